Source: an optimization exercise on an open RTL-to-GDS flow (aim: small area). Production flows keep margins and buffers that such runs may drop. Function was checked by simulation only, so behaviour that the tests miss may differ from the original. Order is by start time. A run may have started before the one above it ended, and the first run may already hold edits. Some runs may be left out. An edit can pass the tests and still lose a function that they never use. The flow treats the clock pin as an ideal source, which a real chip does not have. Power is estimated from default activity; no workload was simulated.

==> flow/design.v <==
module register (out, in, wen, rst, clk);
  parameter n = 1;
  output [n-1:0] out;
  input [n-1:0] in;
  input wen;
  input rst;
  input clk;
  reg [n-1:0] out;
  always @(posedge clk) 
    begin 
      if (rst) 
        out = 0; 
      else if (wen) 
        out = in; 
    end 
endmodule
module PWM(clock_i, rst_i, pos_i, pwm_o
	);
parameter wavelength = 900_000;
parameter offset = 50_000;
parameter sdm = 3125;  
parameter sdd = 16;	 
input clock_i;
input rst_i;
input [7:0] pos_i;
reg reset;
output pwm_o;
reg pwm_o;
reg [7:0] pos_latch;
reg [31:0] counter;
always @ (posedge clock_i)
begin
	if (rst_i) pos_latch <= 8'd0;
	else if (reset) pos_latch <= pos_i;
end
always @ (posedge clock_i)
if (rst_i)
begin
	counter <= 0;
	pwm_o <= 0;
	reset <= 0;
end
else
begin
	counter <= counter + 1;
	if (counter <= ((pos_latch*sdm)/sdd) + offset) pwm_o <= 1;
	else pwm_o <= 0;
	if (counter >= wavelength) 
		begin
			counter <= 0;
			reset <= 1;
		end
	else reset <= 0;
end
endmodule
module shift_8x16_taps(clk, rst, shift, shift_data, tap0, tap1);
input clk, rst, shift;
input [7:0] shift_data;
output [7:0] tap0, tap1;
reg [7:0] sr [15:0];
integer n;
always@(posedge clk)
begin
	if(rst)
	begin
		for(n = 0; n<16; n = n+1)
		begin
			sr[n] <= 8'd0;
		end
	end
	else
	if(shift == 1'b1)
	begin
		for(n = 15; n>0; n = n-1)
		begin
			sr[n] <= sr[n-1];
		end
		sr[0] <= shift_data;
	end
end
assign tap0 = sr[0];
assign tap1 = sr[1];
endmodule
module SPI_slave(clk, rst, SCK, MOSI, MISO, SSEL, byte_received, data);
input clk;
input rst;
input SCK, SSEL, MOSI;
output MISO;
output reg byte_received;	 
output reg [7:0] data;
reg [7:0] byte_data_received;
reg [2:0] SCKr; always @(posedge clk) if(rst) SCKr <= 3'b000; else SCKr <= {SCKr[1:0], SCK};
wire SCK_risingedge = (SCKr[2:1]==2'b01);	 
wire SCK_fallingedge = (SCKr[2:1]==2'b10);	 
reg [2:0] SSELr; always @(posedge clk) if(rst) SSELr <= 3'b000; else SSELr <= {SSELr[1:0], SSEL};
wire SSEL_active = ~SSELr[1];	 
wire SSEL_startmessage = (SSELr[2:1]==2'b10);	 
wire SSEL_endmessage = (SSELr[2:1]==2'b01);	 
reg [1:0] MOSIr; always @(posedge clk) if(rst) MOSIr <= 2'b00; else MOSIr <= {MOSIr[0], MOSI};
wire MOSI_data = MOSIr[1];
reg [2:0] bitcnt;
always @(posedge clk)
begin
	if(rst)
	begin
		bitcnt <= 3'b000;
		byte_data_received <= 8'h00;
	end
	else
	if(~SSEL_active)
		bitcnt <= 3'b000;
	else
	if(SCK_risingedge)
	begin
		bitcnt <= bitcnt + 3'b001;
		byte_data_received <= {byte_data_received[6:0], MOSI_data};
	end
end
always @(posedge clk) if(rst) byte_received <= 1'b0; else byte_received <= SSEL_active && SCK_risingedge && (bitcnt==3'b111);
always @* data = byte_data_received;
reg [7:0] byte_data_sent;
reg [7:0] cnt;
always @(posedge clk) if(rst) cnt <= 8'h00; else if(SSEL_startmessage) cnt <= cnt +8'h1;  
always @(posedge clk)
if(rst)
	byte_data_sent <= 8'h00;
else
if(SSEL_active)
begin
	if(SSEL_startmessage)
		byte_data_sent <= cnt;		 
	else
	if(SCK_fallingedge)
	begin
		if(bitcnt==3'b000)
			byte_data_sent <= 8'h00;  
		else
			byte_data_sent <= {byte_data_sent[6:0], 1'b0};
	end
end
assign MISO = byte_data_sent[7];  
endmodule
module ServoController(clk_i, rst_i, PWM, sclk, miso, mosi, c_en);
input clk_i;
input rst_i;	 
output wire [7:0] PWM;
input sclk, mosi, c_en;
output wire miso;
parameter s_shift = 1'b0;		
parameter s_latch = 1'b1;	
parameter SERVO_COUNT = 8;
wire pwm_0, pwm_1, pwm_2, pwm_3, pwm_4, pwm_5, pwm_6, pwm_7;
wire shift_in;
wire [7:0] shift_data;
wire [7:0] regaddress;
wire [7:0] regdata;
wire pwmpos[SERVO_COUNT - 1:0];
wire write_en0, write_en1, write_en2, write_en3, write_en4, write_en5, write_en6, write_en7;
reg current_state;
reg next_state;
wire en[SERVO_COUNT-1:0];
wire controlen[SERVO_COUNT-1:0];
assign PWM = {pwmpos[7], pwmpos[6], pwmpos[5], pwmpos[4], pwmpos[3], pwmpos[2], pwmpos[1], pwmpos[0]};
assign en[0] = (current_state == s_latch && regaddress == 8'h0);
assign en[1] = (current_state == s_latch && regaddress == 8'h1);
assign en[2] = (current_state == s_latch && regaddress == 8'h2);
assign en[3] = (current_state == s_latch && regaddress == 8'h3);
assign en[4] = (current_state == s_latch && regaddress == 8'h4);
assign en[5] = (current_state == s_latch && regaddress == 8'h5);
assign en[6] = (current_state == s_latch && regaddress == 8'h6);
assign en[7] = (current_state == s_latch && regaddress == 8'h7);
assign controlen[0] = (current_state == s_latch && regaddress == 8'h8);
assign controlen[1] = (current_state == s_latch && regaddress == 8'h9);
assign controlen[2] = (current_state == s_latch && regaddress == 8'hA);
assign controlen[3] = (current_state == s_latch && regaddress == 8'hB);
assign controlen[4] = (current_state == s_latch && regaddress == 8'hC);
assign controlen[5] = (current_state == s_latch && regaddress == 8'hD);
assign controlen[6] = (current_state == s_latch && regaddress == 8'hE);
assign controlen[7] = (current_state == s_latch && regaddress == 8'hF);
wire [7:0] sdata[SERVO_COUNT-1:0];
wire [7:0] cdata[SERVO_COUNT-1:0];
always @(posedge clk_i)
begin
	if(rst_i)
	begin
		next_state <= 1'b0;
		current_state <= 1'b0;
	end
	else
	begin
		if(shift_in) next_state <= next_state + 1'b1;
		current_state <= next_state;
	end
end
genvar i;
generate
for(i=0; i<SERVO_COUNT; i=i+1) begin:data
	register #(8) register(
		.clk(clk_i),
		.in(regdata),
		.out(sdata[i]),
		.rst(rst_i),
		.wen(en[i])
		);	
end
endgenerate
genvar c;
generate
for(c=0; c<SERVO_COUNT; c=c+1) begin:control
	register #(8) register(
		.clk(clk_i),
		.in(regdata),
		.out(cdata[c]),
		.rst(rst_i),
		.wen(controlen[c])
		);	
end
endgenerate
generate
for(i=0; i<SERVO_COUNT; i=i+1) begin:pwmgen
	PWM #(1_000_000, 40_000, 4375, 16) PWMModule(
		.clock_i (clk_i),
		.rst_i (rst_i),
		.pos_i (sdata[i]),
		.pwm_o (pwmpos[i])
	);
end
endgenerate
shift_8x16_taps address_datareg(
	.clk (clk_i),
	.rst (rst_i),
	.shift(shift_in),
	.shift_data(shift_data),
	.tap0(regdata),
	.tap1(regaddress)
	);
SPI_slave spi(
	.clk (clk_i), 
	.rst (rst_i), 
	.SCK (sclk), 
	.MOSI (mosi), 
	.MISO (miso), 
	.SSEL (c_en), 
	.byte_received (shift_in), 
	.data (shift_data)
	);
endmodule
==> flow/run.sh <==
#!/bin/bash
# synth_recipe.tcl (not shown) runs the flow's synth.tcl, then flattens the netlist and writes it again
# the make line also repeats each setting of config.mk as NAME=value (left out here)
make -C /OpenROAD-flow-scripts/flow DESIGN_CONFIG=/design/flow/config.mk WORK_HOME=/design/flow/orfs CLKGATE_MAP_FILE= SYNTH_SCRIPT=/design/flow/synth_recipe.tcl finish
==> flow/config.mk <==
export PLATFORM = sky130hd
export DESIGN_NAME = ServoController
export DESIGN_NICKNAME = ServoController
export VERILOG_FILES = /design/flow/design.v
export SDC_FILE = /design/flow/constraint.sdc
export NUM_CORES = 4
export LEC_CHECK = 0
export CAP_MARGIN = 20
export CORE_MARGIN = 2
export CORE_UTILIZATION = 40
export SLEW_MARGIN = 20
==> flow/constraint.sdc <==
create_clock -name core_clock -period 10.0 [get_ports {clk_i}]
set_input_delay 2.0000 -clock core_clock [delete_from_list [all_inputs] [get_ports {clk_i}]]
set_output_delay 2.0000 -clock core_clock [all_outputs]
set_load 0.01 [all_outputs]
==> run notes, run 1 <==
Synth Flop Type dfxtp_1; drt drc 0; count leader, synth ha_1; RSZ-0062 raised after global routing no; initial antenna violation count 0; Post-Layout Cell Count 4873; post-synth top area share 0.272; IO Pins 14; placed cell count 4773; HP Class flop to flop; Chip Height 293 µm; die width 293 µm; I/O Buffers 13; DRT antenna net count 0; vias in the first global route 23853; top cells by area, synth dfxtp_1, ha_1, fa_1, nor2_1, mux2i_1; worst skew pair latency 0.61 ns; hold buffer count at cts 0; CP Class flop to flop; via count 24683; top achievable clock speed 0.161 GHz; actual slew at the worst max-slew pin 1.01 ns; total routed wirelength 64500 µm; Worst Path Max Fanout 7; Seq/Total Area, Yosys 0.272; max cap viols 0; synthesized area 0.0334 mm²; DIE AREA 0.0859 mm²; Post-synth ARST share 0; count of different cell masters after synthesis 87; cell row count 106; area growth from synthesis to layout 9.80%; routed vias/inst 5.07; Worst Path Arrival 6.72 ns; EDFF count, synth 0; Initial Util 0.402; Final TNS setup 0 ns; total CTS buffers 53; Relative slew margins 0.325; Routability Congestion 0.801; drt first pass iters 5; Root Buffer clkbuf_16; CTS Sinks 454; Hold Vio Cnt, Final 0; Clock transition at path regs 0.07 ns; clock buffer depth 3; GRT overflow 0; Iteration-0 DRC Markers 960; Seq cells post-synth 454; crit path time final 6.21 ns; core area 0.0832 mm²; Nets 4421; largest net degree at the start of global routing 96; FF-to-FF path depth 19; CP Capture Type flop; first-pass GRT wire length 113000 µm; post-CTS setup buffer count 0; fraction of layout cells with a size suffix above 1 0.0330; status finished clean; Post-DP HPWL 49200 µm; H-tree Lvls 2; worst path required time 10.52 ns; worst hold stages 2; Ys Warns 6; Final setup viols 0; diodes inserted 0; area leader, netlist dfxtp_1; period utilization 0.621; startpoint class of the critical path flop; Pins Over Slew Limit 0; CTS tree yes; Mean Syn Cell Area 9.09 µm²; top cell types by occurrence after synthesis ha_1, dfxtp_1, nor2_1; Post-Synthesis Cells 3676; GRT Total Usage 0.153; Layout Skew 0.0231 ns; WL/cell 13.2 µm; reg2reg setup slack 3.79 ns; post-CTS sizing 0
[critical path, stage by stage, from the launching register on]
cell,delay (ns)
dfxtp_1,0.52
fa_1,0.48
fa_1,0.51
fa_1,0.50
ha_1,0.30
ha_1,0.36
a21oi_1,0.27
o22ai_1,0.15
o21ba_2,0.24
or2_2,0.31
a221o_1,0.33
nor3_1,0.30
nand2_1,0.11
xnor2_1,0.18
ha_1,0.26
a21o_1,0.16
a21o_1,0.16
a2111oi_0,0.54
o2111ai_1,0.22
a211oi_1,0.23
[kinds of logic after synthesis]
group                      share of synthesized area
and+or+nand+nor                                0.167
adders and majority gates                      0.275
AOI/OAI and AO/OA                              0.124
DFF                                            0.272
buffers and inverters                         0.0414
xor gates and xnor gates                      0.0747
muxes                                         0.0459
other                                       0.000112
[through the flow]
step           setup slack, ns  utilization  area (µm²)  hold WS (ns)
2_1_floorplan             4.26            -       33800         0.414
3_3_place_gp              3.90        0.420       34900         0.419
3_5_place_dp              3.74        0.420       34900         0.438
4_1_cts                   3.72        0.441       36700         0.448
5_1_grt                   3.20        0.441       36700         0.479
6_report                  3.79        0.441       36700         0.445
[cell type report]
class,count,area [µm²]
Fill cell,8124,46500
Inverter,261,980
Multi-Input combinational cell,2961,23300
Clock inverter,34,387
Clock buffer,66,1430
Tap cell,1080,1350
Timing Repair Buffer,17,161
Sequential cell,454,9090
[state kept, by name, indices dropped and copies added (netlist names)]
name,flops
spi.bitcnt,3
pwmgen.PWMModule.reset,8
spi.SSELr,3
pwmgen.PWMModule.counter,256
spi.byte_data_sent,8
spi.cnt,8
next_state,1
pwmgen.PWMModule.pos_latch,64
data.register.out,64
address_datareg.sr,16
pwmgen.PWMModule.pwm_o,8
current_state,1
spi.MOSIr,2
spi.SCKr,3
spi.byte_data_received,8
spi.byte_received,1
[per-layer routing]
| metal | vias up | global-route usage | part of all wire |
|---|---|---|---|
| met5 | - | 0 | 0 |
| li1 | 13013 | - | - |
| met4 | 0 | 0.0315 | 0.016 |
| met2 | 194 | 0.254 | 0.45 |
| met1 | 11414 | 0.212 | 0.51 |
| met3 | 62 | 0.0190 | 0.025 |
[path summary, 6_finish.rpt]
check	from	endpoint
max	pwmgen[4].PWMModule.pos_latch[5]	pwmgen[4].PWMModule.pwm_o
min reg2reg	spi.MOSIr[1]	spi.byte_data_received[0]
min	spi.MOSIr[1]	spi.byte_data_received[0]
max reg2reg	pwmgen[4].PWMModule.pos_latch[5]	pwmgen[4].PWMModule.pwm_o
[cell usage in the layout, fill, tap and decap left out, drive strengths merged, types with 17 or more instances in the layout]
cell / synthesis / routed
and3: 60 / 60
nor2b: 55 / 55
o21a: 23 / 23
nor3: 36 / 36
ha: 556 / 556
nand2: 168 / 168
a21o: 75 / 75
o31ai: 17 / 17
o21ai: 119 / 119
nor2: 428 / 428
nand3: 115 / 115
clkbuf: 73 / 66
nor4: 38 / 38
inv: 261 / 267
nand3b: 24 / 24
nand4: 49 / 49
nand2b: 44 / 44
a211oi: 20 / 20
fa: 112 / 112
o211ai: 31 / 31
conb: 1 / 96
xnor2: 135 / 135
a21oi: 193 / 193
or3: 26 / 26
xor2: 150 / 150
mux2i: 151 / 151
dfxtp: 454 / 454
and4: 17 / 17
a21boi: 18 / 18
Power of run 1 is not shown: the default activity estimate is doubtful for this run.
==> inputs of run 2 (changes only) <==
==> flow/design.v (replaced) <==
module ServoController(clk_i, rst_i, PWM, sclk, miso, mosi, c_en);
input clk_i;
input rst_i;	 
output wire [7:0] PWM;
input sclk, mosi, c_en;
output wire miso;
reg [2:0] SCKr;
reg [2:0] SSELr;
reg [1:0] MOSIr;
always @(posedge clk_i)
	if (rst_i) begin
		SCKr <= 3'b000;
		SSELr <= 3'b000;
		MOSIr <= 2'b00;
	end else begin
		SCKr <= {SCKr[1:0], sclk};
		SSELr <= {SSELr[1:0], c_en};
		MOSIr <= {MOSIr[0], mosi};
	end
wire sck_rise = (SCKr[2:1] == 2'b01);
wire sck_fall = (SCKr[2:1] == 2'b10);
wire ssel_active = ~SSELr[1];
wire ssel_start = (SSELr[2:1] == 2'b10);
reg [2:0] bitcnt;
always @(posedge clk_i)
	if (rst_i) bitcnt <= 3'b000;
	else if (~ssel_active) bitcnt <= 3'b000;
	else if (sck_rise) bitcnt <= bitcnt + 3'b001;
reg [7:0] rx;
always @(posedge clk_i)
	if (ssel_active && sck_rise) rx <= {rx[6:0], MOSIr[1]};
reg br;		 
reg br_d1;	 
reg par;	 
always @(posedge clk_i) begin
	br <= ~rst_i & ssel_active & sck_rise & (bitcnt == 3'b111);
	br_d1 <= br;
	par <= ~rst_i & (par ^ br);
end
wire wr_ev = par & (br | br_d1);
reg pinv;		 
reg [2:0] paddr;	 
always @(posedge clk_i)
	if (rst_i) begin
		pinv <= 1'b0;
		paddr <= 3'b000;
	end else if (wr_ev) begin
		pinv <= |rx[7:3];
		paddr <= rx[2:0];
	end
wire [7:0] wdata = rx & {8{~rst_i}};
reg [7:0] sd [0:7];	 
reg [7:0] pos [0:7];	 
reg z;
reg nfirst;	 
reg [3:0] p;
reg [7:0] s;
reg [8:0] k;
wire term = (k == 9'h000);
wire wrap = term & (s == 8'hff);
wire load = ~z & (p == 4'h0) & (s == 8'd183) & (k == 9'h07a);	 
wire longstep = (s[3:0] == 4'd15) | (s[3:0] == 4'd2) | (s[3:0] == 4'd4) |
		(s[3:0] == 4'd6) | (s[3:0] == 4'd9) | (s[3:0] == 4'd11) |
		(s[3:0] == 4'd13);
always @(posedge clk_i) begin
	z <= rst_i | load;
	nfirst <= ~rst_i & (nfirst | load);
	if (rst_i) p <= 4'h0;
	else if (z | wrap) p <= {p[2:0], ~(p[3] ^ p[2])};
	if (z) begin
		s <= 8'd110;
		k <= 9'h0b6;
	end else if (term) begin
		s <= s + 8'd1;
		k <= longstep ? 9'h036 : 9'h06c;
	end else
		k <= {k[7:0], ~(k[8] ^ k[4])};
end
wire phase_b = (p == 4'h3);
wire pwm_all = (p == 4'h1) | (phase_b & (s == 8'd0));
wire pwm_cmp = phase_b & nfirst;
function ge8(input [7:0] a, input [7:0] b);
	integer j;
	reg c;
	begin
		c = 1'b1;
		for (j = 0; j < 8; j = j + 1)
			c = (a[j] & ~b[j]) | ((a[j] | ~b[j]) & c);
		ge8 = c;
	end
endfunction
genvar i;
generate
for (i = 0; i < 8; i = i + 1) begin : ch
	always @(posedge clk_i) begin
		if (rst_i | (wr_ev & ~pinv & (paddr == i))) sd[i] <= wdata;
		if (load) pos[i] <= sd[i];
	end
	assign PWM[i] = pwm_all | (pwm_cmp & ge8(pos[i], s));
end
endgenerate
reg [7:0] cnt;
always @(posedge clk_i)
	if (rst_i) cnt <= 8'h00;
	else if (ssel_start) cnt <= cnt + 8'h1;
reg [7:0] byte_data_sent;
always @(posedge clk_i)
	if (rst_i)
		byte_data_sent <= 8'h00;
	else if (ssel_active) begin
		if (ssel_start)
			byte_data_sent <= cnt;
		else if (sck_fall) begin
			if (bitcnt == 3'b000)
				byte_data_sent <= 8'h00;
			else
				byte_data_sent <= {byte_data_sent[6:0], 1'b0};
		end
	end
assign miso = byte_data_sent[7];
endmodule
==> run 2 against run 1 <==
Register-to-register slack better by 3.4 ns. Synthesized cell count down 85%. Sequential share of layout area up 37 points. Core utilization up 2.2 points. Clock skew down 0.0080 ns. Synthesized area down 78%. Worst setup slack better by 1.2 ns. Die area down 77%. Via count down 83%. Global-route usage about the same. Design area down 77%. Critical path depth down 12. Highest routed layer unchanged.
==> run notes, run 2 <==
Fillers 1593 (was 8124); Worst Path Arrival 3.05 ns (was 6.72 ns); drt first pass iters 5 (unchanged); Mean Syn Cell Area 13.7 µm² (was 9.09 µm²); sequential group share of total power 0.555; DP Area 0.00781 mm² (was 0.0349 mm²); Nets 567 (was 4421); Root Buffer clkbuf_16 (unchanged); Routability Congestion 0.839 (was 0.801); area leader, netlist edfxtp_1 (was dfxtp_1); largest net degree at the start of global routing 67 (was 96); multi-input logic area 0.00209 mm² (was 0.0233 mm²); count of different cell masters after synthesis 60 (was 87); Switch Pwr 0.351 mW; post-CTS sizing 0 (unchanged); Relative slew margins 0.330 (was 0.325); post-CTS setup buffer count 0 (unchanged); initial antenna violation count 0 (unchanged); startpoint class of the critical path flop (unchanged); Internal Pwr Total 1.25 mW; Synth Flop Type edfxtp_1 (was dfxtp_1); HP Class flop to flop (unchanged); CTS Sinks 193 (was 454); worst hold stages 0 (was 2); reg2reg setup slack 7.20 ns (was 3.79 ns); top cells by area, synth edfxtp_1, dfxtp_1, nor2b_1, nor2_1, nand2b_1 (was dfxtp_1, ha_1, fa_1, nor2_1, mux2i_1); clock buffer depth 2 (was 3); fraction of layout cells with a size suffix above 1 0.0920 (was 0.0330); Reg2Reg Launch Point s[0] (was pwmgen[4].PWMModule.pos_latch[5]); Comb power frac 0.025; post-synth top area share 0.547 (was 0.272); most frequent cells in the layout edfxtp_1, dfxtp_1, nor2_1 (was ha_1, dfxtp_1, nor2_1); actual slew at the worst max-slew pin 1.00 ns (was 1.01 ns); RSZ-0062 raised after global routing no (unchanged); Ys Warns 3 (was 6); Hold Path Sink br_d1 (was spi.byte_data_received[0]); worst vdd ir 0.131 mV; switching part of the total 0.219; drt drc 0 (unchanged); synthesized area 0.00747 mm² (was 0.0334 mm²); Worst Path Max Fanout 11 (was 7); Clock transition at path regs 0.07 ns (about the same); die width 141 µm (was 293 µm); vias in the first global route 4209 (was 23853); WL/cell 18.1 µm (was 13.2 µm); period utilization 0.505 (was 0.621); diodes inserted 0 (unchanged); IO Pins 14 (unchanged); hold buffer count at cts 0 (unchanged); Initial Util 0.412 (was 0.402); CTS tree yes (unchanged); H-tree Lvls 4 (was 2); Final setup viols 0 (unchanged); worst skew pair latency 0.43 ns (was 0.61 ns); EDFF count, synth 136 (was 0); top cell types by occurrence after synthesis edfxtp_1, dfxtp_1, nor2_1 (was ha_1, dfxtp_1, nor2_1); Post-DP HPWL 9440 µm (was 49200 µm); I/O Buffers 13 (unchanged); top achievable clock speed 0.198 GHz (was 0.161 GHz); Post-Synthesis Cells 544 (was 3676); FF-to-FF path depth 6 (was 19); total leakage power 2.92 nW; Seq/Total Area, Yosys 0.699 (was 0.272); power density over cell area 191 mW/mm²; Iteration-0 DRC Markers 379 (was 960); FF+latch area 0.00523 mm² (was 0.00909 mm²); via count 4245 (was 24683); status finished clean (unchanged); max cap viols 0 (unchanged); GRT Total Usage 0.153 (about the same); Chip Height 141 µm (was 293 µm); area growth from synthesis to layout 12.5% (was 9.80%); cell row count 49 (was 106); Layout Skew 0.0151 ns (was 0.0231 ns); Pins Over Slew Limit 0 (unchanged); CP Class flop to primary output (was flop to flop); Final TNS setup 0 ns (unchanged); routed vias/inst 5.35 (was 5.07); Hold Vio Cnt, Final 0 (unchanged); Seq cells post-synth 193 (was 454); GRT overflow 0 (unchanged); Worst R2R End pos[2][1] (was pwmgen[4].PWMModule.pwm_o); core area 0.0181 mm² (was 0.0832 mm²); clock power share 0.420; total CTS buffers 17 (was 53); WHS 0.393 ns (was 0.445 ns); Post-synth ARST share 0 (unchanged); leading cell type in the layout, fill and taps excluded edfxtp_1 (was ha_1); crit path time final 5.05 ns (was 6.21 ns); first-pass GRT wire length 22700 µm (was 113000 µm); DIE AREA 0.0198 mm² (was 0.0859 mm²); count leader, synth edfxtp_1 (was ha_1); final instance area 0.00840 mm² (was 0.0367 mm²); total routed wirelength 14400 µm (was 64500 µm); DRT antenna net count 0 (unchanged); CP Capture Type primary output (was flop); worst path required time 8.00 ns (was 10.52 ns); hold_sp br (was spi.MOSIr[1])
## run 2: layout make-up
| type | count | area share |
|---|---|---|
| clock buffers | 17 | 0.0506 |
| clock inverters | 14 | 0.0204 |
| inverters | 17 | 0.00759 |
| multi-input cells | 309 | 0.249 |
| flip-flops and latches | 193 | 0.622 |
| well taps | 229 | 0.0341 |
| repair buffers | 15 | 0.0167 |
## run 2: power by group through the flow
stage	sequential, mW	combinational, mW	clock (mW)
2_1_floorplan	0.902	0.0250	0
3_3_place_gp	0.906	0.0396	0
3_5_place_dp	0.907	0.0406	0
4_1_cts	0.889	0.0406	0.687
5_1_grt	0.892	0.0437	0.720
6_report	0.889	0.0399	0.672
## run 2: how the worst max path moves through the flow
stage | from | slack [ns] | end
2_1_floorplan | k[0] | 1.91 | z
3_3_place_gp | s[1] | 5.52 | PWM[6]
3_5_place_dp | s[1] | 5.47 | PWM[6]
4_1_cts | s[1] | 4.99 | PWM[6]
5_1_grt | s[1] | 4.84 | PWM[6]
6_report | s[1] | 4.95 | PWM[6]
## run 2: critical path, cell delays in order, from the launching register on
cell,delay (ns)
dfxtp_1,0.42
inv_2,0.22
ha_1,0.22
nand3_1,0.08
a21oi_1,0.72
a2111oi_0,0.17
nor2_1,0.21
clkdlybuf4s50_1,0.57
## run 2: stage by stage
stage | instances | setup WS (ns) | util | power (mW)
floorplan | 544 | 1.91 | - | 0.927
global placement | 763 | 5.52 | 0.430 | 0.946
detailed placement | 763 | 5.47 | 0.430 | 0.948
CTS | 794 | 4.99 | 0.463 | 1.62
global route | 794 | 4.84 | 0.463 | 1.66
finish | 794 | 4.95 | 0.463 | 1.60
## run 2: logic make-up (layout without fill, tap and decap cells)
group | Yosys count | in the layout | synth area share
AO/OA/AOI/OAI | 85 | 85 | 0.0837
XOR/XNOR | 17 | 17 | 0.0199
adder cells (fa/ha/maj) | 27 | 27 | 0.0402
buffers and inverters | 42 | 63 | 0.0218
flip-flops | 193 | 193 | 0.699
multiplexers | 8 | 8 | 0.0107
AND/OR/NAND/NOR | 172 | 172 | 0.124
## run 2: routing by layer
metal / routed length, µm / track usage / vias up / part of all wire
met4: 281 / 0.0653 / 0 / 0.020
met3: 543 / 0.0316 / 21 / 0.038
met2: 6830 / 0.237 / 104 / 0.48
met5: 0 / 0 / - / 0
met1: 6700 / 0.210 / 2094 / 0.47
li1: - / - / 2026 / -
==> inputs of run 3 (changes only) <==
--- a/flow/design.v
+++ b/flow/design.v
@@ -99,23 +99,20 @@
 	assign PWM[i] = pwm_all | (pwm_cmp & ge8(pos[i], s));
 end
 endgenerate
-reg [7:0] cnt;
+reg [7:0] q;
 always @(posedge clk_i)
-	if (rst_i) cnt <= 8'h00;
-	else if (ssel_start) cnt <= cnt + 8'h1;
-reg [7:0] byte_data_sent;
+	if (rst_i) q <= 8'hff;
+	else if (ssel_start) q <= q + 8'h1;
+reg sv;
 always @(posedge clk_i)
-	if (rst_i)
-		byte_data_sent <= 8'h00;
-	else if (ssel_active) begin
-		if (ssel_start)
-			byte_data_sent <= cnt;
-		else if (sck_fall) begin
-			if (bitcnt == 3'b000)
-				byte_data_sent <= 8'h00;
-			else
-				byte_data_sent <= {byte_data_sent[6:0], 1'b0};
-		end
-	end
-assign miso = byte_data_sent[7];
+	if (rst_i) sv <= 1'b0;
+	else if (ssel_start) sv <= 1'b1;
+	else if (ssel_active & sck_fall & (bitcnt == 3'b000)) sv <= 1'b0;
+reg rs;
+always @(posedge clk_i) rs <= ~rst_i & (sck_rise | (rs & ~ssel_start));
+wire [2:0] idx = ~bitcnt + {2'b00, SCKr[2] & rs};
+wire miso_now = sv & q[idx];
+reg miso_prev;
+always @(posedge clk_i) miso_prev <= miso;
+assign miso = SSELr[2] ? miso_prev : miso_now;
 endmodule
--- a/flow/config.mk
+++ b/flow/config.mk
@@ -7,5 +7,6 @@
 export LEC_CHECK = 0
 export CAP_MARGIN = 20
 export CORE_MARGIN = 2
-export CORE_UTILIZATION = 40
+export CORE_UTILIZATION = 65
+export CTS_BUF_LIST = sky130_fd_sc_hd__clkbuf_4 sky130_fd_sc_hd__clkbuf_8
 export SLEW_MARGIN = 20
==> run 3 against run 2 <==
Sequential cell count down 5. Core utilization up 26 points. Count of clock-buffer cells in the layout grew 4. Synthesized area rose by 2.1%. Die area is 36% lower. Sequential power shrank 2%. First-iteration DRC count shrank 14%. Final cell count decreased by 11%. Via count fell by 1.7%. Worst setup slack worse by 0.042 ns. Critical path type unchanged. Critical endpoint is now PWM[5]. Largest cell class unchanged.
==> run notes, run 3 <==
first-pass GRT wire length 21500 µm (was 22700 µm); Mean Syn Cell Area 14.2 µm² (was 13.7 µm²); Post-DP HPWL 8940 µm (was 9440 µm); IO Pins 14 (unchanged); H-tree Lvls 4 (unchanged); diodes inserted 0 (unchanged); fraction of layout cells with a size suffix above 1 0.114 (was 0.0920); synthesized area 0.00763 mm² (was 0.00747 mm²); total CTS buffers 17 (unchanged); most frequent cells in the layout edfxtp_1, dfxtp_1, nor2b_1 (was edfxtp_1, dfxtp_1, nor2_1); routed vias/inst 5.92 (was 5.35); CP Capture Type primary output (unchanged); core area 0.0114 mm² (was 0.0181 mm²); CTS Sinks 188 (was 193); Clock transition at path regs 0.09 ns (was 0.07 ns); max cap viols 0 (unchanged); kind of cell adding the most delay to the critical path simple AND/OR/NAND/NOR gates (was compound AO/OA/AOI/OAI gates); HP Class flop to flop (unchanged); count of different cell masters after synthesis 72 (was 60); Ys Warns 3 (unchanged); DRT antenna net count 0 (unchanged); post-CTS setup buffer count 0 (unchanged); initial antenna violation count 0 (unchanged); worst skew pair latency 0.44 ns (was 0.43 ns); WL/cell 18.7 µm (was 18.1 µm); largest net degree at the start of global routing 67 (unchanged); area growth from synthesis to layout 8.20% (was 12.5%); drt first pass iters 4 (was 5); Synth Flop Type edfxtp_1 (unchanged); Post-Synthesis Cells 536 (was 544); Chip Height 112 µm (was 141 µm); worst-path cell chain inv_1 > ha_1 > nand2_1 > nor2_1 > or3b_2 > nand3b_1 > clkdlybuf4s50_1 (was inv_2 > ha_1 > nand3_1 > a21oi_1 > a2111oi_0 > nor2_1 > clkdlybuf4s50_1); GRT Total Usage 0.223 (was 0.153); Post-Layout Cell Count 705 (was 794); hold buffer count at cts 0 (unchanged); I/O Buffers 13 (unchanged); crit path time final 5.09 ns (was 5.05 ns); Relative slew margins 0.349 (was 0.330); placed cell count 673 (was 763); total leakage power 2.95 nW (was 2.92 nW); clock buffer depth 2 (unchanged); Initial Util 0.668 (was 0.412); startpoint class of the critical path flop (unchanged); GRT overflow 0 (unchanged); Worst Path Max Fanout 12 (was 11); cell row count 39 (was 49); area leader, netlist edfxtp_1 (unchanged); reg2reg setup slack 7.29 ns (was 7.20 ns); period utilization 0.509 (was 0.505); DIE AREA 0.0126 mm² (was 0.0198 mm²); actual slew at the worst max-slew pin 0.974 ns (was 1.00 ns); Root Buffer clkbuf_8 (was clkbuf_16); total routed wirelength 13200 µm (was 14400 µm); slowest stage cell, crit path nor2_1 (was a21oi_1); EDFF count, synth 136 (unchanged); Iteration-0 DRC Markers 327 (was 379); Routability Congestion 0.788 (was 0.839); Worst Path Arrival 3.09 ns (was 3.05 ns); CP Class flop to primary output (unchanged); worst path required time 8.00 ns (about the same); Worst path max stage delay 0.71 ns (was 0.72 ns); Nets 565 (was 567); top cells by area, synth edfxtp_1, dfxtp_1, nor2b_1, nand2b_1, maj3_1 (was edfxtp_1, dfxtp_1, nor2b_1, nor2_1, nand2b_1); Seq cells post-synth 188 (was 193); vias in the first global route 4236 (was 4209); worst vdd ir 0.139 mV (was 0.131 mV); top achievable clock speed 0.197 GHz (was 0.198 GHz); status finished clean (unchanged); top cell types by occurrence after synthesis edfxtp_1, dfxtp_1, nor2b_1 (was edfxtp_1, dfxtp_1, nor2_1); CTS tree yes (unchanged); Layout Skew 0.0140 ns (was 0.0151 ns); Post-synth ARST share 0 (unchanged); WHS 0.380 ns (was 0.393 ns); RSZ-0062 raised after global routing no (unchanged); Final setup viols 0 (unchanged); Final TNS setup 0 ns (unchanged); count leader, synth edfxtp_1 (unchanged); drt drc 0 (unchanged); power density over cell area 172 mW/mm² (was 191 mW/mm²); via count 4171 (was 4245); post-CTS sizing 0 (unchanged); Seq/Total Area, Yosys 0.672 (was 0.699); final instance area 0.00825 mm² (was 0.00840 mm²); die width 112 µm (was 141 µm); leading cell type in the layout, fill and taps excluded edfxtp_1 (unchanged); Hold Vio Cnt, Final 0 (unchanged); CP Buf/Inv Count 2 (unchanged); post-synth top area share 0.535 (was 0.547); DP Area 0.00784 mm² (was 0.00781 mm²); Pins Over Slew Limit 0 (unchanged)
run 3: cells by family (layout without fill, tap and decap cells):
group,count (synthesis),in the layout,share of synthesized area
mux,11,11,0.0179
compound gates,78,78,0.0866
fa+ha+maj,33,33,0.0471
xor+xnor,15,15,0.0172
flops,188,188,0.672
simple gates,174,174,0.136
buf+inv,37,63,0.0231
run 3: through the flow:
stage / power [mW] / util / setup WS (ns)
3_5_place_dp: 0.936 / 0.687 / 5.40
6_report: 1.42 / 0.723 / 4.91
5_1_grt: 1.47 / 0.723 / 4.69
2_1_floorplan: 0.916 / - / 4.87
4_1_cts: 1.43 / 0.723 / 4.90
3_3_place_gp: 0.934 / 0.687 / 5.50
run 3: final cells by class:
type / instances / area (µm²)
Clock buffer: 21 / 264
Clock inverter: 11 / 145
Fill cell: 747 / 3170
Inverter: 16 / 60.1
Multi-Input combinational cell: 311 / 2330
Sequential cell: 188 / 5120
Tap cell: 143 / 179
Timing Repair Buffer: 15 / 145
run 3: power breakdown:
group          internal [mW]  switching [mW]  leakage [nW]  total [mW]
Sequential             0.860          0.0115          1.72       0.872
Clock                  0.259           0.246         0.208       0.505
Combinational         0.0194          0.0272          1.02      0.0466
run 3: final timing paths:
kind         start   endpoint  cells past startpoint
min reg2reg     br      br_d1                      0
min             br      br_d1                      0
max reg2reg   s[0]  pos[0][6]                      5
max           p[2]     PWM[5]                      7
run 3: layer usage:
metal / part of all wire / track usage
met1: 0.43 / 0.287
met2: 0.51 / 0.372
met5: 0 / 0
met4: 0.017 / 0.0821
met3: 0.044 / 0.0562
==> inputs of run 4 (changes only) <==
==> flow/flow/run.sh (new file) <==
#!/bin/bash
# Standard ORFS flow with smaller port buffers and a clock tree without dummy loads.
bash standard.sh \
  'BUFFER_PORTS_ARGS=-buffer_cell sky130_fd_sc_hd__buf_1' \
  'CTS_ARGS=-sink_clustering_enable -repair_clock_nets -dont_use_dummy_load -buf_list {sky130_fd_sc_hd__clkbuf_4 sky130_fd_sc_hd__clkbuf_8}' \
  finish > flow.log 2>&1
==> flow/standard.sh (new file) <==
#!/bin/bash
# synth_recipe.tcl (not shown) runs the flow's synth.tcl, then flattens the netlist and writes it again
# the make line also repeats each setting of config.mk as NAME=value (left out here)
make -C /OpenROAD-flow-scripts/flow DESIGN_CONFIG=/design/flow/config.mk WORK_HOME=/design/flow/orfs CLKGATE_MAP_FILE= SYNTH_SCRIPT=/design/flow/synth_recipe.tcl "${@:-finish}"
--- a/flow/config.mk
+++ b/flow/config.mk
@@ -8,5 +8,4 @@
 export CAP_MARGIN = 20
 export CORE_MARGIN = 2
 export CORE_UTILIZATION = 65
-export CTS_BUF_LIST = sky130_fd_sc_hd__clkbuf_4 sky130_fd_sc_hd__clkbuf_8
 export SLEW_MARGIN = 20
removed: flow/run.sh
==> run 4 against run 3 <==
Design area shrank 3.2%. Hold slack gained 0.0057 ns. Non-clock buffer count decreased by 1. Worst setup slack improved by 0.46 ns. Fmax is 9.9% higher. Register-to-register slack better by 0.04 ns. Synthesized area is the same. Still clean on timing, DRC and antenna. Core utilization is 2.3 points lower. Wire length rose by 0.64%. Highest routed layer unchanged. Combinational power is 9.2% lower.
==> run notes, run 4 <==
status finished clean (unchanged); slowest stage cell, crit path nor2_1 (unchanged); worst-path cell chain inv_1 > ha_1 > nand2_1 > nor2_1 > o221a_2 > o2111ai_1 > nand3_1 > buf_1 (was inv_1 > ha_1 > nand2_1 > nor2_1 > or3b_2 > nand3b_1 > clkdlybuf4s50_1); Final setup viols 0 (unchanged); Worst Path Arrival 2.63 ns (was 3.09 ns); Post-synth ARST share 0 (unchanged); Chip Height 112 µm (unchanged); Worst R2R End pos[5][2] (was pos[0][6]); count of different cell masters after synthesis 72 (unchanged); hold_sp br (unchanged); synthesized area 0.00763 mm² (unchanged); hold buffer count at cts 0 (unchanged); WL/cell 19.3 µm (was 18.7 µm); multiplexer area fraction after synthesis 0.0179 (unchanged); Fillers 784 (was 747); first-pass GRT wire length 21700 µm (was 21500 µm); Adder-Cell Fraction of Synth Area 0.0471 (unchanged); diodes inserted 0 (unchanged); initial antenna violation count 0 (unchanged); IO Pins 14 (unchanged); WHS 0.385 ns (was 0.380 ns); Iteration-0 DRC Markers 269 (was 327); xor/xnor share of the synthesized area 0.0172 (unchanged); area growth from synthesis to layout 4.76% (was 8.20%); fraction of layout cells with a size suffix above 1 0.0934 (was 0.114); worst hold stages 0 (unchanged); power density over cell area 160 mW/mm² (was 172 mW/mm²); I/O Buffers 13 (unchanged); Seq/Total Area, Yosys 0.672 (unchanged); die width 112 µm (unchanged); Mean Syn Cell Area 14.2 µm² (unchanged); GRT overflow 0 (unchanged); placed cell count 672 (was 673); Pins Over Slew Limit 0 (unchanged); Post-Synthesis Cells 536 (unchanged); Synth Area in Simple Gates 0.136 (unchanged); cell row count 39 (unchanged); Internal Pwr Total 1.03 mW (was 1.14 mW); post-CTS setup buffer count 0 (unchanged); EDFF count, synth 136 (unchanged); routed vias/inst 6.01 (was 5.92); Relative slew margins 0.344 (was 0.349); Routability Congestion 0.787 (was 0.788); reg2reg setup slack 7.33 ns (was 7.29 ns); GRT Total Usage 0.228 (was 0.223); Switch Pwr 0.252 mW (was 0.284 mW); Ys Warns 3 (unchanged); total leakage power 2.83 nW (was 2.95 nW); CTS tree yes (unchanged); worst skew pair latency 0.46 ns (was 0.44 ns); Initial Util 0.668 (unchanged); drt drc 0 (unchanged); total routed wirelength 13300 µm (was 13200 µm); CP Capture Type primary output (unchanged); count leader, synth edfxtp_1 (unchanged); worst vdd ir 0.135 mV (was 0.139 mV); sequential group share of total power 0.682 (was 0.613); worst path required time 8.00 ns (about the same); Clock transition at path regs 0.08 ns (was 0.09 ns); Nets 564 (was 565); leading cell type in the layout, fill and taps excluded edfxtp_1 (unchanged); Post-DP HPWL 9150 µm (was 8940 µm); top cells by area, synth edfxtp_1, dfxtp_1, nor2b_1, nand2b_1, maj3_1 (unchanged); actual slew at the worst max-slew pin 0.985 ns (was 0.974 ns); HP Class flop to flop (unchanged); total CTS buffers 17 (unchanged); max cap viols 0 (unchanged); largest family of logic cells by synthesized area simple AND/OR/NAND/NOR gates (unchanged); vias in the first global route 4190 (was 4236); Synth Flop Type edfxtp_1 (unchanged); drt first pass iters 5 (was 4); Layout Skew 0.0359 ns (was 0.0140 ns); Comb power frac 0.033 (about the same); Seq cells post-synth 188 (unchanged); post-CTS sizing 0 (unchanged); via count 4144 (was 4171); largest net degree at the start of global routing 67 (unchanged); crit path time final 4.63 ns (was 5.09 ns); area leader, netlist edfxtp_1 (unchanged); CP Class flop to primary output (unchanged); post-synth top area share 0.535 (unchanged); total power 1.28 mW (was 1.42 mW); switching part of the total 0.197 (was 0.200); DIE AREA 0.0126 mm² (unchanged); DRT antenna net count 0 (unchanged); Synth Area in Compound Gates 0.0866 (unchanged); FF-to-FF path depth 5 (unchanged); startpoint class of the critical path flop (unchanged); clock buffer depth 2 (unchanged); Hold Vio Cnt, Final 0 (unchanged); Worst path max stage delay 0.69 ns (was 0.71 ns); Hold Path Sink br_d1 (unchanged); Final TNS setup 0 ns (unchanged); period utilization 0.463 (was 0.509); Post-Layout Cell Count 689 (was 705); clock power share 0.284 (was 0.355); Root Buffer clkbuf_8 (unchanged); Reg2Reg Launch Point s[0] (unchanged); top cell types by occurrence after synthesis edfxtp_1, dfxtp_1, nor2b_1 (unchanged); top achievable clock speed 0.216 GHz (was 0.197 GHz); CP Launch Point p[2] (unchanged); core area 0.0114 mm² (unchanged); Worst Path Max Fanout 12 (unchanged); CTS Sinks 188 (unchanged); H-tree Lvls 4 (unchanged); most frequent cells in the layout edfxtp_1, dfxtp_1, nor2b_1 (unchanged); RSZ-0062 raised after global routing no (unchanged)
run 4: kinds of logic (layout without fill, tap and decap cells):
logic type / after synthesis / in the layout
and+or+nand+nor: 174 / 174
adders and majority gates: 33 / 33
buffers and inverters: 37 / 47
DFF: 188 / 188
muxes: 11 / 11
xor gates and xnor gates: 15 / 15
AOI/OAI and AO/OA: 78 / 78
run 4: through the flow:
stage / instance area, µm² / utilization / setup slack [ns]
floorplan: 7630 / - / 4.87
global placement: 7760 / 0.679 / 5.91
detailed placement: 7760 / 0.679 / 5.80
CTS: 7990 / 0.700 / 5.33
global route: 7990 / 0.700 / 5.12
finish: 7990 / 0.700 / 5.37
run 4: worst max-delay path by stage:
| stage | endpoint | slack [ns] | cells after the start |
|---|---|---|---|
| finish | PWM[7] | 5.37 | 8 |
| floorplan | pos[0][0] | 4.87 | 4 |
| CTS | PWM[7] | 5.33 | 8 |
| global route | PWM[7] | 5.12 | 8 |
| detailed placement | PWM[7] | 5.80 | 8 |
| global placement | PWM[5] | 5.91 | 7 |
run 4: worst max-delay path: cells and delay by family, from the launching register on:
family | cells | cell delay (ns)
flops | 1 | 0.32
compound gates | 2 | 0.49
simple gates | 3 | 1.02
fa+ha+maj | 1 | 0.16
buf+inv | 2 | 0.21
run 4: cell type report:
| class | count | area [µm²] | share of cell area |
|---|---|---|---|
| inverter | 16 | 60.1 | 0.00752 |
| sequential | 188 | 5120 | 0.641 |
| tap | 143 | 179 | 0.0224 |
| timing repair buffer | 14 | 57.6 | 0.00720 |
| clock buffer | 17 | 234 | 0.0293 |
| multi-input combinational | 311 | 2330 | 0.292 |
run 4: power by group through the flow:
stage | clock [mW] | combinational [mW] | sequential [mW]
after global placement | 0 | 0.0416 | 0.889
after floorplan | 0 | 0.0311 | 0.885
after detailed placement | 0 | 0.0429 | 0.890
final | 0.364 | 0.0423 | 0.872
after CTS | 0.371 | 0.0430 | 0.873
after global routing | 0.400 | 0.0471 | 0.875
run 4: layer usage:
layer	wire, µm	vias to the layer above	track usage
met5	0	-	0
met4	167	0	0.0837
met3	594	19	0.0508
met2	6510	93	0.366
met1	6030	2037	0.310
li1	-	1995	-
==> inputs of run 5 (changes only) <==
==> flow/flow/run.sh (replaced) <==
#!/bin/bash
bash standard.sh \
  'BUFFER_PORTS_ARGS=-buffer_cell sky130_fd_sc_hd__buf_1' \
  'CTS_ARGS=-sink_clustering_enable -repair_clock_nets -dont_use_dummy_load -sink_clustering_size 20 -buf_list {sky130_fd_sc_hd__clkbuf_16 sky130_fd_sc_hd__clkbuf_4}' \
  finish > flow.log 2>&1
--- a/flow/config.mk
+++ b/flow/config.mk
@@ -7,5 +7,5 @@
 export LEC_CHECK = 0
 export CAP_MARGIN = 20
 export CORE_MARGIN = 2
-export CORE_UTILIZATION = 65
+export CORE_UTILIZATION = 70
 export SLEW_MARGIN = 20
==> run 5 against run 4 <==
Via count increased by 1.6%. Critical endpoint is now PWM[5]. Count of clock-buffer cells in the layout unchanged. Highest routed layer unchanged. Wire length increased by 3.9%.
==> run notes, run 5 <==
leading cell type in the layout, fill and taps excluded edfxtp_1 (unchanged); CP Capture Type primary output (unchanged); Relative slew margins 0.337 (was 0.344); fraction of layout cells with a size suffix above 1 0.0934 (unchanged); count of different cell masters after synthesis 72 (unchanged); area growth from synthesis to layout 7.22% (was 4.76%); top cell types by occurrence after synthesis edfxtp_1, dfxtp_1, nor2b_1 (unchanged); worst vdd ir 0.184 mV (was 0.135 mV); worst-path cell chain inv_1 > ha_1 > nand2_1 > nor2_1 > or3b_2 > nand3b_1 > buf_1 (was inv_1 > ha_1 > nand2_1 > nor2_1 > o221a_2 > o2111ai_1 > nand3_1 > buf_1); most frequent cells in the layout edfxtp_1, dfxtp_1, nor2b_1 (unchanged); area leader, netlist edfxtp_1 (unchanged); crit path time final 4.75 ns (was 4.63 ns); actual slew at the worst max-slew pin 0.994 ns (was 0.985 ns); Initial Util 0.710 (was 0.668); total power 1.45 mW (was 1.28 mW); Chip Height 108 µm (was 112 µm); routed vias/inst 6.14 (was 6.01); GRT Total Usage 0.261 (was 0.228); HP Class flop to flop (unchanged); drt drc 0 (unchanged); top achievable clock speed 0.211 GHz (was 0.216 GHz); first-pass GRT wire length 22200 µm (was 21700 µm); core area 0.0107 mm² (was 0.0114 mm²); DRT antenna net count 0 (unchanged); fin util 0.761 (was 0.700); Synth Flop Type edfxtp_1 (unchanged); I/O Buffers 13 (unchanged); Final setup viols 0 (unchanged); EDFF count, synth 136 (unchanged); post-CTS setup buffer count 0 (unchanged); top cells by area, synth edfxtp_1, dfxtp_1, nor2b_1, nand2b_1, maj3_1 (unchanged); startpoint class of the critical path flop (unchanged); CP Class flop to primary output (unchanged); hold buffer count at cts 0 (unchanged); Worst Path Max Fanout 12 (unchanged); vias in the first global route 4330 (was 4190); worst skew pair latency 0.43 ns (was 0.46 ns); WHS 0.392 ns (was 0.385 ns); Fillers 681 (was 784); Final TNS setup 0 ns (unchanged); switching part of the total 0.190 (was 0.197); count leader, synth edfxtp_1 (unchanged); CTS tree yes (unchanged); post-CTS sizing 0 (unchanged); drt first pass iters 4 (was 5); Seq/Total Area, Yosys 0.672 (unchanged); total leakage power 2.91 nW (was 2.83 nW); Worst Path Arrival 2.75 ns (was 2.63 ns); Ys Warns 3 (unchanged); Post-Synthesis Cells 536 (unchanged); FF+latch area 0.00512 mm² (unchanged); Nets 564 (unchanged); max cap viols 0 (unchanged); Pins Over Slew Limit 0 (unchanged); post-synth top area share 0.535 (unchanged); clock power share 0.366 (was 0.284); CTS Sinks 188 (unchanged); Worst path max stage delay 0.72 ns (was 0.69 ns); IO Pins 14 (unchanged); Post-DP HPWL 9140 µm (was 9150 µm); Post-Layout Cell Count 686 (was 689); via count 4209 (was 4144); Layout Skew 0.0169 ns (was 0.0359 ns); cell row count 38 (was 39); Hold Vio Cnt, Final 0 (unchanged); Comb power frac 0.030 (was 0.033); worst path required time 8.00 ns (about the same); power density over cell area 177 mW/mm² (was 160 mW/mm²); die width 108 µm (was 112 µm); WL/cell 20.2 µm (was 19.3 µm); Clock transition at path regs 0.06 ns (was 0.08 ns); Seq cells post-synth 188 (unchanged); RSZ-0062 raised after global routing no (unchanged); multi-input logic area 0.00233 mm² (unchanged); Internal Pwr Total 1.17 mW (was 1.03 mW); Post-synth ARST share 0 (unchanged); DIE AREA 0.0117 mm² (was 0.0126 mm²); Routability Congestion 0.781 (was 0.787); status finished clean (unchanged); period utilization 0.475 (was 0.463); Iteration-0 DRC Markers 290 (was 269); Mean Syn Cell Area 14.2 µm² (unchanged); Root Buffer clkbuf_16 (was clkbuf_8); synthesized area 0.00763 mm² (unchanged); GRT overflow 0 (unchanged); total routed wirelength 13800 µm (was 13300 µm); slowest stage cell, crit path nor2_1 (unchanged); H-tree Lvls 4 (unchanged); largest net degree at the start of global routing 67 (unchanged); initial antenna violation count 0 (unchanged); diodes inserted 0 (unchanged); total CTS buffers 17 (unchanged); placed cell count 669 (was 672); sequential group share of total power 0.604 (was 0.682); clock buffer depth 2 (unchanged); Switch Pwr 0.275 mW (was 0.252 mW)
run 5: logic make-up after synthesis:
group           share of synthesized area
flops                               0.672
simple gates                        0.136
compound gates                     0.0866
buf+inv                            0.0231
fa+ha+maj                          0.0471
xor+xnor                           0.0172
mux                                0.0179
run 5: layer usage:
metal	vias to the layer above	wire [µm]	GRT usage
li1	1993	-	-
met5	-	0	0
met1	2069	5860	0.326
met4	0	337	0.118
met2	119	6940	0.435
met3	28	688	0.0627
run 5: power groups by stage:
stage | Sequential (mW) | Combinational (mW) | Clock (mW)
5_1_grt | 0.876 | 0.0473 | 0.572
3_3_place_gp | 0.889 | 0.0409 | 0
2_1_floorplan | 0.885 | 0.0311 | 0
4_1_cts | 0.874 | 0.0433 | 0.537
6_report | 0.874 | 0.0433 | 0.530
3_5_place_dp | 0.890 | 0.0426 | 0
run 5: worst max-delay path: cells and delay by family (launching register included):
family	cells	cell delay (ns)
DFF	1	0.33
buffers and inverters	2	0.23
and+or+nand+nor	4	1.61
adders and majority gates	1	0.18
run 5: final timing paths:
path / endpoint / slack [ns] / cells after the start / startpoint
max reg2reg: pos[5][1] / 7.24 / 5 / s[0]
max: PWM[5] / 5.25 / 7 / p[2]
min reg2reg: br_d1 / 0.39 / 0 / br
min: br_d1 / 0.39 / 0 / br
run 5: area by class of cell:
class | instances | area share
flip-flops and latches | 188 | 0.627
multi-input cells | 311 | 0.285
clock buffers | 17 | 0.0520
well taps | 140 | 0.0214
inverters | 16 | 0.00734
repair buffers | 14 | 0.00704
run 5: per-stage QoR:
step | worst slack, ns | area, µm²
finish | 5.25 | 8180
global route | 5.06 | 8180
CTS | 5.24 | 8180
detailed placement | 5.70 | 7750
global placement | 5.87 | 7750
floorplan | 4.87 | 7630
==> inputs of run 6 (changes only) <==
==> flow/flow/run.sh (replaced) <==
#!/bin/bash
# Layout flow: the standard synthesis, then an area-oriented re-mapping of
# its combinational logic (registers untouched), then the standard ORFS flow
# with small port buffers and a clock tree without dummy loads.
set -u
HERE=$(pwd)
R=$HERE/orfs/results/$FLOW_PLATFORM/ServoController/base
LIB=$FLOW_HOME/platforms/$FLOW_PLATFORM/lib/sky130_fd_sc_hd__tt_025C_1v80.lib

bash standard.sh synth > synth.log 2>&1 || { echo "standard synthesis failed"; exit 1; }
cp $R/1_2_yosys.v standard_1_2_yosys.v

python3 flow/mkmap.py $LIB combmap.v > mkmap.log 2>&1
export LIB MAP=$HERE/combmap.v TOP=$FLOW_TOP IN_V=$HERE/standard_1_2_yosys.v OUT_V=$HERE/resyn.v ABC_SCRIPT=$HERE/flow/resyn.abc
export DONT_USE="$(sed -n '/DONT_USE_CELLS/,/^#/p' $FLOW_HOME/platforms/$FLOW_PLATFORM/config.mk | grep -o 'sky130_fd_sc_hd__[a-z0-9_]*' | tr '\n' ' ')"
if yosys -c flow/resyn.tcl > resyn.log 2>&1 && [ -s resyn.v ]; then
  cp resyn.v $R/1_2_yosys.v
  rm -f $R/1_synth.odb
else
  echo "re-mapping failed; keeping the standard netlist"
fi

bash standard.sh \
  'BUFFER_PORTS_ARGS=-buffer_cell sky130_fd_sc_hd__buf_1' \
  'CTS_ARGS=-sink_clustering_enable -repair_clock_nets -dont_use_dummy_load -buf_list {sky130_fd_sc_hd__clkbuf_8}' \
  finish > flow.log 2>&1
==> flow/flow/mkmap.py (new file) <==
# Writes a yosys techmap file that gives every combinational sky130hd cell
# its logic function (from the liberty 'function' attributes).
import re, sys
lib = sys.argv[1]
txt = open(lib).read()
out = []
# split into cell blocks
for m in re.finditer(r'\n\s*cell\s*\(\s*"?(\w+)"?\s*\)\s*\{', txt):
    name = m.group(1)
    start = m.end()
    depth = 1; i = start
    while depth:
        c = txt[i]
        if c == '{': depth += 1
        elif c == '}': depth -= 1
        i += 1
    body = txt[start:i]
    if re.search(r'\b(ff|latch|statetable)\s*\(', body): continue
    pins = []
    for pm in re.finditer(r'\n\s*pin\s*\(\s*"?(\w+)"?\s*\)\s*\{', body):
        ps = pm.end(); d = 1; j = ps
        while d:
            c = body[j]
            if c == '{': d += 1
            elif c == '}': d -= 1
            j += 1
        pb = body[ps:j]
        dirm = re.search(r'direction\s*:\s*"?(\w+)"?', pb)
        fm = re.search(r'\bfunction\s*:\s*"([^"]*)"', pb)
        pins.append((pm.group(1), dirm.group(1) if dirm else None, fm.group(1) if fm else None))
    ins = [p for p in pins if p[1] == 'input']
    outs = [p for p in pins if p[1] == 'output']
    if not outs or any(o[2] is None for o in outs): continue
    if any(p[1] not in ('input', 'output') for p in pins): continue
    def conv(f):
        f = f.replace('!', '~').replace('+', '|').replace('*', '&')
        f = re.sub(r'\)\s*\(', ') & (', f)
        # implicit AND by space between operands
        f = re.sub(r'(\w|\))\s+(?=[\w(~])', r'\1 & ', f)
        return f
    ports = [p[0] for p in ins] + [p[0] for p in outs]
    s = "module %s(%s);\n" % (name, ", ".join(ports))
    for p in ins: s += "  input %s;\n" % p[0]
    for p in outs: s += "  output %s;\n  assign %s = %s;\n" % (p[0], p[0], conv(p[2]))
    s += "endmodule\n"
    out.append(s)
open(sys.argv[2], 'w').write("(* techmap_celltype = \"\" *)\n" if False else "")
open(sys.argv[2], 'a').write("".join(out))
print(len(out), "cells")
==> flow/flow/resyn.abc (new file) <==
strash
dch -f
amap
topo
==> flow/flow/resyn.tcl (new file) <==
# Re-map the combinational logic of the standard synthesis netlist for area.
# Flip-flops are kept as they are (same instances, names and cell types).
# env: IN_V OUT_V LIB MAP TOP ABC_SCRIPT DONT_USE
yosys read_liberty -lib -ignore_miss_dir $::env(LIB)
yosys read_verilog -defer $::env(IN_V)
yosys hierarchy -top $::env(TOP)
yosys tee -o $::env(OUT_V).before.stat stat -liberty $::env(LIB)
yosys read_verilog -lib $::env(MAP)
yosys techmap -map $::env(MAP)
yosys techmap
yosys opt -purge
set du {}
foreach c $::env(DONT_USE) { lappend du -dont_use $c }
yosys abc -liberty $::env(LIB) {*}$du -script $::env(ABC_SCRIPT)
yosys opt_clean -purge
yosys splitnets
yosys opt_clean -purge
yosys hilomap -singleton -hicell sky130_fd_sc_hd__conb_1 HI -locell sky130_fd_sc_hd__conb_1 LO
yosys insbuf -buf sky130_fd_sc_hd__buf_4 A X
yosys check -assert
yosys tee -o $::env(OUT_V).stat stat -liberty $::env(LIB)
yosys write_verilog -noattr -nohex -nodec $::env(OUT_V)
==> run 6 against run 5 <==
Largest power group unchanged. Sequential cell count did not move. Register-to-register slack got worse by 0.60 ns. Still clean on timing, DRC and antenna. Worst setup slack got worse by 0.11 ns. Power fell by 13%. Hold slack improved by 0.00097 ns. Via count rose by 0.21%. Critical path type unchanged. Sequential power barely moved. Clock skew rose by 0.011 ns.
==> run notes, run 6 <==
status finished clean (unchanged); DRT antenna net count 0 (unchanged); HP Class flop to flop (unchanged); core area 0.00964 mm² (was 0.0107 mm²); leading cell type in the layout, fill and taps excluded edfxtp_1 (unchanged); vias in the first global route 3975 (was 4330); synthesized area 0.00688 mm² (was 0.00763 mm²); area growth from synthesis to layout 7.05% (was 7.22%); period utilization 0.486 (was 0.475); first-pass GRT wire length 20100 µm (was 22200 µm); Relative slew margins 0.359 (was 0.337); reg2reg setup slack 6.64 ns (was 7.24 ns); worst-path cell chain clkinv_1 > nand2_1 > nor4_1 > o21ai_0 > buf_4 > clkinv_1 > nor2_1 > clkinv_1 > o311a_1 > buf_1 (was inv_1 > ha_1 > nand2_1 > nor2_1 > or3b_2 > nand3b_1 > buf_1); CTS Sinks 188 (unchanged); Worst Path Arrival 2.86 ns (was 2.75 ns); Final setup viols 0 (unchanged); Chip Height 103 µm (was 108 µm); worst skew pair latency 0.44 ns (was 0.43 ns); largest net degree at the start of global routing 34 (was 67); Pins Over Slew Limit 0 (unchanged); cell row count 36 (was 38); Mean Syn Cell Area 13.4 µm² (was 14.2 µm²); placed cell count 665 (was 669); total CTS buffers 17 (unchanged); RSZ-0062 raised after global routing no (unchanged); via count 4218 (was 4209); post-CTS sizing 0 (unchanged); GRT overflow 0 (unchanged); Layout Skew 0.0275 ns (was 0.0169 ns); Nets 556 (was 564); Hold Vio Cnt, Final 0 (unchanged); routed vias/inst 6.18 (was 6.14); drt drc 0 (unchanged); kind of cell adding the most delay to the critical path buffers and inverters (was simple AND/OR/NAND/NOR gates); actual slew at the worst max-slew pin 0.951 ns (was 0.994 ns); Root Buffer clkbuf_8 (was clkbuf_16); Post-Synthesis Cells 515 (was 536); DIE AREA 0.0106 mm² (was 0.0117 mm²); Iteration-0 DRC Markers 254 (was 290); initial antenna violation count 0 (unchanged); diodes inserted 0 (unchanged); Post-Layout Cell Count 682 (was 686); H-tree Lvls 4 (unchanged); Fillers 608 (was 681); total routed wirelength 12900 µm (was 13800 µm); Clock transition at path regs 0.09 ns (was 0.06 ns); fraction of layout cells with a size suffix above 1 0.0401 (was 0.0934); Final TNS setup 0 ns (unchanged); power density over cell area 172 mW/mm² (was 177 mW/mm²); multi-input logic area 0.00160 mm² (was 0.00233 mm²); max cap viols 0 (unchanged); total leakage power 2.43 nW (was 2.91 nW); FF+latch area 0.00512 mm² (unchanged); die width 103 µm (was 108 µm); IO Pins 14 (unchanged); fin util 0.764 (was 0.761); WL/cell 18.8 µm (was 20.2 µm); clock buffer depth 2 (unchanged); Worst Path Max Fanout 16 (was 12); total power 1.27 mW (was 1.45 mW); top achievable clock speed 0.206 GHz (was 0.211 GHz); startpoint class of the critical path flop (unchanged); WHS 0.393 ns (was 0.392 ns); Ys Warns 3 (unchanged); slowest stage cell, crit path dfxtp_1 (was nor2_1); hold buffer count at cts 0 (unchanged); worst path required time 8.00 ns (about the same); Worst path max stage delay 0.49 ns (was 0.72 ns); drt first pass iters 5 (was 4); crit path time final 4.86 ns (was 4.75 ns); I/O Buffers 13 (unchanged); Initial Util 0.714 (was 0.710); Routability Congestion 0.860 (was 0.781); CP Buf/Inv Count 5 (was 2); worst vdd ir 0.161 mV (was 0.184 mV); Post-DP HPWL 8800 µm (was 9140 µm); GRT Total Usage 0.263 (was 0.261); crit-path most repeated cell clkinv_1; CP Capture Type primary output (unchanged); most frequent cells in the layout edfxtp_1, nor2_1, dfxtp_1 (was edfxtp_1, dfxtp_1, nor2b_1); CTS tree yes (unchanged); post-CTS setup buffer count 0 (unchanged); CP Class flop to primary output (unchanged)
[run 6: cell types whose count changed in the layout (fill, tap and decap cells not counted), sizes merged, moves of 18 or more]
cell,before,now
nor2b,38,20
nand2b,37,0
maj3,22,0
nor2,36,60
clkinv,0,44
nand2,11,42
o21ai,2,22
[run 6: layout make-up]
cell class | count | area share
sequential | 188 | 0.696
multi-input combinational | 283 | 0.217
clock buffer | 17 | 0.0318
tap | 133 | 0.0226
inverter | 44 | 0.0224
timing repair buffer | 17 | 0.0107
[run 6: metrics by stage]
stage / cell area (µm²) / setup WS [ns]
final: 7370 / 5.14
after global routing: 7370 / 4.87
after CTS: 7370 / 5.14
after detailed placement: 7130 / 5.63
after global placement: 7130 / 5.73
after floorplan: 6880 / 1.73
[run 6: worst reg2reg max path: stages (launching register included)]
cell      delay (ns)
dfxtp_1         0.32
or4_1           0.59
nor3_1          0.43
clkinv_1        0.35
o41ai_1         0.88
clkinv_1        0.33
a221oi_1        0.36
[run 6: power breakdown]
part | switching [mW] | internal (mW) | total (mW)
clock | 0.206 | 0.150 | 0.357
combinational | 0.0287 | 0.0101 | 0.0388
sequential | 0.00943 | 0.861 | 0.871
total | 0.244 | 1.02 | 1.27
[run 6: worst paths after layout]
path / start / endpoint / depth (start not counted)
max reg2reg: k[2] / p[2] / 6
min: br / br_d1 / 0
min reg2reg: br / br_d1 / 0
max: s[3] / PWM[2] / 10
[run 6: routing by layer]
layer	part of all wire	track usage	vias to the layer above
li1	-	-	2022
met1	0.42	0.349	2022
met2	0.50	0.428	149
met3	0.057	0.0637	25
met4	0.026	0.103	0
met5	0	0	-
==> inputs of run 7 (changes only) <==
--- a/flow/design.v
+++ b/flow/design.v
@@ -11,12 +11,11 @@
 	if (rst_i) begin
 		SCKr <= 3'b000;
 		SSELr <= 3'b000;
-		MOSIr <= 2'b00;
 	end else begin
 		SCKr <= {SCKr[1:0], sclk};
 		SSELr <= {SSELr[1:0], c_en};
-		MOSIr <= {MOSIr[0], mosi};
 	end
+always @(posedge clk_i) MOSIr <= {MOSIr[0], mosi};
 wire sck_rise = (SCKr[2:1] == 2'b01);
 wire sck_fall = (SCKr[2:1] == 2'b10);
 wire ssel_active = ~SSELr[1];
==> flow/flow/run.sh (replaced) <==
#!/bin/bash
# Layout flow: the standard synthesis, then an area-oriented re-mapping of
# its combinational logic (registers untouched), then the standard ORFS flow
# with small port buffers and a clock tree without dummy loads, whose
# buffers are downsized after CTS where the clock-pin slew allows.
set -u
HERE=$(pwd)
R=$HERE/orfs/results/$FLOW_PLATFORM/ServoController/base
P=$FLOW_HOME/platforms/$FLOW_PLATFORM
LIB=$P/lib/sky130_fd_sc_hd__tt_025C_1v80.lib
ARGS=('BUFFER_PORTS_ARGS=-buffer_cell sky130_fd_sc_hd__buf_1'
      'CTS_ARGS=-sink_clustering_enable -repair_clock_nets -dont_use_dummy_load -buf_list {sky130_fd_sc_hd__clkbuf_8}')

bash standard.sh synth > synth.log 2>&1 || { echo "standard synthesis failed"; exit 1; }
cp $R/1_2_yosys.v standard_1_2_yosys.v

python3 flow/mkmap.py $LIB combmap.v > mkmap.log 2>&1
export LIB MAP=$HERE/combmap.v TOP=$FLOW_TOP IN_V=$HERE/standard_1_2_yosys.v OUT_V=$HERE/resyn.v ABC_SCRIPT=$HERE/flow/resyn.abc
export DONT_USE="$(sed -n '/DONT_USE_CELLS/,/^#/p' $P/config.mk | grep -o 'sky130_fd_sc_hd__[a-z0-9_]*' | tr '\n' ' ')"
if yosys -c flow/resyn.tcl > resyn.log 2>&1 && [ -s resyn.v ]; then
  cp resyn.v $R/1_2_yosys.v
  rm -f $R/1_synth.odb
else
  echo "re-mapping failed; keeping the standard netlist"
fi

bash standard.sh "${ARGS[@]}" cts > flow_to_cts.log 2>&1 || { echo "flow up to CTS failed"; exit 1; }

cp $R/4_cts.odb 4_cts_before_downsize.odb
if ODB=$R/4_cts.odb SDC=$R/4_cts.sdc TLEF=$P/lef/sky130_fd_sc_hd.tlef LEF=$P/lef/sky130_fd_sc_hd_merged.lef \
   RC=$P/setRC.tcl SMALL="sky130_fd_sc_hd__clkbuf_4" LIMIT_NS=0.110 \
   openroad -no_init -exit flow/downsize_clk.tcl > downsize_clk.log 2>&1; then
  touch $R/4_cts.odb
else
  echo "clock buffer downsizing failed; keeping the CTS result"
  cp 4_cts_before_downsize.odb $R/4_cts.odb
fi
rm -f 4_cts_before_downsize.odb

bash standard.sh "${ARGS[@]}" finish > flow.log 2>&1
==> flow/flow/downsize_clk.tcl (new file) <==
# Replace clock-tree buffers by a smaller size where the flip-flop clock-pin
# slew stays below a limit (placement parasitics), then write the database back.
# env: ODB SDC LIB TLEF LEF RC SMALL LIMIT_NS
read_lef $::env(TLEF)
read_lef $::env(LEF)
read_liberty $::env(LIB)
read_db $::env(ODB)
read_sdc $::env(SDC)
source $::env(RC)
set_propagated_clock [all_clocks]
estimate_parasitics -placement
proc worst_clk_slew {} {
  set w 0
  foreach pin [get_pins -hierarchical */CLK] {
    set s [get_property $pin slew_max]
    if {$s > $w} {set w $s}
  }
  return $w
}
set limit $::env(LIMIT_NS)
puts "start worst clock-pin slew [worst_clk_slew]"
set bufs {}
foreach inst [get_cells *] {
  set m [get_property $inst ref_name]
  if {[string match sky130_fd_sc_hd__clkbuf_* $m]} { lappend bufs [list [get_property $inst full_name] $m] }
}
set n 0
foreach b $bufs {
  lassign $b name master
  foreach small $::env(SMALL) {
    if {$small eq $master} break
    replace_cell [get_cells $name] $small
    estimate_parasitics -placement
    if {[worst_clk_slew] > $limit} {
      replace_cell [get_cells $name] $master
      estimate_parasitics -placement
    } else { incr n; break }
  }
}
puts "downsized $n of [llength $bufs] clock buffers; worst clock-pin slew [worst_clk_slew]"
report_worst_slack -min
report_worst_slack -max
write_db $::env(ODB)
==> run 7 against run 6 <==
Worst setup slack worse by 0.20 ns. Design area is 1.6% lower. Synthesized area is 0.78% lower. Critical path depth is 1 lower. Sequential power is 0.7% lower. Fmax is 3.9% lower. Still clean on timing, DRC and antenna. Highest routed layer unchanged.
==> run notes, run 7 <==
status finished clean (unchanged); hold buffer count at cts 0 (unchanged); total routed wirelength 12400 µm (was 12900 µm); crit-path most repeated cell clkinv_1 (unchanged); core area 0.00964 mm² (unchanged); die width 103 µm (about the same); CP Capture Type primary output (unchanged); Relative slew margins 0.463 (was 0.359); cell row count 36 (unchanged); Worst Path Arrival 3.06 ns (was 2.86 ns); Switch Pwr 0.235 mW (was 0.244 mW); switching part of the total 0.193 (about the same); DRT antenna net count 0 (unchanged); kind of cell adding the most delay to the critical path buffers and inverters (unchanged); RSZ-0062 raised after global routing no (unchanged); worst skew pair latency 0.56 ns (was 0.44 ns); crit path time final 5.06 ns (was 4.86 ns); FF+latch area 0.00512 mm² (unchanged); hold_sp MOSIr[0] (was br); synthesized area 0.00683 mm² (was 0.00688 mm²); routed vias/inst 6.11 (was 6.18); Clock transition at path regs 0.08 ns (was 0.09 ns); Reg2Reg Launch Point k[2] (unchanged); slowest stage cell, crit path or4_1 (was dfxtp_1); Post-Synthesis Cells 514 (was 515); area growth from synthesis to layout 6.16% (was 7.05%); clock buffer depth 2 (unchanged); clock power share 0.260 (was 0.282); leading cell type in the layout, fill and taps excluded edfxtp_1 (unchanged); worst-path cell chain clkinv_1 > nand2_1 > or4_1 > o22ai_1 > clkinv_1 > nand2_1 > clkinv_1 > a31oi_1 > buf_1 (was clkinv_1 > nand2_1 > nor4_1 > o21ai_0 > buf_4 > clkinv_1 > nor2_1 > clkinv_1 > o311a_1 > buf_1); multi-input logic area 0.00153 mm² (was 0.00160 mm²); Worst R2R End p[0] (was p[2]); H-tree Lvls 4 (unchanged); Routability Congestion 0.844 (was 0.860); CTS tree yes (unchanged); total leakage power 2.40 nW (was 2.43 nW); Iteration-0 DRC Markers 252 (was 254); first-pass GRT wire length 19200 µm (was 20100 µm); drt first pass iters 6 (was 5); Hold Vio Cnt, Final 0 (unchanged); CTS Sinks 188 (unchanged); I/O Buffers 13 (unchanged); sequential group share of total power 0.711 (was 0.688); post-CTS sizing 0 (unchanged); Comb power frac 0.029 (was 0.031); CP Buf/Inv Count 4 (was 5); IO Pins 14 (unchanged); Pins Over Slew Limit 0 (unchanged); most frequent cells in the layout edfxtp_1, nor2_1, dfxtp_1 (unchanged); initial antenna violation count 0 (unchanged); fraction of layout cells with a size suffix above 1 0.0366 (was 0.0401); Final TNS setup 0 ns (unchanged); largest net degree at the start of global routing 67 (was 34); reg2reg setup slack 6.23 ns (was 6.64 ns); fin util 0.752 (was 0.764); Internal Pwr Total 0.981 mW (was 1.02 mW); GRT overflow 0 (unchanged); worst vdd ir 0.119 mV (was 0.161 mV); Layout Skew 0.0389 ns (was 0.0275 ns); Initial Util 0.708 (was 0.714); top achievable clock speed 0.197 GHz (was 0.206 GHz); post-CTS setup buffer count 0 (unchanged); FF-to-FF path depth 13 (was 6); Mean Syn Cell Area 13.3 µm² (was 13.4 µm²); WL/cell 18.3 µm (was 18.8 µm); total CTS buffers 17 (unchanged); HP Class flop to flop (unchanged); via count 4150 (was 4218); Hold Path Sink MOSIr[1] (was br_d1); max cap viols 0 (unchanged); Worst Path Max Fanout 16 (unchanged); startpoint class of the critical path flop (unchanged); Fillers 646 (was 608); Worst path max stage delay 0.52 ns (was 0.49 ns); Post-DP HPWL 8630 µm (was 8800 µm); power density over cell area 168 mW/mm² (was 172 mW/mm²); diodes inserted 0 (unchanged); worst hold stages 0 (unchanged); Final setup viols 0 (unchanged); period utilization 0.506 (was 0.486); vias in the first global route 3945 (was 3975); worst path required time 8.00 ns (about the same); Nets 553 (was 556); DIE AREA 0.0106 mm² (about the same); Chip Height 103 µm (about the same); GRT Total Usage 0.253 (was 0.263); actual slew at the worst max-slew pin 0.806 ns (was 0.951 ns); drt drc 0 (unchanged); Root Buffer clkbuf_8 (unchanged); Ys Warns 3 (unchanged); CP Class flop to primary output (unchanged)
==> run 7: how the worst max path moves through the flow <==
stage,start,end,slack (ns),depth (start not counted)
after floorplan,s[2],pos[0][0],2.10,4
after global placement,s[3],PWM[1],5.59,9
after detailed placement,s[3],PWM[1],5.51,9
after CTS,s[3],PWM[1],5.01,9
after global routing,s[3],PWM[1],4.63,9
final,s[3],PWM[1],4.94,9
==> run 7: area by class of cell <==
type | instances | share of cell area
Sequential cell | 188 | 0.707
Clock buffer | 17 | 0.0254
Tap cell | 133 | 0.0230
Timing Repair Buffer | 15 | 0.00880
Inverter | 49 | 0.0254
Multi-Input combinational cell | 277 | 0.211
==> run 7: worst reg2reg max path: stages (launching register included) <==
cell and delay [ns]:
dfxtp_1 0.32, or4_1 0.57, nor4_1 0.49, clkinv_1 0.34
nor2_1 0.21, nand2_1 0.10, nor2_1 0.18, nand2_1 0.11
nor2_1 0.16, nand2_1 0.11, o21ai_0 0.49, clkinv_1 0.29
a22oi_1 0.24, nor2_1 0.06
==> run 7: per-layer routing <==
metal / up-vias / part of all wire / GRT usage
met4: 0 / 0.023 / 0.110
met1: 2004 / 0.41 / 0.299
li1: 1989 / - / -
met2: 135 / 0.53 / 0.447
met5: - / 0 / 0
met3: 22 / 0.046 / 0.0549
==> run 7: power groups by stage <==
stage                     clock, mW  combinational (mW)  sequential, mW
after floorplan                   0              0.0223           0.879
after global placement            0              0.0342           0.881
after detailed placement          0              0.0355           0.883
after CTS                     0.363              0.0355           0.865
after global routing          0.351              0.0394           0.867
final                         0.316              0.0355           0.865
==> run 7: stage by stage <==
stage               power, mW  std cells  area [µm²]  setup slack (ns)  hold slack, ns
finish                   1.22        679        7250              4.94           0.334
CTS                      1.26        679        7300              5.01           0.339
global route             1.26        679        7250              4.63           0.348
detailed placement      0.918        662        7070              5.51           0.315
global placement        0.915        662        7070              5.59           0.319
floorplan               0.901        514        6830              2.10           0.310
==> inputs of run 8 (changes only) <==
--- a/flow/flow/run.sh
+++ b/flow/flow/run.sh
@@ -28,7 +28,7 @@
 
 cp $R/4_cts.odb 4_cts_before_downsize.odb
 if ODB=$R/4_cts.odb SDC=$R/4_cts.sdc TLEF=$P/lef/sky130_fd_sc_hd.tlef LEF=$P/lef/sky130_fd_sc_hd_merged.lef \
-   RC=$P/setRC.tcl SMALL="sky130_fd_sc_hd__clkbuf_4" LIMIT_NS=0.110 \
+   RC=$P/setRC.tcl SMALL="sky130_fd_sc_hd__clkbuf_4" LIMIT_NS=0.118 \
    openroad -no_init -exit flow/downsize_clk.tcl > downsize_clk.log 2>&1; then
   touch $R/4_cts.odb
 else
--- a/flow/config.mk
+++ b/flow/config.mk
@@ -7,5 +7,5 @@
 export LEC_CHECK = 0
 export CAP_MARGIN = 20
 export CORE_MARGIN = 2
-export CORE_UTILIZATION = 70
+export CORE_UTILIZATION = 85
 export SLEW_MARGIN = 20
==> run 8 against run 7 <==
Still clean on timing, DRC and antenna. Worst setup slack worse by 0.47 ns. Clock power grew 3%. First-iteration DRC count grew to 2.9 times the previous value. Count of clock-buffer cells in the layout is the same. Hold slack improved by 0.056 ns. Die area decreased by 17%. Fmax decreased by 8.5%. Via count rose by 13%. Synthesized area stayed put. Clock skew up 0.0025 ns.
==> run notes, run 8 <==
cell row count 32 (was 36); Root Buffer clkbuf_8 (unchanged); core area 0.00777 mm² (was 0.00964 mm²); clock power share 0.265 (was 0.260); Iteration-0 DRC Markers 720 (was 252); slowest stage cell, crit path or4_1 (unchanged); worst path required time 8.00 ns (about the same); crit-path most repeated cell clkinv_1 (unchanged); hold buffer count at cts 0 (unchanged); fraction of layout cells with a size suffix above 1 0.0366 (unchanged); max cap viols 0 (unchanged); clock buffer depth 2 (unchanged); Clock transition at path regs 0.12 ns (was 0.08 ns); actual slew at the worst max-slew pin 0.803 ns (was 0.806 ns); I/O Buffers 13 (unchanged); pre-CTS setup slack 5.41 ns (was 5.51 ns); die width 93.6 µm (was 103 µm); HP Class flop to flop (unchanged); diodes inserted 0 (unchanged); Hold Vio Cnt, Final 0 (unchanged); post-CTS setup buffer count 0 (unchanged); period utilization 0.554 (was 0.506); Mean Syn Cell Area 13.3 µm² (unchanged); GRT Total Usage 0.406 (was 0.253); power density over cell area 171 mW/mm² (was 168 mW/mm²); CP Capture Type primary output (unchanged); Final setup viols 0 (unchanged); total CTS buffers 17 (unchanged); largest net degree at the start of global routing 67 (unchanged); Initial Util 0.879 (was 0.708); worst-path cell chain clkinv_1 > nand2_1 > or4_1 > o22ai_1 > clkinv_1 > nand2_1 > clkinv_1 > nor3_1 > buf_1 (was clkinv_1 > nand2_1 > or4_1 > o22ai_1 > clkinv_1 > nand2_1 > clkinv_1 > a31oi_1 > buf_1); Relative slew margins 0.465 (was 0.463); Post-Synthesis Cells 514 (unchanged); drt drc 0 (unchanged); routed vias/inst 7.26 (was 6.11); worst skew pair latency 0.57 ns (was 0.56 ns); DRT antenna net count 0 (unchanged); synthesized area 0.00683 mm² (unchanged); crit path time final 5.54 ns (was 5.06 ns); Internal Pwr Total 0.973 mW (was 0.981 mW); Chip Height 93.6 µm (was 103 µm); Routability Congestion 0.869 (was 0.844); initial antenna violation count 0 (unchanged); IO Pins 14 (unchanged); Comb power frac 0.031 (was 0.029); Worst Path Max Fanout 16 (unchanged); via count 4705 (was 4150); Post-DP HPWL 9460 µm (was 8630 µm); sequential group share of total power 0.704 (was 0.711); switching part of the total 0.209 (was 0.193); WL/cell 25.1 µm (was 18.3 µm); Final TNS setup 0 ns (unchanged); DIE AREA 0.00877 mm² (was 0.0106 mm²); most frequent cells in the layout edfxtp_1, nor2_1, dfxtp_1 (unchanged); first-pass GRT wire length 25200 µm (was 19200 µm); final worst slack 4.46 ns (was 4.94 ns); leading cell type in the layout, fill and taps excluded edfxtp_1 (unchanged); H-tree Lvls 4 (unchanged); total leakage power 2.39 nW (was 2.40 nW); GRT overflow 0 (unchanged); total routed wirelength 16300 µm (was 12400 µm); CP Class flop to primary output (unchanged); startpoint class of the critical path flop (unchanged); RSZ-0062 raised after global routing no (unchanged); area growth from synthesis to layout 5.40% (was 6.16%); Nets 553 (unchanged); vias in the first global route 4607 (was 3945); CTS Sinks 188 (unchanged); Ys Warns 3 (unchanged); top achievable clock speed 0.181 GHz (was 0.197 GHz); drt first pass iters 7 (was 6); CTS tree yes (unchanged); worst vdd ir 0.131 mV (was 0.119 mV); total power 1.23 mW (was 1.22 mW); Worst path max stage delay 0.51 ns (was 0.52 ns); Layout Skew 0.0414 ns (was 0.0389 ns); Pins Over Slew Limit 0 (unchanged); status finished clean (unchanged); Worst Path Arrival 3.54 ns (was 3.06 ns); Switch Pwr 0.258 mW (was 0.235 mW); post-CTS sizing 0 (unchanged)
[run 8: metrics by stage]
step | instances | util | area (µm²) | hold slack (ns)
after global placement | 631 | 0.905 | 7030 | 0.320
after global routing | 648 | 0.927 | 7200 | 0.406
after detailed placement | 631 | 0.905 | 7030 | 0.315
after floorplan | 514 | - | 6830 | 0.310
final | 648 | 0.927 | 7200 | 0.390
after CTS | 648 | 0.935 | 7260 | 0.336
[run 8: critical path: cells and delay by family, from the launching register on]
| kind | cells | cell delay, ns |
|---|---|---|
| compound gates | 1 | 0.47 |
| buf+inv | 4 | 0.94 |
| flops | 1 | 0.38 |
| simple gates | 4 | 1.18 |
[run 8: power groups by stage]
stage          Combinational [mW]  Clock (mW)  Sequential [mW]
6_report                   0.0381       0.326            0.867
3_5_place_dp               0.0358           0            0.883
4_1_cts                    0.0370       0.371            0.866
3_3_place_gp               0.0335           0            0.881
2_1_floorplan              0.0223           0            0.879
5_1_grt                    0.0415       0.350            0.868
[run 8: path summary, 6_finish.rpt]
| check | startpoint | endpoint | slack [ns] | depth (start not counted) |
|---|---|---|---|---|
| worst max-delay path | s[3] | PWM[6] | 4.46 | 9 |
| worst min-delay path | MOSIr[0] | MOSIr[1] | 0.39 | 0 |
| worst max register to register | k[0] | p[0] | 5.89 | 13 |
| worst min register to register | MOSIr[0] | MOSIr[1] | 0.39 | 0 |
[run 8: metal layers]
layer	share of wire	vias up	global-route usage	routed length, µm
li1	-	1988	-	-
met1	0.34	2169	0.482	5560
met2	0.51	441	0.685	8270
met3	0.096	107	0.107	1570
met4	0.054	0	0.217	875
met5	0	-	0	0
[run 8: layout make-up]
type                       count  area, µm²
inverter                      49        184
timing repair buffer          15       63.8
clock buffer                  17        171
multi-input combinational    277       1530
fill                         234        569
tap                          102        128
sequential                   188       5120
==> inputs of run 9 (changes only) <==
--- a/flow/design.v
+++ b/flow/design.v
@@ -53,38 +53,39 @@
 reg z;
 reg nfirst;	 
 reg [3:0] p;
-reg [7:0] s;
+reg [7:0] sn;
 reg [8:0] k;
-wire term = (k == 9'h000);
-wire wrap = term & (s == 8'hff);
-wire load = ~z & (p == 4'h0) & (s == 8'd183) & (k == 9'h07a);	 
-wire longstep = (s[3:0] == 4'd15) | (s[3:0] == 4'd2) | (s[3:0] == 4'd4) |
-		(s[3:0] == 4'd6) | (s[3:0] == 4'd9) | (s[3:0] == 4'd11) |
-		(s[3:0] == 4'd13);
+wire term = (k == 9'h04d);
+wire wrap = term & (sn == 8'h00);				 
+wire load = ~z & (p == 4'h0) & (sn == 8'h48) & (k == 9'h07f);	 
+wire [3:0] sl = ~sn[3:0];
+wire longstep = (sl == 4'd15) | (sl == 4'd2) | (sl == 4'd4) |
+		(sl == 4'd6) | (sl == 4'd9) | (sl == 4'd11) |
+		(sl == 4'd13);
 always @(posedge clk_i) begin
 	z <= rst_i | load;
 	nfirst <= ~rst_i & (nfirst | load);
 	if (rst_i) p <= 4'h0;
 	else if (z | wrap) p <= {p[2:0], ~(p[3] ^ p[2])};
 	if (z) begin
-		s <= 8'd110;
-		k <= 9'h0b6;
+		sn <= 8'h91;	 
+		k <= 9'h16f;
 	end else if (term) begin
-		s <= s + 8'd1;
-		k <= longstep ? 9'h036 : 9'h06c;
+		sn <= sn - 8'd1;
+		k <= longstep ? 9'h1f7 : 9'h1ef;
 	end else
-		k <= {k[7:0], ~(k[8] ^ k[4])};
+		k <= {k[7:0], ~(k[8] ^ k[1])};
 end
 wire phase_b = (p == 4'h3);
-wire pwm_all = (p == 4'h1) | (phase_b & (s == 8'd0));
+wire pwm_all = (p == 4'h1) | (phase_b & (sn == 8'hff));
 wire pwm_cmp = phase_b & nfirst;
-function ge8(input [7:0] a, input [7:0] b);
+function ge8(input [7:0] a, input [7:0] bn);
 	integer j;
 	reg c;
 	begin
 		c = 1'b1;
 		for (j = 0; j < 8; j = j + 1)
-			c = (a[j] & ~b[j]) | ((a[j] | ~b[j]) & c);
+			c = (a[j] & bn[j]) | ((a[j] | bn[j]) & c);
 		ge8 = c;
 	end
 endfunction
@@ -95,7 +96,7 @@
 		if (rst_i | (wr_ev & ~pinv & (paddr == i))) sd[i] <= wdata;
 		if (load) pos[i] <= sd[i];
 	end
-	assign PWM[i] = pwm_all | (pwm_cmp & ge8(pos[i], s));
+	assign PWM[i] = pwm_all | (pwm_cmp & ge8(pos[i], sn));
 end
 endgenerate
 reg [7:0] q;
--- a/flow/flow/run.sh
+++ b/flow/flow/run.sh
@@ -28,7 +28,7 @@
 
 cp $R/4_cts.odb 4_cts_before_downsize.odb
 if ODB=$R/4_cts.odb SDC=$R/4_cts.sdc TLEF=$P/lef/sky130_fd_sc_hd.tlef LEF=$P/lef/sky130_fd_sc_hd_merged.lef \
-   RC=$P/setRC.tcl SMALL="sky130_fd_sc_hd__clkbuf_4" LIMIT_NS=0.118 \
+   RC=$P/setRC.tcl SMALL="sky130_fd_sc_hd__clkbuf_4" LIMIT_NS=0.110 \
    openroad -no_init -exit flow/downsize_clk.tcl > downsize_clk.log 2>&1; then
   touch $R/4_cts.odb
 else
--- a/flow/config.mk
+++ b/flow/config.mk
@@ -7,5 +7,5 @@
 export LEC_CHECK = 0
 export CAP_MARGIN = 20
 export CORE_MARGIN = 2
-export CORE_UTILIZATION = 85
+export CORE_UTILIZATION = 70
 export SLEW_MARGIN = 20
==> run 9 against run 8 <==
Synthesized cell count fell by 1.9%. Worst setup slack improved by 0.56 ns. Non-clock buffer count did not move. Sequential power fell by 0.5%. Critical path type unchanged.
==> run notes, run 9 <==
power density over cell area 168 mW/mm² (was 171 mW/mm²); Worst Path Max Fanout 22 (was 16); Worst Path Arrival 2.98 ns (was 3.54 ns); via count 4113 (was 4705); cell row count 36 (was 32); Hold Vio Cnt, Final 0 (unchanged); worst skew pair latency 0.58 ns (was 0.57 ns); Iteration-0 DRC Markers 292 (was 720); first-pass GRT wire length 19600 µm (was 25200 µm); HP Class flop to flop (unchanged); DRT antenna net count 0 (unchanged); Initial Util 0.710 (was 0.879); clock buffer depth 2 (unchanged); drt first pass iters 5 (was 7); core area 0.00964 mm² (was 0.00777 mm²); total routed wirelength 12500 µm (was 16300 µm); Nets 543 (was 553); GRT Total Usage 0.259 (was 0.406); total CTS buffers 17 (unchanged); post-CTS setup buffer count 0 (unchanged); post-CTS sizing 0 (unchanged); Fillers 625 (was 234); most frequent cells in the layout edfxtp_1, nor2_1, dfxtp_1 (unchanged); Relative slew margins 0.461 (was 0.465); CTS tree yes (unchanged); hold buffer count at cts 0 (unchanged); Mean Syn Cell Area 13.6 µm² (was 13.3 µm²); die width 103 µm (was 93.6 µm); routed vias/inst 6.15 (was 7.26); Chip Height 103 µm (was 93.6 µm); Routability Congestion 0.833 (was 0.869); synthesized area 0.00684 mm² (was 0.00683 mm²); worst vdd ir 0.146 mV (was 0.131 mV); Post-DP HPWL 8640 µm (was 9460 µm); Final setup viols 0 (unchanged); top achievable clock speed 0.201 GHz (was 0.181 GHz); IO Pins 14 (unchanged); I/O Buffers 13 (unchanged); drt drc 0 (unchanged); total power 1.22 mW (was 1.23 mW); diodes inserted 0 (unchanged); WL/cell 18.7 µm (was 25.1 µm); largest net degree at the start of global routing 67 (unchanged); Layout Skew 0.0389 ns (was 0.0414 ns); leading cell type in the layout, fill and taps excluded edfxtp_1 (unchanged); Root Buffer clkbuf_8 (unchanged); RSZ-0062 raised after global routing no (unchanged); area growth from synthesis to layout 6.23% (was 5.40%); startpoint class of the critical path flop (unchanged); GRT overflow 0 (unchanged); period utilization 0.498 (was 0.554); vias in the first global route 3921 (was 4607); Pins Over Slew Limit 0 (unchanged); max cap viols 0 (unchanged); DIE AREA 0.0106 mm² (was 0.00877 mm²); initial antenna violation count 0 (unchanged); CP Class flop to primary output (unchanged); CP Capture Type primary output (unchanged); Ys Warns 3 (unchanged); Clock transition at path regs 0.08 ns (was 0.12 ns); status finished clean (unchanged); worst path required time 8.00 ns (about the same); fraction of layout cells with a size suffix above 1 0.0373 (was 0.0366); Final TNS setup 0 ns (unchanged); CTS Sinks 188 (unchanged); Post-Synthesis Cells 504 (was 514); total leakage power 2.42 nW (was 2.39 nW); actual slew at the worst max-slew pin 0.809 ns (was 0.803 ns); crit path time final 4.98 ns (was 5.54 ns); H-tree Lvls 4 (unchanged)
-- run 9: path summary, 6_finish.rpt --
check / cells after the start / slack [ns] / to / from
hold reg to reg: 0 / 0.33 / MOSIr[1] / MOSIr[0]
setup / recovery: 10 / 5.02 / PWM[1] / sn[1]
setup reg to reg: 8 / 7.29 / p[0] / sn[2]
hold / removal: 0 / 0.33 / MOSIr[1] / MOSIr[0]
-- run 9: worst max-delay path, cell delays in order (launching register included) --
cell and delay, ns:
dfxtp_1 0.82, o22a_1 0.25, a21oi_1 0.04, a21oi_1 0.20, a221oi_1 0.07, nor2_1 0.14, a221oi_1 0.06, a2111oi_0 0.45
nor2_1 0.10, o21ai_0 0.12, buf_1 0.18
-- run 9: stage by stage --
stage / setup slack [ns] / instance area [µm²] / hold slack, ns / util / std cells
after floorplan: 1.98 / 6840 / 0.310 / - / 504
after global placement: 5.78 / 7080 / 0.319 / 0.735 / 652
after detailed placement: 5.66 / 7080 / 0.323 / 0.735 / 652
after CTS: 5.18 / 7310 / 0.341 / 0.759 / 669
after global routing: 4.68 / 7270 / 0.347 / 0.754 / 669
final: 5.02 / 7270 / 0.334 / 0.754 / 669
-- run 9: routing by layer --
layer / share of wire / wire length, µm / global-route usage / vias up
met5: 0 / 0 / 0 / -
met4: 0.030 / 376 / 0.105 / 0
met3: 0.062 / 771 / 0.0773 / 37
met2: 0.52 / 6560 / 0.444 / 154
met1: 0.38 / 4810 / 0.309 / 1956
li1: - / - / - / 1966
-- run 9: area by class of cell --
type                       instances  area [µm²]  area share
clock buffer                      17         190      0.0262
tap                              133         166      0.0229
sequential                       188        5120       0.705
timing repair buffer              15        63.8     0.00878
inverter                          46         173      0.0237
multi-input combinational        270        1550       0.214
-- run 9: power by group --
part	leakage, nW	internal (mW)	switching [mW]
combinational	0.588	0.00958	0.0268
sequential	1.73	0.856	0.00786
clock	0.104	0.120	0.205
==> inputs of run 10 (changes only) <==
--- a/flow/flow/run.sh
+++ b/flow/flow/run.sh
@@ -28,7 +28,7 @@
 
 cp $R/4_cts.odb 4_cts_before_downsize.odb
 if ODB=$R/4_cts.odb SDC=$R/4_cts.sdc TLEF=$P/lef/sky130_fd_sc_hd.tlef LEF=$P/lef/sky130_fd_sc_hd_merged.lef \
-   RC=$P/setRC.tcl SMALL="sky130_fd_sc_hd__clkbuf_4" LIMIT_NS=0.110 \
+   RC=$P/setRC.tcl SMALL="sky130_fd_sc_hd__clkbuf_4" LIMIT_NS=0.112 \
    openroad -no_init -exit flow/downsize_clk.tcl > downsize_clk.log 2>&1; then
   touch $R/4_cts.odb
 else
--- a/flow/config.mk
+++ b/flow/config.mk
@@ -7,5 +7,5 @@
 export LEC_CHECK = 0
 export CAP_MARGIN = 20
 export CORE_MARGIN = 2
-export CORE_UTILIZATION = 70
+export CORE_UTILIZATION = 80
 export SLEW_MARGIN = 20
==> run 10 against run 9 <==
Wire length up 17%. Critical path depth unchanged. Die area down 12%. Fmax down 6.1%. Hold slack better by 0.027 ns. Largest cell class unchanged. Highest routed layer unchanged.
==> run notes, run 10 <==
status finished clean (unchanged); DIE AREA 0.00931 mm² (was 0.0106 mm²); Initial Util 0.829 (was 0.710); core area 0.00826 mm² (was 0.00964 mm²); H-tree Lvls 4 (unchanged); Final setup viols 0 (unchanged); actual slew at the worst max-slew pin 0.828 ns (was 0.809 ns); drt drc 0 (unchanged); total CTS buffers 17 (unchanged); CP Capture Type primary output (unchanged); RSZ-0062 raised after global routing no (unchanged); Mean Syn Cell Area 13.6 µm² (unchanged); Post-Synthesis Cells 504 (unchanged); clock power share 0.259 (was 0.265); final worst slack 4.70 ns (was 5.02 ns); Clock transition at path regs 0.10 ns (was 0.08 ns); Comb power frac 0.031 (was 0.030); WHS 0.362 ns (was 0.334 ns); diodes inserted 0 (unchanged); Pins Over Slew Limit 0 (unchanged); worst vdd ir 0.116 mV (was 0.146 mV); area growth from synthesis to layout 5.45% (was 6.23%); Worst Path Max Fanout 22 (unchanged); fin util 0.874 (was 0.754); fraction of layout cells with a size suffix above 1 0.0373 (unchanged); die width 96.5 µm (was 103 µm); Relative slew margins 0.448 (was 0.461); largest net degree at the start of global routing 67 (unchanged); vias in the first global route 4149 (was 3921); sequential group share of total power 0.709 (was 0.705); total leakage power 2.41 nW (was 2.42 nW); Iteration-0 DRC Markers 468 (was 292); worst skew pair latency 0.56 ns (was 0.58 ns); Final TNS setup 0 ns (unchanged); period utilization 0.530 (was 0.498); post-CTS setup buffer count 0 (unchanged); Ys Warns 3 (unchanged); leading cell type in the layout, fill and taps excluded edfxtp_1 (unchanged); crit path time final 5.30 ns (was 4.98 ns); Post-DP HPWL 9460 µm (was 8640 µm); switching part of the total 0.203 (was 0.196); post-CTS sizing 0 (unchanged); hold buffer count at cts 0 (unchanged); Routability Congestion 0.878 (was 0.833); Nets 543 (unchanged); max cap viols 0 (unchanged); clock buffer depth 2 (unchanged); IO Pins 14 (unchanged); CTS tree yes (unchanged); most frequent cells in the layout edfxtp_1, nor2_1, dfxtp_1 (unchanged); Hold Vio Cnt, Final 0 (unchanged); startpoint class of the critical path flop (unchanged); placed cell count 624 (was 652); initial antenna violation count 0 (unchanged); drt first pass iters 8 (was 5); Chip Height 96.5 µm (was 103 µm); first-pass GRT wire length 21700 µm (was 19600 µm); GRT overflow 0 (unchanged); worst path required time 8.00 ns (about the same); power density over cell area 169 mW/mm² (was 168 mW/mm²); via count 4521 (was 4113); GRT Total Usage 0.335 (was 0.259); CTS Sinks 188 (unchanged); top achievable clock speed 0.189 GHz (was 0.201 GHz); CP Class flop to primary output (unchanged); pre-CTS setup slack 5.60 ns (was 5.66 ns); synthesized area 0.00684 mm² (unchanged); Post-Layout Cell Count 641 (was 669); Root Buffer clkbuf_8 (unchanged); Worst Path Arrival 3.30 ns (was 2.98 ns); Layout Skew 0.0273 ns (was 0.0389 ns); routed vias/inst 7.05 (was 6.15); total routed wirelength 14700 µm (was 12500 µm); cell row count 33 (was 36); WL/cell 22.9 µm (was 18.7 µm); DRT antenna net count 0 (unchanged); Switch Pwr 0.247 mW (was 0.240 mW); I/O Buffers 13 (unchanged); Internal Pwr Total 0.972 mW (was 0.985 mW); HP Class flop to flop (unchanged)
-- run 10: cell types whose count changed in the layout (fill, tap and decap cells not counted) --
cell      change
clkbuf_4      +3
clkbuf_8      -3
-- run 10: worst max-delay path, cell delays in order, from the launching register on --
cell and delay [ns]:
dfxtp_1 0.81, o22a_1 0.26, a21oi_1 0.05, a21oi_1 0.22, a221oi_1 0.07, nor2_1 0.16, a221oi_1 0.08, a2111oi_0 0.64
nor2_1 0.10, o21ai_0 0.16, buf_1 0.21
-- run 10: power by group through the flow --
stage / registers, mW / logic (mW) / clock network (mW)
2_1_floorplan: 0.878 / 0.0228 / 0
3_3_place_gp: 0.880 / 0.0350 / 0
3_5_place_dp: 0.882 / 0.0373 / 0
4_1_cts: 0.865 / 0.0376 / 0.365
5_1_grt: 0.866 / 0.0424 / 0.339
6_report: 0.865 / 0.0383 / 0.316
-- run 10: area by class of cell --
type                       instances  area, µm²
clock buffer                      17        171
inverter                          46        173
fill                             354       1040
timing repair buffer              15       63.8
sequential                       188       5120
multi-input combinational        270       1550
tap                              105        131
-- run 10: layer usage --
metal	up-vias	share of wire	global-route usage
met4	0	0.041	0.141
met2	338	0.52	0.579
met3	76	0.092	0.0962
met1	2133	0.35	0.395
li1	1974	-	-
met5	-	0	0
-- run 10: path summary, 6_finish.rpt --
check / start / to / slack (ns) / cells past startpoint
max: sn[1] / PWM[1] / 4.70 / 10
min: MOSIr[0] / MOSIr[1] / 0.36 / 0
min reg2reg: MOSIr[0] / MOSIr[1] / 0.36 / 0
max reg2reg: sn[3] / p[1] / 7.17 / 8
-- run 10: metrics by stage --
step	cell area (µm²)	power [mW]
2_1_floorplan	6840	0.901
3_3_place_gp	7050	0.915
3_5_place_dp	7050	0.919
4_1_cts	7280	1.27
5_1_grt	7220	1.25
6_report	7220	1.22
==> inputs of run 11 (changes only) <==
--- a/flow/flow/run.sh
+++ b/flow/flow/run.sh
@@ -15,9 +15,31 @@
 cp $R/1_2_yosys.v standard_1_2_yosys.v
 
 python3 flow/mkmap.py $LIB combmap.v > mkmap.log 2>&1
-export LIB MAP=$HERE/combmap.v TOP=$FLOW_TOP IN_V=$HERE/standard_1_2_yosys.v OUT_V=$HERE/resyn.v ABC_SCRIPT=$HERE/flow/resyn.abc
+export LIB MAP=$HERE/combmap.v TOP=$FLOW_TOP IN_V=$HERE/standard_1_2_yosys.v
 export DONT_USE="$(sed -n '/DONT_USE_CELLS/,/^#/p' $P/config.mk | grep -o 'sky130_fd_sc_hd__[a-z0-9_]*' | tr '\n' ' ')"
-if yosys -c flow/resyn.tcl > resyn.log 2>&1 && [ -s resyn.v ]; then
+# Re-map with each ABC script of flow/resyn_scripts.txt (4 at a time) and
+# keep the netlist with the smallest cell area.
+mkdir -p resyn
+n=0
+while IFS= read -r line; do
+  [ -z "$line" ] && continue
+  n=$((n+1))
+  echo "$line" | tr ';' '\n' > resyn/s$n.abc
+  ( ABC_SCRIPT=$HERE/resyn/s$n.abc OUT_V=$HERE/resyn/r$n.v timeout 600 yosys -c flow/resyn.tcl > resyn/r$n.log 2>&1 ) &
+  if (( n % 4 == 0 )); then wait; fi
+done < flow/resyn_scripts.txt
+wait
+best=""; best_area=""
+for i in $(seq 1 $n); do
+  if [ -s resyn/r$i.v ] && [ -s resyn/r$i.v.stat ]; then
+    a=$(grep "Chip area" resyn/r$i.v.stat | awk '{print $NF}')
+    echo "script $i: $a" >> resyn/summary.log
+    if [ -z "$best" ] || awk -v a=$a -v b=$best_area 'BEGIN{exit !(a<b)}'; then best=$i; best_area=$a; fi
+  fi
+done
+if [ -n "$best" ]; then
+  echo "chosen script $best ($best_area)" >> resyn/summary.log
+  cp resyn/r$best.v resyn.v
   cp resyn.v $R/1_2_yosys.v
   rm -f $R/1_synth.odb
 else
@@ -28,7 +50,7 @@
 
 cp $R/4_cts.odb 4_cts_before_downsize.odb
 if ODB=$R/4_cts.odb SDC=$R/4_cts.sdc TLEF=$P/lef/sky130_fd_sc_hd.tlef LEF=$P/lef/sky130_fd_sc_hd_merged.lef \
-   RC=$P/setRC.tcl SMALL="sky130_fd_sc_hd__clkbuf_4" LIMIT_NS=0.112 \
+   RC=$P/setRC.tcl SMALL="sky130_fd_sc_hd__clkbuf_4" LIMIT_NS=0.110 \
    openroad -no_init -exit flow/downsize_clk.tcl > downsize_clk.log 2>&1; then
   touch $R/4_cts.odb
 else
==> flow/flow/resyn_scripts.txt (new file) <==
strash;dch -f;amap;topo
strash;dc2;dch -f;amap;topo
&get -n;&st;&deepsyn -I 10 -J 50 -S 7;&put;amap;topo
&get -n;&st;&deepsyn -I 10 -J 50 -S 1;&put;amap;topo
&get -n;&st;&deepsyn -I 10 -J 50 -S 2;&put;dch -f;amap;topo
&get -n;&st;&deepsyn -I 3 -J 20;&put;amap;topo
strash;dch -f;map -a;topo
&get -n;&st;&dch -f;&nf -R 1000 -p;&put
--- a/flow/config.mk
+++ b/flow/config.mk
@@ -7,5 +7,5 @@
 export LEC_CHECK = 0
 export CAP_MARGIN = 20
 export CORE_MARGIN = 2
-export CORE_UTILIZATION = 80
+export CORE_UTILIZATION = 70
 export SLEW_MARGIN = 20
removed: flow/flow/resyn.abc
==> run 11 against run 10 <==
Non-clock buffer count stayed put. Register-to-register slack got worse by 0.49 ns. Worst setup slack gained 0.44 ns. Final cell count rose by 3.4%. Sequential power about the same. Power down 0.59%. First-iteration DRC count fell by 42%. Core utilization down 10 points. Clock skew is 0.013 ns higher. Wire length is 22% lower. Global-route usage shrank 9.5 points. Synthesized cell count down 0.40%. Critical endpoint is now PWM[0].
==> run notes, run 11 <==
slowest stage cell, crit path dfxtp_1 (unchanged); cell row count 35 (was 33); Final TNS setup 0 ns (unchanged); worst path required time 8.00 ns (about the same); HP Class flop to flop (unchanged); Critical Path End PWM[0] (was PWM[1]); post-CTS sizing 0 (unchanged); WL/cell 17.3 µm (was 22.9 µm); hold buffer count at cts 0 (unchanged); CTS Sinks 188 (unchanged); crit path time final 4.86 ns (was 5.30 ns); most frequent cells in the layout edfxtp_1, nor2_1, dfxtp_1 (unchanged); Post-DP HPWL 7880 µm (was 9460 µm); status finished clean (unchanged); CP Capture Type primary output (unchanged); Final setup viols 0 (unchanged); GRT overflow 0 (unchanged); routed vias/inst 6.00 (was 7.05); DIE AREA 0.0105 mm² (was 0.00931 mm²); actual slew at the worst max-slew pin 0.804 ns (was 0.828 ns); worst skew pair latency 0.56 ns (about the same); largest net degree at the start of global routing 67 (unchanged); vias in the first global route 3784 (was 4149); Clock transition at path regs 0.10 ns (about the same); worst hold stages 0 (unchanged); CP Class flop to primary output (unchanged); Fillers 582 (was 354); fraction of layout cells with a size suffix above 1 0.0375 (was 0.0373); area growth from synthesis to layout 6.15% (was 5.45%); reg2reg setup slack 6.68 ns (was 7.17 ns); Post-Synthesis Cells 502 (was 504); total leakage power 2.38 nW (was 2.41 nW); top achievable clock speed 0.206 GHz (was 0.189 GHz); Iteration-0 DRC Markers 273 (was 468); Initial Util 0.728 (was 0.829); Worst Path Max Fanout 18 (was 22); CP Buf/Inv Count 2 (was 1); Routability Congestion 0.827 (was 0.878); max cap viols 0 (unchanged); via count 3981 (was 4521); CP Launch Point sn[3] (was sn[1]); Pins Over Slew Limit 0 (unchanged); RSZ-0062 raised after global routing no (unchanged); die width 102 µm (was 96.5 µm); Mean Syn Cell Area 13.5 µm² (was 13.6 µm²); startpoint class of the critical path flop (unchanged); power density over cell area 169 mW/mm² (about the same); core area 0.00928 mm² (was 0.00826 mm²); post-CTS setup buffer count 0 (unchanged); worst-path cell chain clkinv_1 > o21ai_0 > nor3_1 > o21ai_1 > o211ai_1 > buf_1 (was o22a_1 > a21oi_1 > a21oi_1 > a221oi_1 > nor2_1 > a221oi_1 > a2111oi_0 > nor2_1 > o21ai_0 > buf_1); initial antenna violation count 0 (unchanged); IO Pins 14 (unchanged); period utilization 0.486 (was 0.530); H-tree Lvls 4 (unchanged); clock buffer depth 2 (unchanged); diodes inserted 0 (unchanged); Reg2Reg Launch Point k[0] (was sn[3]); Chip Height 102 µm (was 96.5 µm); leading cell type in the layout, fill and taps excluded edfxtp_1 (unchanged); Ys Warns 3 (unchanged); kind of cell adding the most delay to the critical path compound AO/OA/AOI/OAI gates (unchanged); Post-Layout Cell Count 663 (was 641); Nets 541 (was 543); Relative slew margins 0.464 (was 0.448); placed cell count 646 (was 624); drt first pass iters 5 (was 8); worst vdd ir 0.174 mV (was 0.116 mV); Worst R2R End p[3] (was p[1]); synthesized area 0.00676 mm² (was 0.00684 mm²); Layout Skew 0.0404 ns (was 0.0273 ns); CP Depth 6 (was 10); Hold Vio Cnt, Final 0 (unchanged); drt drc 0 (unchanged); Worst Path Arrival 2.86 ns (was 3.30 ns); FF-to-FF path depth 12 (was 8); total CTS buffers 17 (unchanged); DRT antenna net count 0 (unchanged); first-pass GRT wire length 18300 µm (was 21700 µm); Worst path max stage delay 0.73 ns (was 0.81 ns); total routed wirelength 11400 µm (was 14700 µm); CTS tree yes (unchanged); Root Buffer clkbuf_8 (unchanged); GRT Total Usage 0.239 (was 0.335); I/O Buffers 13 (unchanged)
[run 11: worst min-delay path by stage]
stage,from,endpoint
2_1_floorplan,MOSIr[0],MOSIr[1]
3_3_place_gp,MOSIr[0],MOSIr[1]
3_5_place_dp,MOSIr[0],MOSIr[1]
4_1_cts,MOSIr[0],MOSIr[1]
5_1_grt,MOSIr[0],MOSIr[1]
6_report,MOSIr[0],MOSIr[1]
[run 11: cell type report]
type / count / area (µm²) / share of cell area
Sequential cell: 188 / 5120 / 0.715
Multi-Input combinational cell: 266 / 1460 / 0.203
Clock buffer: 17 / 184 / 0.0256
Inverter: 48 / 180 / 0.0251
Tap cell: 129 / 161 / 0.0225
Timing Repair Buffer: 15 / 63.8 / 0.00890
[run 11: layer usage]
| metal | up-vias | global-route usage | share of wire |
|---|---|---|---|
| met5 | - | 0 | 0 |
| met3 | 22 | 0.0602 | 0.039 |
| met1 | 1926 | 0.299 | 0.43 |
| met2 | 104 | 0.409 | 0.52 |
| met4 | 0 | 0.0872 | 0.017 |
| li1 | 1929 | - | - |
[run 11: metrics by stage]
step,setup slack (ns),area (µm²),hold WS (ns),power [mW],util
finish,5.14,7170,0.339,1.21,0.773
global route,4.85,7170,0.352,1.25,0.773
CTS,4.99,7220,0.345,1.26,0.778
detailed placement,5.48,6990,0.322,0.914,0.753
global placement,5.68,6990,0.318,0.912,0.753
floorplan,1.90,6760,0.310,0.899,-
[run 11: report_power, final]
group | internal, mW | switching, mW | total (mW)
sequential | 0.855 | 0.00792 | 0.863
clock | 0.115 | 0.200 | 0.316
combinational | 0.00891 | 0.0246 | 0.0335
total | 0.979 | 0.233 | 1.21
==> inputs of run 12 (changes only) <==
--- a/flow/flow/run.sh
+++ b/flow/flow/run.sh
@@ -50,7 +50,7 @@
 
 cp $R/4_cts.odb 4_cts_before_downsize.odb
 if ODB=$R/4_cts.odb SDC=$R/4_cts.sdc TLEF=$P/lef/sky130_fd_sc_hd.tlef LEF=$P/lef/sky130_fd_sc_hd_merged.lef \
-   RC=$P/setRC.tcl SMALL="sky130_fd_sc_hd__clkbuf_4" LIMIT_NS=0.110 \
+   RC=$P/setRC.tcl SMALL="sky130_fd_sc_hd__clkbuf_4" LIMIT_NS=0.112 \
    openroad -no_init -exit flow/downsize_clk.tcl > downsize_clk.log 2>&1; then
   touch $R/4_cts.odb
 else
--- a/flow/config.mk
+++ b/flow/config.mk
@@ -7,5 +7,5 @@
 export LEC_CHECK = 0
 export CAP_MARGIN = 20
 export CORE_MARGIN = 2
-export CORE_UTILIZATION = 70
+export CORE_UTILIZATION = 80
 export SLEW_MARGIN = 20
==> run 12 against run 11 <==
Synthesized area is the same. Still clean. Clock skew shrank 0.0093 ns. First-iteration DRC count grew 48%. Highest routed layer unchanged. Wire length grew 10%. Register-to-register slack gained 0.04 ns. Core utilization grew 9.6 points.
==> run notes, run 12 <==
Hold Path Sink MOSIr[1] (unchanged); period utilization 0.501 (was 0.486); actual slew at the worst max-slew pin 0.822 ns (was 0.804 ns); diodes inserted 0 (unchanged); CTS Sinks 188 (unchanged); Iteration-0 DRC Markers 404 (was 273); worst path required time 8.00 ns (about the same); reg2reg setup slack 6.72 ns (was 6.68 ns); status finished clean (unchanged); Reg2Reg Launch Point k[0] (unchanged); switching part of the total 0.199 (was 0.192); Final TNS setup 0 ns (unchanged); placed cell count 622 (was 646); WL met2 6690 µm (was 5930 µm); post-CTS setup buffer count 0 (unchanged); drt first pass iters 5 (unchanged); top layer in use met4 (unchanged); CTS tree yes (unchanged); hold buffer count at cts 0 (unchanged); Worst Path Arrival 3.01 ns (was 2.86 ns); slowest stage cell, crit path dfxtp_1 (unchanged); CP Class flop to primary output (unchanged); Post-Layout Cell Count 639 (was 663); Ys Warns 3 (unchanged); initial antenna violation count 0 (unchanged); Post-Synthesis Cells 502 (unchanged); HP Class flop to flop (unchanged); total routed wirelength 12600 µm (was 11400 µm); first-pass GRT wire length 19500 µm (was 18300 µm); met3 wire len 825 µm (was 441 µm); top achievable clock speed 0.200 GHz (was 0.206 GHz); H-tree Lvls 4 (unchanged); post-CTS sizing 0 (unchanged); area growth from synthesis to layout 5.61% (was 6.15%); drt drc 0 (unchanged); most frequent cells in the layout edfxtp_1, nor2_1, dfxtp_1 (unchanged); CP Capture Type primary output (unchanged); core area 0.00822 mm² (was 0.00928 mm²); I/O Buffers 13 (unchanged); met1 wire length 4660 µm (was 4890 µm); sequential group share of total power 0.709 (was 0.712); Hold Vio Cnt, Final 0 (unchanged); Layout Skew 0.0311 ns (was 0.0404 ns); Post-DP HPWL 8400 µm (was 7880 µm); max cap viols 0 (unchanged); Worst path max stage delay 0.72 ns (was 0.73 ns); leading cell type in the layout, fill and taps excluded edfxtp_1 (unchanged); Switch Pwr 0.242 mW (was 0.233 mW); Clock transition at path regs 0.10 ns (about the same); worst skew pair latency 0.58 ns (was 0.56 ns); FF-to-FF path depth 12 (unchanged); GRT Total Usage 0.298 (was 0.239); routed vias/inst 6.54 (was 6.00); Nets 541 (unchanged); Worst R2R End p[2] (was p[3]); Root Buffer clkbuf_8 (unchanged); GRT overflow 0 (unchanged); via count 4179 (was 3981); Internal Pwr Total 0.975 mW (was 0.979 mW); RSZ-0062 raised after global routing no (unchanged); Worst Path Max Fanout 18 (unchanged); worst hold stages 0 (unchanged); Final setup viols 0 (unchanged); hold_sp MOSIr[0] (unchanged); Mean Syn Cell Area 13.5 µm² (unchanged); clock power share 0.263 (was 0.260); DP Area 0.00696 mm² (was 0.00699 mm²); fraction of layout cells with a size suffix above 1 0.0375 (unchanged); crit path time final 5.01 ns (was 4.86 ns); clock buffer depth 2 (unchanged); vias in the first global route 4024 (was 3784); cell row count 33 (was 35); largest net degree at the start of global routing 67 (unchanged); synthesized area 0.00676 mm² (unchanged); Routability Congestion 0.793 (was 0.827); Relative slew margins 0.448 (was 0.464); kind of cell adding the most delay to the critical path compound AO/OA/AOI/OAI gates (unchanged); startpoint class of the critical path flop (unchanged); worst vdd ir 0.129 mV (was 0.174 mV); Pins Over Slew Limit 0 (unchanged); Chip Height 95.9 µm (was 102 µm); Comb power frac 0.028 (about the same); IO Pins 14 (unchanged); die width 95.9 µm (was 102 µm); DIE AREA 0.00920 mm² (was 0.0105 mm²); final instance area 0.00714 mm² (was 0.00717 mm²); total leakage power 2.38 nW (about the same); total CTS buffers 17 (unchanged); total power 1.22 mW (was 1.21 mW); DRT antenna net count 0 (unchanged); worst-path cell chain clkinv_1 > o21ai_0 > nor3_1 > o21ai_1 > o211ai_1 > buf_1 (unchanged); Initial Util 0.822 (was 0.728); WL/cell 19.7 µm (was 17.3 µm); power density over cell area 171 mW/mm² (was 169 mW/mm²); CP Buf/Inv Count 2 (unchanged)
-- run 12: worst max-delay path by stage --
stage,cells past startpoint,slack [ns],startpoint,endpoint
floorplan,4,1.90,k[2],pos[0][0]
CTS,6,4.92,sn[3],PWM[4]
finish,6,4.99,sn[3],PWM[4]
detailed placement,6,5.40,sn[3],PWM[4]
global placement,6,5.70,sn[3],PWM[5]
global route,10,4.82,sn[1],PWM[2]
-- run 12: cell type report --
cell class                 count  area (µm²)
clock buffer                  17         178
fill                         387        1080
inverter                      48         180
multi-input combinational    266        1460
sequential                   188        5120
tap                          105         131
timing repair buffer          15        63.8
-- run 12: layer usage --
layer  up-vias  GRT usage
li1       1933          -
met1      1982      0.348
met2       219      0.525
met3        45     0.0619
met4         0      0.151
met5         -          0
-- run 12: metrics by stage --
step                      hold slack, ns  setup WS [ns]  utilization
after floorplan                    0.310           1.90            -
after global placement             0.319           5.70        0.847
after detailed placement           0.340           5.40        0.847
after CTS                          0.355           4.92        0.875
after global routing               0.357           4.82        0.868
final                              0.350           4.99        0.868
-- run 12: power by group through the flow --
stage	combinational [mW]	clock, mW	sequential [mW]
after global placement	0.0318	0	0.879
after floorplan	0.0211	0	0.877
final	0.0342	0.321	0.863
after detailed placement	0.0338	0	0.880
after global routing	0.0378	0.345	0.865
after CTS	0.0339	0.365	0.863
==> inputs of run 13 (changes only) <==
--- a/flow/design.v
+++ b/flow/design.v
@@ -25,9 +25,9 @@
 	if (rst_i) bitcnt <= 3'b000;
 	else if (~ssel_active) bitcnt <= 3'b000;
 	else if (sck_rise) bitcnt <= bitcnt + 3'b001;
-reg [7:0] rx;
+reg [7:0] rxn;
 always @(posedge clk_i)
-	if (ssel_active && sck_rise) rx <= {rx[6:0], MOSIr[1]};
+	if (ssel_active && sck_rise) rxn <= {rxn[6:0], ~MOSIr[1]};
 reg br;		 
 reg br_d1;	 
 reg par;	 
@@ -38,16 +38,16 @@
 end
 wire wr_ev = par & (br | br_d1);
 reg pinv;		 
-reg [2:0] paddr;	 
+reg [2:0] paddrn;	 
 always @(posedge clk_i)
 	if (rst_i) begin
 		pinv <= 1'b0;
-		paddr <= 3'b000;
+		paddrn <= 3'b111;
 	end else if (wr_ev) begin
-		pinv <= |rx[7:3];
-		paddr <= rx[2:0];
+		pinv <= ~&rxn[7:3];
+		paddrn <= rxn[2:0];
 	end
-wire [7:0] wdata = rx & {8{~rst_i}};
+wire [7:0] wdata = ~(rxn | {8{rst_i}});
 reg [7:0] sd [0:7];	 
 reg [7:0] pos [0:7];	 
 reg z;
@@ -93,7 +93,7 @@
 generate
 for (i = 0; i < 8; i = i + 1) begin : ch
 	always @(posedge clk_i) begin
-		if (rst_i | (wr_ev & ~pinv & (paddr == i))) sd[i] <= wdata;
+		if (rst_i | (wr_ev & ~pinv & (paddrn == 7 - i))) sd[i] <= wdata;
 		if (load) pos[i] <= sd[i];
 	end
 	assign PWM[i] = pwm_all | (pwm_cmp & ge8(pos[i], sn));
==> run 13 against run 12 <==
Non-clock buffer count increased by 1. Synthesized area decreased by 0.17%. Clock skew increased by 0.0079 ns. Design area about the same. Via count increased by 3.7%. Final cell count decreased by 1.1%. Fmax decreased by 2.3%. Critical endpoint is now PWM[0].
==> run notes, run 13 <==
Nets 534 (was 541); startpoint class of the critical path flop (unchanged); Iteration-0 DRC Markers 505 (was 404); GRT Total Usage 0.326 (was 0.298); drt drc 0 (unchanged); die width 95.8 µm (was 95.9 µm); most frequent cells in the layout edfxtp_1, dfxtp_1, nor2_1 (was edfxtp_1, nor2_1, dfxtp_1); hold_sp MOSIr[0] (unchanged); CTS tree yes (unchanged); Worst R2R End p[0] (was p[2]); power density over cell area 171 mW/mm² (about the same); Final TNS setup 0 ns (unchanged); final worst slack 4.87 ns (was 4.99 ns); total CTS buffers 17 (unchanged); total routed wirelength 14100 µm (was 12600 µm); Post-DP HPWL 9070 µm (was 8400 µm); total leakage power 2.39 nW (was 2.38 nW); post-CTS sizing 0 (unchanged); reg2reg setup slack 6.64 ns (was 6.72 ns); placed cell count 615 (was 622); synthesized area 0.00675 mm² (was 0.00676 mm²); Worst path max stage delay 0.69 ns (was 0.72 ns); period utilization 0.513 (was 0.501); worst path required time 8.00 ns (about the same); slowest stage cell, crit path dfxtp_1 (unchanged); WL/cell 22.3 µm (was 19.7 µm); IO Pins 14 (unchanged); leading cell type in the layout, fill and taps excluded edfxtp_1 (unchanged); DIE AREA 0.00918 mm² (was 0.00920 mm²); worst skew pair latency 0.56 ns (was 0.58 ns); worst vdd ir 0.137 mV (was 0.129 mV); CTS Sinks 188 (unchanged); post-CTS setup buffer count 0 (unchanged); Post-Synthesis Cells 494 (was 502); DRT antenna net count 0 (unchanged); Final setup viols 0 (unchanged); vias in the first global route 4127 (was 4024); most used routing layer met2 (unchanged); Post-Layout Cell Count 632 (was 639); Initial Util 0.825 (was 0.822); diodes inserted 0 (unchanged); Layout Skew 0.0390 ns (was 0.0311 ns); GRT overflow 0 (unchanged); RSZ-0062 raised after global routing no (unchanged); CP Class flop to primary output (unchanged); Worst Path Max Fanout 13 (was 18); top achievable clock speed 0.195 GHz (was 0.200 GHz); clock buffer depth 2 (unchanged); pre-CTS setup slack 5.72 ns (was 5.40 ns); drt first pass iters 25 (was 5); total power 1.22 mW (about the same); Hold Vio Cnt, Final 0 (unchanged); CP Capture Type primary output (unchanged); status finished clean (unchanged); cell row count 33 (unchanged); kind of cell adding the most delay to the critical path compound AO/OA/AOI/OAI gates (unchanged); met3 usage 0.0619 (unchanged); I/O Buffers 13 (unchanged); core area 0.00818 mm² (was 0.00822 mm²); crit-path most repeated cell o21ai_0; via count 4332 (was 4179); first-pass GRT wire length 21200 µm (was 19500 µm); Pins Over Slew Limit 0 (unchanged); Chip Height 95.8 µm (was 95.9 µm); FF-to-FF path depth 17 (was 12); crit path time final 5.13 ns (was 5.01 ns); worst hold stages 0 (unchanged); met1 global-route usage 0.410 (was 0.348); largest net degree at the start of global routing 67 (unchanged); actual slew at the worst max-slew pin 0.994 ns (was 0.822 ns); initial antenna violation count 0 (unchanged); CP Buf/Inv Count 2 (unchanged); Worst Path Arrival 3.13 ns (was 3.01 ns); HP Class flop to flop (unchanged); Root Buffer clkbuf_8 (unchanged); area growth from synthesis to layout 5.73% (was 5.61%); H-tree Lvls 4 (unchanged); Global Route met2 Usage 0.563 (was 0.525); Ys Warns 3 (unchanged); hold buffer count at cts 0 (unchanged); Hold Path Sink MOSIr[1] (unchanged); max cap viols 0 (unchanged); routed vias/inst 6.85 (was 6.54); Reg2Reg Launch Point k[2] (was k[0]); worst-path cell chain clkinv_1 > a21oi_1 > a222oi_1 > o21ai_0 > o21a_1 > a221oi_1 > o21ai_0 > buf_1 (was clkinv_1 > o21ai_0 > nor3_1 > o21ai_1 > o211ai_1 > buf_1); Clock transition at path regs 0.11 ns (was 0.10 ns); fraction of layout cells with a size suffix above 1 0.0398 (was 0.0375); Mean Syn Cell Area 13.7 µm² (was 13.5 µm²); Routability Congestion 0.842 (was 0.793); Relative slew margins 0.330 (was 0.448)
run 13: power breakdown:
| part | total (mW) | leakage, nW | switching (mW) | internal (mW) |
|---|---|---|---|---|
| clock | 0.319 | 0.0989 | 0.207 | 0.111 |
| sequential | 0.864 | 1.73 | 0.00903 | 0.855 |
| combinational | 0.0341 | 0.559 | 0.0260 | 0.00814 |
| total | 1.22 | 2.39 | 0.242 | 0.974 |
run 13: layout make-up:
type                    count  area, µm²
fillers                   332       1040
inverters                  41        154
flip-flops and latches    188       5120
multi-input cells         265       1470
well taps                 105        131
repair buffers             16       71.3
clock buffers              17        178
run 13: routing by layer:
layer / up-vias / routed length (µm)
met4: 0 / 551
met1: 2087 / 5140
met2: 269 / 7300
met5: - / 0
li1: 1918 / -
met3: 58 / 1130
run 13: worst max-delay path by stage:
stage | startpoint | to | slack (ns) | cells past startpoint
4_1_cts | sn[2] | PWM[0] | 5.17 | 8
3_5_place_dp | sn[2] | PWM[1] | 5.72 | 8
2_1_floorplan | sn[3] | pos[0][0] | 1.87 | 3
5_1_grt | sn[2] | PWM[1] | 4.81 | 8
6_report | sn[2] | PWM[0] | 4.87 | 8
3_3_place_gp | sn[2] | PWM[0] | 5.96 | 8
run 13: through the flow:
stage          hold WS [ns]  cell area [µm²]   util
4_1_cts               0.344             7190  0.879
6_report              0.343             7130  0.872
3_3_place_gp          0.315             6950  0.851
3_5_place_dp          0.318             6950  0.851
2_1_floorplan         0.310             6750      -
5_1_grt               0.363             7130  0.872

[re-timing with driven ports]
The flow's constraints put no driver on any port. The routed layouts listed below were extracted and timed again, unchanged, in two steps.
Step 1, drivers: a clkbuf_16 drives clk_i and a buf_2 each remaining input, both assumed.
Step 2 adds t to the input delays and takes it off the output delays; t is the mean of the earliest and latest rising clock arrival at the registers after step 1. Input paths then give back, and output paths get back, about the clock's delay inside the block.
a / b / c = no drivers / after step 1 / after step 2; a / b = the first two.
| run | t, ns | slack for setup (ns) | worst setup path after step 2 | worst data-port slew with drivers (ns) |
|---|---|---|---|---|
| run 1 | 0.659 | 3.793 / 3.793 / 3.793 | register to register | 0.04 |
| run 2 | 0.470 | 4.955 / 4.912 / 5.382 | register to output | 0.03 |
| run 3 | 0.471 | 4.912 / 4.876 / 5.347 | register to output | 0.04 |
| run 4 | 0.480 | 5.371 / 5.332 / 5.812 | register to output | 0.03 |
| run 5 | 0.459 | 5.249 / 5.208 / 5.666 | register to output | 0.03 |
| run 6 | 0.455 | 5.135 / 5.102 / 5.557 | register to output | 0.03 |
| run 7 | 0.571 | 4.935 / 4.906 / 5.477 | register to output | 0.03 |
| run 8 | 0.580 | 4.465 / 4.433 / 5.013 | register to output | 0.03 |
| run 9 | 0.595 | 5.020 / 4.986 / 5.581 | register to output | 0.03 |
| run 10 | 0.579 | 4.697 / 4.662 / 5.241 | register to output | 0.03 |
| run 11 | 0.568 | 5.139 / 5.107 / 5.674 | register to output | 0.03 |
| run 12 | 0.590 | 4.992 / 4.962 / 5.552 | register to output | 0.04 |
| run 13 | 0.574 | 4.872 / 4.840 / 5.414 | register to output | 0.03 |
After both steps every run listed still meets setup and hold.
